Background: an optimization exercise with open tools, aiming at small area. Do not read the settings as production practice. Only simulation tests tie the RTL to the original design; equivalence was not proved. The runs stand in the order in which they began. Some may have run side by side, so a run need not build on the results above it, and the first need not be the original design. Not every run is shown, and edits may drop behaviour that the tests do not exercise. The clock cells of runs 8 and 9 come from the design's own scripts or RTL, not from TritonCTS. The clock port is modelled as an ideal driver, which makes a skipped or thinned clock tree look cheaper than it is; a real chip needs a root buffer or a tree. No activity file was given, so power comes from the tool's default toggle rates.

--- design.v ---
module dvf(clk, rst, data_in, div);
input clk, rst;
input [19:0] data_in;
output div;
reg [19:0] cnt1, cnt2, cnt3;
reg div_odd_1, div_odd_2, div_even;
always @(posedge clk or negedge rst) begin
	if(!rst) begin
		cnt1 = 0;
		div_even = 0;
	end
	else begin
		cnt1 = cnt1 + 1;
		if(cnt1 >= data_in>>1) begin
			cnt1 = 0;
			div_even = ~div_even;
		end
	end
end
always @(posedge clk or negedge rst) begin
	if(!rst) begin
		cnt2 = 0;
		div_odd_1 = 0;
	end
	else begin
		cnt2 = cnt2 + 1;
		if(cnt2 == (data_in+20'd1)>>1) begin
			div_odd_1 = ~div_odd_1;
		end
		else if(cnt2 == data_in) begin
			cnt2 = 0;
			div_odd_1 = ~div_odd_1;
		end
	end
end
always @(negedge clk or negedge rst) begin
	if(!rst) begin
		cnt3 = 0;
		div_odd_2 = 0;
	end
	else begin
		cnt3 = cnt3 + 1;
		if(cnt3 == (data_in+20'd1)>>1) begin
			div_odd_2 = ~div_odd_2;
		end
		else if(cnt3 == data_in) begin
			cnt3 = 0;
			div_odd_2 = ~div_odd_2;
		end
	end
end
assign div = data_in[0] ? (div_odd_1 | div_odd_2) : div_even;
endmodule
--- config.mk ---
export PLATFORM = sky130hd
export DESIGN_NAME = dvf
export DESIGN_NICKNAME = dvf
export VERILOG_FILES = /design/flow/design.v
export SDC_FILE = /design/flow/constraint.sdc
export NUM_CORES = 4
export LEC_CHECK = 0
export CAP_MARGIN = 20
export CORE_MARGIN = 2
export CORE_UTILIZATION = 40
export SLEW_MARGIN = 20
--- run.sh ---
#!/bin/bash
# synth_recipe.tcl (not shown) runs the flow's synth.tcl, then flattens the netlist and writes it again
# the make line also repeats each setting of config.mk as NAME=value (left out here)
make -C /OpenROAD-flow-scripts/flow DESIGN_CONFIG=/design/flow/config.mk WORK_HOME=/design/flow/orfs CLKGATE_MAP_FILE= SYNTH_SCRIPT=/design/flow/synth_recipe.tcl finish
--- constraint.sdc ---
create_clock -name core_clock -period 12.0 [get_ports {clk}]
set_input_delay 2.4000 -clock core_clock [delete_from_list [all_inputs] [get_ports {clk}]]
set_output_delay 2.4000 -clock core_clock [all_outputs]
set_load 0.01 [all_outputs]
==> notes.md, run 1 <==
first-pass GRT wire length=24600 um; core area=0.0138 mm2; Rows=43; PostCTS Resize Cnt=0; CTS tree=built; via count=4736; HPWL Detailed=about 12000 um; Clock Latency Late Sink=approximately 0.34 ns; internal cell power=roughly 0.42 mW; Post-CTS Hold Fix Bufs=0; antenna-violating nets left=0; status=timing/DRC/antenna clean; max-slew violations=0; Slew headroom=about a third; # setup viols final=0; setup_tns=0 ns; Min-Delay Path Class=reg -> reg; largest cells by area after synthesis=dfrtp_1, xnor2_1, dfrtn_1, xor2_1, ha_1; gr usage total=a little over a fifth; Gate power share=between 10% and 20%; Slew @ Worst Pin=just over 1 ns; final hold violations=0; Fillers=between 1000 and 1500; FF+latch count, synth=63; distinct cell type count of the synthesized netlist=66; Setup CP Type=in -> reg; Sw Pwr=about 0.15 mW; Yosys top cell by area=dfrtp_1; multi-input logic area=0.00376 mm2; clock buffer depth=2; CP Launch Type=input pin; drt first-iter violations=around 370; clock slew at reported path FFs=around 0.04 ns; Placer Congestion=~0.9; Via-to-Cell Ratio=~5.6; EDFF count, synth=0; Nets=702; Setup crit end kind=register; layout cells sized above 1=a little under 6%; yosys warns=1; TritonCTS Buffers=9; clk root buf=clkbuf_16; area of the mapped netlist=0.00560 mm2; post-synthesis sequential area ratio=between 20% and 30%; Switching Fraction=~27%; Clock Sinks=63; final hold slack=0.442 ns; total power=~0.57 mW; CP Data Arrival Time=approximately 5.6 ns; Pre-Repair DR Iteration Count=4; antenna diode count=0; Reg power frac=38.7%; average cell area after synthesis=8.61 um2; Port Buffer Count=22; placed insts=between 800 and 900; register area=approximately 0.0016 mm2; post-synth top area share=around a fifth; initial antenna violation count=0; worst hold stages=1; peak supply drop=~0.000060 V; Die Wd=about 120 um; Layout Cells excl Fill=842; path depth of the worst reg2reg path=8; Chip Height=~120 um; RSZ-0062 raised after global routing=no; syn_nets=around 700; skew final=approximately 0.0033 ns; cells after synthesis=650; pwr/cell area=91.4 mW/mm2; post-route core utilization=roughly 45%; number of global-route vias before repair=between 4000 and 5000; IO Pins=23; P_leak=about 2.6 nW; routed wire length=approximately 15000 um; Initial Util=~41%; largest net degree at the start of global routing=42; ys async rst share=100%; Synth Flop Type=dfrtp_1; MaxCap Viol Count=0; Clk network pwr share=a little under half; Post-CTS Setup Repair Bufs=0; peak fanout along the critical path=19; grt total ovfl=0; H-tree levels=3; full die area=approximately 0.015 mm2; Required @ worst endpoint=about 6.2 ns; DR DRC count=0; drt wl/cell=approximately 18 um; layout overhead on the synthesized area=11.7%
routing by layer:
| layer | share of wire, % | GRT usage (%) |
|---|---|---|
| met1 | 46 | 30.1 |
| met2 | 46 | 33.9 |
| met3 | 5.7 | 4.28 |
| met4 | 1.9 | 7.54 |
| met5 | 0 | 0 |
Yosys cell counts (2+ instances only):
master     instances
buf_4              2
nand3b_1           2
nand4_1           22
o21ai_0           10
a31oi_1            3
and3_1            12
nand2_1           35
a21oi_1           11
nor3_1            22
mux2_2             2
a41oi_1            2
nor2b_1           26
o31ai_1            2
inv_1             22
nor4_1            20
xor2_1            33
and2_1             3
o32ai_1            3
xnor2_1           94
or4_1             10
o21a_1             4
nor2_1            67
o211ai_1           5
nand2b_1           7
o2111a_1           2
a21o_1            10
clkbuf_1          23
or3_1              4
nand3_1           40
dfrtp_1           42
mux2i_1            5
xnor3_1            8
ha_1              23
o2111ai_1          2
a2bb2oi_1          2
dfrtn_1           21
and4_1            10
buf_2             11
critical path, stage by stage:
cell,delay [ns]
clkdlybuf4s50_1,0.67
nand4_1,0.45
nor4_1,0.60
xnor2_1,0.24
xor2_1,0.22
nand3b_1,0.12
and4bb_2,0.24
a311oi_4,0.28
buf_4,0.28
nor2_1,0.07
sequential cells by signal, indices dropped and copies added (netlist names):
register,count
cnt1,20
cnt2,20
cnt3,20
div_even,1
div_odd_1,1
div_odd_2,1
worst paths after layout:
| kind | startpoint | endpoint | slack (ns) |
|---|---|---|---|
| max | data_in[5] | cnt3[2] | 0.59 |
| min | div_odd_2 | div_odd_2 | 0.44 |
| max reg2reg | cnt2[0] | cnt2[6] | 7.80 |
| min reg2reg | div_odd_2 | div_odd_2 | 0.44 |
| max in group asynchronous | rst | cnt3[12] | 3.56 |
| min in group asynchronous | rst | cnt2[5] | 2.05 |
cells by family after synthesis:
logic type | Yosys count | synth area share, %
xor gates and xnor gates | 135 | 23.1
adders and majority gates | 23 | 5.14
buffers and inverters | 60 | 4.56
other | 1 | 0.0670
and+or+nand+nor | 291 | 28.2
AOI/OAI and AO/OA | 70 | 9.48
DFF | 63 | 28.2
muxes | 7 | 1.30
final cells by class:
class	count	area share, %
multi-input cells	527	60.2
flip-flops and latches	63	25.2
repair buffers	34	4.88
clock buffers	10	3.82
well taps	180	3.60
inverters	22	1.32
clock inverters	6	0.960
power groups by stage:
stage | sequential [mW] | clock, mW | combinational, mW
2_1_floorplan | 0.223 | 0 | 0.0511
3_3_place_gp | 0.225 | 0 | 0.0811
3_5_place_dp | 0.225 | 0 | 0.0818
4_1_cts | 0.222 | 0.273 | 0.0825
5_1_grt | 0.222 | 0.281 | 0.0907
6_report | 0.221 | 0.268 | 0.0823
cells in the final DEF (no fill, tap or decap), drive strengths merged, types with 21 or more instances in the layout:
| cell | count |
|---|---|
| inv | 22 |
| nand3 | 40 |
| xnor2 | 94 |
| nor3 | 22 |
| nor2 | 67 |
| xor2 | 33 |
| ha | 23 |
| clkdlybuf4s50 | 21 |
| nand4 | 23 |
| nor2b | 26 |
| dfrtp | 42 |
| dfrtn | 21 |
| nor4 | 21 |
| nand2 | 35 |
through the flow:
stage | instance area, um2 | setup WS [ns]
after floorplan | 5600 | 1.05
after global placement | 5950 | 0.499
after detailed placement | 5950 | 0.311
after CTS | 6250 | 0.686
after global routing | 6250 | 0.466
final | 6250 | 0.586
==> run 2: changes to the inputs <==
==> design.v (replaced) <==
module dvf(clk, rst, data_in, div);
input clk, rst;
input [19:0] data_in;
output div;
reg [18:0] c1;
reg e;
wire [18:0] n1 = c1 + 19'd1;
always @(posedge clk or negedge rst) begin
	if(!rst) begin
		c1 <= 0;
		e <= 0;
	end else if(n1 >= data_in[19:1]) begin
		c1 <= 0;
		e <= ~e;
	end else
		c1 <= n1;
end
reg [19:0] c3;
reg o1, o2;
wire [19:0] n3 = c3 + 20'd1;
wire [19:0] half = (data_in + 20'd1) >> 1;
always @(negedge clk or negedge rst) begin
	if(!rst) begin
		c3 <= 0;
		o2 <= 0;
	end else if(n3 == half) begin
		c3 <= n3;
		o2 <= ~o2;
	end else if(n3 == data_in) begin
		c3 <= 0;
		o2 <= ~o2;
	end else
		c3 <= n3;
end
always @(posedge clk or negedge rst) begin
	if(!rst)
		o1 <= 0;
	else
		o1 <= o2;
end
assign div = data_in[0] ? (o1 | o2) : e;
endmodule
==> run 2 against run 1 <==
Still clean. Synthesized cell count decreased by 29%. Sequential share of layout area decreased by 1.2 points. Clock skew increased by 0.0055 ns. Cell count decreased by 28%. Sequential cell count decreased by 21. Power decreased by 42%. Worst hold slack improved by 0.0042 ns. Global-route usage decreased by 1.2 points. Area after synthesis decreased by 29%. Clock power decreased by 63%. Die area decreased by 28%.
==> notes.md, run 2 <==
status=timing/DRC/antenna clean; Area after DPL=approximately 0.0043 mm2; ys async rst share=100%; Post-CTS Hold Fix Bufs=0; antenna diode count=0; EDFF count, synth=0; crit-path cells=clkdlybuf4s50_1 -> ha_1 -> nand4_1 -> nor4_1 -> xnor2_1 -> xnor3_1 -> nand4_1 -> nor3_1 -> a41oi_4 -> buf_4 -> nor2_1; syn_nets=504; Initial Util=about 41%; post-synth top area share=13.2%; yosys warns=1; Post-CTS Setup Repair Bufs=0; setup_tns=0 ns; peak supply drop=between 0.00003 and 0.00004 V; clock slew at reported path FFs=0.06 ns; commonest cells after routing, fill and taps aside=xnor2_1, nor2_1, nand3_1, inv_1, nand4_1; Die Wd=around 100 um; full die area=between 0.01 and 0.015 mm2; # setup viols final=0; Largest register FFs=20; gr usage total=around a fifth; Nets=around 520; Chip Height=between 100 and 150 um; CP dominant cell by count=nand4_1; via count=~3600; CTS tree=built; Required @ worst endpoint=about 6.1 ns; clock buffer depth=2; CP Data Arrival Time=5.26 ns; largest cells by area after synthesis=dfrtn_1, dfrtp_1, xnor2_1, ha_1, xnor3_1; Synth Flop Type=dfrtp_1; H-tree levels=2; Yosys top cell by area=dfrtn_1; drt wl/cell=between 15 and 20 um; Pre-Repair DR Iteration Count=5; Placer Congestion=a little over 0.9; average cell area after synthesis=around 8.6 um2; FF+latch count, synth=42; Final Cell Area=~0.0044 mm2; number of global-route vias before repair=about 3500; register with the most flip-flops=c3; RR Startpoint=o2; Setup crit end kind=register; final hold slack=approximately 0.45 ns; RSZ-0062 raised after global routing=no; worst stage delay on the critical path=between 0.5 and 0.6 ns; grt total ovfl=0; hold_sp=o2; initial antenna violation count=0; IO Pins=23; routed wire length=~11000 um; post-synthesis sequential area ratio=approximately a quarter; CP Launch Type=input pin; drt first-iter violations=232; DR DRC count=0; Port Buffer Count=22; PostCTS Resize Cnt=0; layout overhead on the synthesized area=10.3%; clk root buf=clkbuf_8; Clock Sinks=between 40 and 50; largest net degree at the start of global routing=between 40 and 50; max-slew violations=0; Via-to-Cell Ratio=5.86; pwr/cell area=around 75 mW/mm2; Setup CP Type=in -> reg; peak fanout along the critical path=14; HPWL Detailed=between 8000 and 9000 um; P_leak=around 1.8 nW; area of the mapped netlist=0.00398 mm2; most common cell after layout, fill and taps aside=xnor2_1; count leader, synth=xnor2_1; layout cells sized above 1=around 3.4%; Slew @ Worst Pin=between 0.7 and 0.8 ns; worst setup path start=data_in[0]; distinct cell type count of the synthesized netlist=56; TritonCTS Buffers=5; Min-Delay Path Class=reg -> reg; skew final=0.00882 ns; first-pass GRT wire length=between 15000 and 20000 um; Slew headroom=between 40% and 50%; final hold violations=0; Critical Path Slowest Stage Cell=clkdlybuf4s50_1; cells after synthesis=460; core area=approximately 0.01 mm2; Post-synth top cells=xnor2_1, nor2_1, nand3_1, inv_1, nand4_1; antenna-violating nets left=0; MaxCap Viol Count=0; Rows=36; Clock Latency Late Sink=approximately 0.30 ns
[run 2: cell count changes after synthesis, moves of 6 or more]
cell	previous run	this run
a21boi_0	0	19
nor2b_1	26	10
xor2_1	33	17
nor2_1	67	40
and4_1	10	3
nand3_1	40	29
a21o_1	10	4
nand2_1	35	18
dfrtp_1	42	21
xnor2_1	94	53
clkbuf_1	23	9
buf_2	11	5
[run 2: critical path, delay by kind of cell]
family	cells	cell delay [ns]
buffers and inverters	2	0.84
AOI/OAI and AO/OA	1	0.33
and+or+nand+nor	5	1.01
adders and majority gates	1	0.25
xor gates and xnor gates	2	0.43
[run 2: kinds of logic after synthesis]
family	share of synthesized area, %
simple gates	25.6
compound gates	15.9
xor+xnor	20.6
flops	26.4
buf+inv	4.34
fa+ha+maj	6.92
mux	0.252
[run 2: layout make-up]
cell class,instances,area (um2)
Clock buffer,7,86.3
Clock inverter,1,5.00
Fill cell,994,5350
Inverter,24,90.1
Multi-Input combinational cell,377,2750
Sequential cell,42,1050
Tap cell,133,166
Timing Repair Buffer,24,233
[run 2: stage by stage]
stage                     util [%]  instances  setup WS (ns)  power (mW)
after global placement        44.1        600          0.643       0.229
after detailed placement      44.1        600          0.589       0.231
after global routing          45.0        608          0.640       0.347
after CTS                     45.0        608          0.893       0.333
after floorplan                  -        460           1.09       0.204
final                         45.0        608          0.873       0.329
[run 2: final timing paths]
check,end,slack (ns),cells after the start
worst min-delay path,o2,0.45,1
min in group asynchronous,o1,2.10,1
worst max-delay path,c3[3],0.87,11
worst min register to register,o2,0.45,1
worst max register to register,o1,5.48,0
max in group asynchronous,o2,3.61,1
[run 2: routing by layer]
metal  vias to the layer above  track usage, %  part of all wire (%)
met1                      1702            28.3                    47
met4                         0            7.05                   2.9
met5                         -               0                     0
met3                        23            2.58                   5.4
met2                       120            33.4                    45
li1                       1717               -                     -
[run 2: power breakdown]
| group | internal [mW] | switching (mW) | leakage [nW] | total (mW) |
|---|---|---|---|---|
| Sequential | 0.148 | 0.00737 | 0.532 | 0.156 |
| Combinational | 0.0345 | 0.0389 | 1.19 | 0.0733 |
| Clock | 0.0466 | 0.0535 | 0.0482 | 0.100 |
| Total | 0.229 | 0.0997 | 1.77 | 0.329 |
==> run 3: changes to the inputs <==
==> design.v (replaced) <==
module dvf(clk, rst, data_in, div);
input clk, rst;
input [19:0] data_in;
output div;
wire b = data_in[0];
wire [18:0] h = data_in[19:1];
reg [18:0] c1;
reg e;
wire [19:0] q;       
wire [18:0] n1;      
wire [19:0] g;       
assign q[0] = 1'b1;
assign g[0] = 1'b1;
genvar i;
generate for (i = 0; i < 19; i = i + 1) begin : ev
	assign n1[i] = c1[i] ^ q[i];
	assign q[i+1] = c1[i] & q[i];
	assign g[i+1] = (n1[i] & ~h[i]) | (n1[i] & g[i]) | (~h[i] & g[i]);
end endgenerate
wire hit1 = g[19];
always @(posedge clk or negedge rst) begin
	if(!rst) begin
		c1 <= 0;
		e <= 0;
	end else begin
		c1 <= n1 & {19{~hit1}};
		e <= e ^ hit1;
	end
end
reg [19:0] c3;
reg o1, o2;
wire [20:0] p;       
wire [19:0] n3;      
wire [19:0] x;
assign p[0] = 1'b1;
generate for (i = 0; i < 20; i = i + 1) begin : od
	assign n3[i] = c3[i] ^ p[i];
	assign p[i+1] = c3[i] & p[i];
	assign x[i] = b ? c3[i] : n3[i];
end endgenerate
wire hitA = (x[18:0] == h) & ~n3[19];
wire hitB = (x[19:1] == h) & ~x[0];
wire clr = hitB & ~hitA;
always @(negedge clk or negedge rst) begin
	if(!rst) begin
		c3 <= 0;
		o2 <= 0;
	end else begin
		c3 <= n3 & {20{~clr}};
		o2 <= o2 ^ (hitA | hitB);
	end
end
always @(posedge clk or negedge rst) begin
	if(!rst)
		o1 <= 0;
	else
		o1 <= o2;
end
assign div = b ? (o1 | o2) : e;
endmodule
==> flow/run.sh (new file) <==
#!/bin/bash
# Standard ORFS layout with small port buffers and a small clock tree.
set -euo pipefail
bash standard.sh \
  "BUFFER_PORTS_ARGS=-buffer_cell sky130_fd_sc_hd__buf_1" \
  "CTS_ARGS=-sink_clustering_enable -repair_clock_nets -dont_use_dummy_load -buf_list sky130_fd_sc_hd__clkbuf_4 -root_buf sky130_fd_sc_hd__clkbuf_4 -sink_clustering_size 12" \
  finish > make.log 2>&1
==> standard.sh (new file) <==
#!/bin/bash
# synth_recipe.tcl (not shown) runs the flow's synth.tcl, then flattens the netlist and writes it again
# the make line also repeats each setting of config.mk as NAME=value (left out here)
make -C /OpenROAD-flow-scripts/flow DESIGN_CONFIG=/design/flow/config.mk WORK_HOME=/design/flow/orfs CLKGATE_MAP_FILE= SYNTH_SCRIPT=/design/flow/synth_recipe.tcl "${@:-finish}"
removed: run.sh
==> run 3 against run 2 <==
Still clean. Wire length is 52% lower. Clock skew is 0.0041 ns higher. Area after synthesis down 28%. Die area down 27%. Worst hold slack better by 0.0076 ns. Critical path depth fell by 2. First-iteration DRC count decreased by 84%. Core utilization down 0.26 points. Sequential power about the same. Critical endpoint is now c3[1].
==> notes.md, run 3 <==
number of global-route vias before repair=~1900; register area=0.00105 mm2; drt wl/cell=roughly 14 um; CP Data Arrival Time=5.01 ns; P_leak=1.48 nW; EDFF count, synth=0; Final Cell Area=about 0.003 mm2; largest cells by area after synthesis=dfrtn_1, dfrtp_1, ha_1, xnor2_1, mux2i_1; Chip Height=88.6 um; via count=roughly 1800; Setup crit end kind=register; antenna-violating nets left=0; syn_nets=roughly 320; Post-synth top cells=ha_1, xnor2_1, dfrtn_1, dfrtp_1, nor2b_2; Slew @ Worst Pin=0.898 ns; Clock Latency Late Sink=0.34 ns; max-slew violations=0; post-synth top area share=~18%; Post-CTS Setup Repair Bufs=0; crit-path cells=buf_1 -> mux2i_1 -> xnor2_1 -> nor4_1 -> nand4_1 -> nor4_2 -> nor2b_2 -> buf_4 -> nor2b_2; Synth Flop Type=dfrtp_1; ys async rst share=between 90% and 100%; status=timing/DRC/antenna clean; HPWL Detailed=between 4000 and 5000 um; Placer Congestion=between 0.8 and 0.9; CP Launch Type=input pin; CP dominant cell by count=nor2b_2; distinct cell type count of the synthesized netlist=39; CTS tree=built; post-route core utilization=between 40 and 50%; Rows=30; antenna diode count=0; Layout Cells excl Fill=380; largest net degree at the start of global routing=26; Yosys top cell by area=dfrtn_1; setup_tns=0 ns; commonest cells after routing, fill and taps aside=ha_1, xnor2_1, dfrtp_1, dfrtn_1, buf_1; IO Pins=23; Required @ worst endpoint=6.16 ns; cells after synthesis=260; full die area=around 0.0078 mm2; Pre-Repair DR Iteration Count=4; Critical Path Slowest Stage Cell=buf_1; Fillers=between 600 and 700; skew final=about 0.013 ns; peak fanout along the critical path=20; grt total ovfl=0; crit path buf inv count=2; post-synthesis sequential area ratio=between 30% and 40%; first-pass GRT wire length=9020 um; area of the mapped netlist=between 0.002 and 0.003 mm2; most common cell after layout, fill and taps aside=ha_1; PostCTS Resize Cnt=0; H-tree levels=2; DR DRC count=0; Area after DPL=0.00304 mm2; Nets=roughly 340; yosys warns=1; average cell area after synthesis=approximately 11 um2; initial antenna violation count=0; TritonCTS Buffers=5; core area=0.00687 mm2; clock buffer depth=2; multi-input logic area=0.00170 mm2; Slew headroom=around two fifths; Min-Delay Path Class=reg -> reg; peak supply drop=0.0000390 V; gr usage total=between 10% and 20%; final hold violations=0; worst stage delay on the critical path=0.65 ns; # setup viols final=0; Clock Sinks=42; Largest register FFs=20; routed wire length=5320 um; drt first-iter violations=36; count leader, synth=ha_1; cell family with most CP delay=simple AND/OR/NAND/NOR gates; layout cells sized above 1=12.3%; Setup CP Type=in -> reg; Post-CTS Hold Fix Bufs=0; Die Wd=about 90 um; Port Buffer Count=22; FF+latch count, synth=between 40 and 50; Initial Util=between 40% and 50%; clock slew at reported path FFs=0.07 ns; layout overhead on the synthesized area=7.52%; pwr/cell area=approximately 96 mW/mm2; register with the most flip-flops=c3; MaxCap Viol Count=0; Via-to-Cell Ratio=between 4 and 5; placed insts=roughly 380; RSZ-0062 raised after global routing=no; clk root buf=clkbuf_4
-- run 3: cell count changes in the layout (fill, tap and decap cells not counted), moves of 20 or more --
| cell | delta |
|---|---|
| clkdlybuf4s50_1 | -21 |
| nor2_1 | -36 |
| nor3_1 | -20 |
| buf_1 | +21 |
| nand3_1 | -27 |
-- run 3: stage by stage --
stage | power [mW] | hold WS, ns | worst slack [ns]
after floorplan | 0.216 | 0.408 | 1.82
after global routing | 0.316 | 0.477 | 0.958
final | 0.295 | 0.454 | 1.16
after CTS | 0.300 | 0.458 | 1.15
after detailed placement | 0.238 | 0.455 | 0.825
after global placement | 0.236 | 0.431 | 0.815
-- run 3: logic make-up after synthesis --
kind of cell	share of synthesized area, %
fa+ha+maj	16.8
buf+inv	3.80
compound gates	5.33
simple gates	17.6
flops	36.7
mux	5.95
xor+xnor	13.8
-- run 3: path summary, 6_finish.rpt --
| check | start | end | slack, ns | cells after the start |
|---|---|---|---|---|
| worst min register to register | c3[0] | c3[0] | 0.45 | 1 |
| min in group asynchronous | rst | c1[3] | 2.07 | 1 |
| worst min-delay path | c3[0] | c3[0] | 0.45 | 1 |
| worst max-delay path | data_in[0] | c3[1] | 1.16 | 9 |
| worst max register to register | o2 | o1 | 5.49 | 0 |
| max in group asynchronous | rst | o2 | 3.34 | 2 |
-- run 3: layout make-up --
class                      count  share of cell area [%]
multi-input combinational    196                    55.3
timing repair buffer          25                    3.46
sequential                    42                    34.2
clock buffer                   5                    1.22
tap                           96                    3.90
inverter                      16                    1.95
-- run 3: routing by layer --
layer / up-vias / GRT usage, % / part of all wire (%)
met4: 0 / 3.58 / 1.0
met5: - / 0 / 0
met1: 870 / 21.7 / 52
li1: 939 / - / -
met3: 4 / 2.89 / 2.4
met2: 18 / 23.3 / 45
-- run 3: where the power goes --
group | total, mW | internal (mW) | switching, mW
combinational | 0.0745 | 0.0377 | 0.0368
clock | 0.0609 | 0.0197 | 0.0412
sequential | 0.159 | 0.155 | 0.00470
==> run 4: changes to the inputs <==
==> flow/run.sh (replaced) <==
#!/bin/bash
# Standard ORFS layout with small port buffers and a small clock tree.
set -euo pipefail
bash standard.sh \
  "BUFFER_PORTS_ARGS=-buffer_cell sky130_fd_sc_hd__buf_1" \
  "CTS_ARGS=-sink_clustering_enable -repair_clock_nets -dont_use_dummy_load -buf_list sky130_fd_sc_hd__clkbuf_4 -root_buf sky130_fd_sc_hd__clkbuf_4 -sink_clustering_size 10" \
  finish > make.log 2>&1
==> run 4 against run 3 <==
Clock power about the same. Sequential power barely moved. Combinational power barely moved. Core utilization unchanged. Via count stayed put. Area after synthesis did not move. Sequential cell count did not move. Synthesized cell count did not move. Sequential share of layout area did not move. Critical path depth stayed put. Register-to-register slack is essentially flat.
==> notes.md, run 4 <==
DR DRC count=0; register with the most flip-flops=c3; EDFF count, synth=0; MaxCap Viol Count=0; Sw Pwr=around 0.083 mW; Slew @ Worst Pin=between 0.8 and 0.9 ns; final hold slack=between 0.4 and 0.5 ns; post-synthesis sequential area ratio=36.7%; layout overhead on the synthesized area=7.52%; drt first-iter violations=36; Min-Delay Path Class=reg -> reg; first-pass GRT wire length=roughly 9000 um; peak fanout along the critical path=20; clk root buf=clkbuf_4; Synth Flop Type=dfrtp_1; Area after DPL=roughly 0.0030 mm2; peak supply drop=between 0.00003 and 0.00004 V; Via-to-Cell Ratio=around 4.8; commonest cells after routing, fill and taps aside=ha_1, xnor2_1, dfrtp_1, dfrtn_1, buf_1; ys async rst share=100%; Fillers=688; Rows=30; antenna diode count=0; hold worst-path end=c3[0]; setup_tns=0 ns; Setup crit end kind=register; skew final=roughly 0.013 ns; clock slew at reported path FFs=0.07 ns; Yosys top cell by area=dfrtn_1; count leader, synth=ha_1; Reg power frac=54.1%; CP Data Arrival Time=5.01 ns; largest cells by area after synthesis=dfrtn_1, dfrtp_1, ha_1, xnor2_1, mux2i_1; P_leak=1.48 nW; CTS tree=built; Required @ worst endpoint=between 6 and 7 ns; Slew headroom=40.2%; Switching Fraction=28.1%; worst hold stages=1; total power=0.295 mW; Final Cell Area=between 0.003 and 0.004 mm2; RR Startpoint=o2; drt wl/cell=between 10 and 15 um; status=timing/DRC/antenna clean; clock buffer depth=2; via count=~1800; routed wire length=~5300 um; yosys warns=1; Chip Height=between 80 and 90 um; Reg-to-Reg End=o1; layout cells sized above 1=about an eighth; grt total ovfl=0; TritonCTS Buffers=5; Clock Latency Late Sink=0.34 ns; distinct cell type count of the synthesized netlist=39; multi-input logic area=0.00170 mm2; internal cell power=roughly 0.21 mW; full die area=roughly 0.008 mm2; post-synth top area share=a little under a fifth; Initial Util=a little over two fifths; Clock Sinks=between 40 and 50; register area=between 0.001 and 0.0015 mm2; post-route core utilization=between 40% and 50%; Clk network pwr share=between 20% and 30%; Post-synth top cells=ha_1, xnor2_1, dfrtn_1, dfrtp_1, nor2b_2; syn_nets=317; Nets=343; largest net degree at the start of global routing=26; max-slew violations=0; # setup viols final=0; Largest register FFs=20; average cell area after synthesis=~11 um2; Setup WS pre-CTS=between 0.8 and 0.9 ns; pwr/cell area=around 96 mW/mm2; IO Pins=23; Placer Congestion=around 0.82; gr usage total=approximately 15%; RSZ-0062 raised after global routing=no; cells after synthesis=260; most common cell after layout, fill and taps aside=ha_1; Port Buffer Count=22; hold_sp=c3[0]; FF+latch count, synth=42; r2r setup slk=~5.5 ns; placed insts=between 300 and 400; core area=0.00687 mm2; final hold violations=0; Die Wd=~89 um; Pre-Repair DR Iteration Count=4; Post-CTS Setup Repair Bufs=0; CP Launch Type=input pin; Gate power share=between 20% and 30%; HPWL Detailed=4380 um; area of the mapped netlist=0.00286 mm2; path depth of the worst reg2reg path=0; PostCTS Resize Cnt=0; initial antenna violation count=0; H-tree levels=2; Post-CTS Hold Fix Bufs=0; Layout Cells excl Fill=380; Setup CP Type=in -> reg; worst setup margin=around 1.2 ns; number of global-route vias before repair=about 1900; antenna-violating nets left=0
-- run 4: cell counts in the layout (fill, tap and decap cells not counted) --
No cell type changed its count.
-- run 4: layout make-up --
cell class                      count  share of cell area, %
Tap cell                           96                   3.90
Clock buffer                        5                   1.22
Multi-Input combinational cell    196                   55.3
Inverter                           16                   1.95
Timing Repair Buffer               25                   3.46
Sequential cell                    42                   34.2
-- run 4: how the worst max path moves through the flow --
stage | start | to | slack [ns] | depth (start not counted)
final | data_in[0] | c3[1] | 1.16 | 9
after detailed placement | data_in[0] | c3[1] | 0.82 | 9
after CTS | data_in[0] | c3[1] | 1.15 | 9
after global routing | data_in[0] | c3[4] | 0.96 | 9
after floorplan | data_in[0] | c3[11] | 1.82 | 9
after global placement | data_in[0] | c3[13] | 0.82 | 9
-- run 4: worst max-delay path, stage by stage --
cell and delay [ns]:
buf_1 0.65, mux2i_1 0.46, xnor2_1 0.11, nor4_1 0.34, nand4_1 0.16, nor4_2 0.31, nor2b_2 0.18, buf_4 0.31
nor2b_2 0.07
-- run 4: metal layers --
layer | vias to the layer above | GRT usage, % | wire length [um]
li1 | 939 | - | -
met1 | 870 | 21.7 | 2750
met2 | 18 | 23.3 | 2380
met3 | 4 | 2.89 | 125
met4 | 0 | 3.58 | 55
met5 | - | 0 | 0
-- run 4: power by group through the flow --
stage / logic [mW] / registers [mW] / clock network (mW)
2_1_floorplan: 0.0547 / 0.161 / 0
4_1_cts: 0.0758 / 0.160 / 0.0643
3_5_place_dp: 0.0753 / 0.163 / 0
3_3_place_gp: 0.0739 / 0.162 / 0
5_1_grt: 0.0857 / 0.161 / 0.0688
6_report: 0.0745 / 0.159 / 0.0609
-- run 4: kinds of logic after synthesis --
kind of cell    synth area share [%]
compound gates                  5.33
simple gates                    17.6
mux                             5.95
fa+ha+maj                       16.8
xor+xnor                        13.8
flops                           36.7
buf+inv                         3.80
==> run 5: changes to the inputs <==
--- a/design.v
+++ b/design.v
@@ -18,37 +18,35 @@
 	assign g[i+1] = (n1[i] & ~h[i]) | (n1[i] & g[i]) | (~h[i] & g[i]);
 end endgenerate
 wire hit1 = g[19];
+always @(posedge clk)
+	c1 <= n1 & {19{rst & ~hit1}};
 always @(posedge clk or negedge rst) begin
-	if(!rst) begin
-		c1 <= 0;
+	if(!rst)
 		e <= 0;
-	end else begin
-		c1 <= n1 & {19{~hit1}};
+	else
 		e <= e ^ hit1;
-	end
 end
-reg [19:0] c3;
+reg [19:0] c2;
 reg o1, o2;
 wire [20:0] p;       
-wire [19:0] n3;      
+wire [19:0] n2;      
 wire [19:0] x;
 assign p[0] = 1'b1;
 generate for (i = 0; i < 20; i = i + 1) begin : od
-	assign n3[i] = c3[i] ^ p[i];
-	assign p[i+1] = c3[i] & p[i];
-	assign x[i] = b ? c3[i] : n3[i];
+	assign n2[i] = c2[i] ^ p[i];
+	assign p[i+1] = c2[i] & p[i];
+	assign x[i] = b ? c2[i] : n2[i];
 end endgenerate
-wire hitA = (x[18:0] == h) & ~n3[19];
+wire hitA = (x[18:0] == h) & ~n2[19];
 wire hitB = (x[19:1] == h) & ~x[0];
 wire clr = hitB & ~hitA;
+always @(posedge clk)
+	c2 <= n2 & {20{rst & ~clr}};
 always @(negedge clk or negedge rst) begin
-	if(!rst) begin
-		c3 <= 0;
+	if(!rst)
 		o2 <= 0;
-	end else begin
-		c3 <= n3 & {20{~clr}};
-		o2 <= o2 ^ (hitA | hitB);
-	end
+	else
+		o2 <= o1 ^ (hitA | hitB);
 end
 always @(posedge clk or negedge rst) begin
 	if(!rst)
==> run 5 against run 4 <==
Worst hold slack better by 0.018 ns. Die area down 7.2%. Power down 20%. Clock power about the same. Critical endpoint is now o2. Largest cell class unchanged.
==> notes.md, run 5 <==
status=timing/DRC/antenna clean; Placer Congestion=approximately 0.78; Post-CTS Hold Fix Bufs=0; antenna-violating nets left=0; yosys warns=1; CP Launch Type=register; Clock Latency Late Sink=0.36 ns; Port Buffer Count=22; most common cell after layout, fill and taps aside=dfxtp_1; Synth Flop Type=dfxtp_1; MaxCap Viol Count=0; distinct cell type count of the synthesized netlist=39; Via-to-Cell Ratio=between 5 and 6; post-synthesis sequential area ratio=around a third; CTS tree=built; count leader, synth=dfxtp_1; ys async rst share=7.14%; drt first-iter violations=approximately 50; final hold violations=0; pwr/cell area=84.0 mW/mm2; Pre-Repair DR Iteration Count=5; H-tree levels=2; Chip Height=about 85 um; full die area=about 0.0073 mm2; clk root buf=clkbuf_4; P_leak=about 1.3 nW; Reg-to-Reg End=o2; Clock Sinks=42; number of global-route vias before repair=approximately 1700; CP dominant cell by count=ha_1; Fillers=about 630; commonest cells after routing, fill and taps aside=dfxtp_1, xnor2_1, and2_1, ha_1, buf_1; Nets=roughly 340; DR DRC count=0; register with the most flip-flops=c2; Setup crit end kind=register; area of the mapped netlist=~0.0026 mm2; hold worst-path end=c1[0]; cells after synthesis=~260; worst stage delay on the critical path=roughly 0.37 ns; Post-synth top cells=dfxtp_1, xnor2_1, and2_1, ha_1, mux2i_1; Min-Delay Path Class=reg -> reg; clock slew at reported path FFs=between 0.1 and 0.15 ns; TritonCTS Buffers=5; # setup viols final=0; peak fanout along the critical path=5; skew final=approximately 0.024 ns; cell family with most CP delay=adder cells; largest net degree at the start of global routing=21; FF+latch count, synth=42; setup_tns=0 ns; core area=around 0.0064 mm2; drt wl/cell=between 10 and 15 um; layout overhead on the synthesized area=6.39%; EDFF count, synth=0; via count=1800; Yosys top cell by area=dfxtp_1; multi-input logic area=about 0.0017 mm2; antenna diode count=0; Initial Util=41.4%; crit path buf inv count=0; RSZ-0062 raised after global routing=no; IO Pins=23; gr usage total=14.6%; PostCTS Resize Cnt=0; routed wire length=slightly below 5000 um; Post-CTS Setup Repair Bufs=0; hold_sp=c1[0]; crit-path cells=ha_1 -> ha_1 -> ha_1 -> ha_1 -> ha_1 -> ha_1 -> ha_1 -> ha_1 -> ha_1 -> ha_1 -> ha_1 -> ha_1 -> ha_1 -> ha_1 -> ha_1 -> ha_1 -> ha_1 -> ha_1 -> mux2i_1 -> xnor2_1 -> nor4_1 -> nand4_1 -> nor2b_1 -> xnor2_1; Slew @ Worst Pin=between 0.6 and 0.7 ns; Largest register FFs=20; path depth of the worst reg2reg path=24; register area=856 um2; HPWL Detailed=between 3000 and 4000 um; Slew headroom=a little under 60%; max-slew violations=0; CP Data Arrival Time=roughly 5.2 ns; placed insts=~350; layout cells sized above 1=around 4.3%; first-pass GRT wire length=about 8300 um; largest cells by area after synthesis=dfxtp_1, ha_1, xnor2_1, and2_1, mux2i_1; Die Wd=between 80 and 90 um; Layout Cells excl Fill=~360; peak supply drop=approximately 0.000042 V; average cell area after synthesis=10.3 um2; syn_nets=between 300 and 400; Rows=29; worst hold stages=1; grt total ovfl=0; Setup CP Type=reg -> reg; r2r setup slk=around 1.0 ns; Required @ worst endpoint=a little over 6 ns; Critical Path Slowest Stage Cell=dfxtp_1; clock buffer depth=2; RR Startpoint=c2[0]; initial antenna violation count=0; post-synth top area share=between 20 and 30%
run 5: cell types whose count changed in the layout (fill, tap and decap cells not counted), moves of 5 or more:
| cell | previous run | this run |
|---|---|---|
| nor2b_2 | 19 | 1 |
| dfrtp_1 | 21 | 2 |
| and2_1 | 17 | 36 |
| dfxtp_1 | 0 | 39 |
| dfrtn_1 | 21 | 1 |
| nor2b_1 | 8 | 13 |
run 5: per-layer routing:
metal / wire length, um / global-route usage [%]
met1: 2380 / 19.3
met2: 2260 / 23.2
met3: 162 / 3.31
met4: 71 / 5.34
met5: 0 / 0
run 5: worst max path at each step:
stage,from,end,slack (ns),depth (start not counted)
after floorplan,c2[0],o2,1.36,24
after global placement,c2[0],o2,1.08,24
after detailed placement,c2[0],o2,1.04,24
after CTS,c2[0],o2,1.0,24
after global routing,c2[0],o2,0.68,24
final,c2[0],o2,1.04,24
run 5: cell type report:
| cell class | instances | share of cell area, % |
|---|---|---|
| multi-input combinational | 197 | 59.9 |
| sequential | 42 | 30.4 |
| tap | 77 | 3.42 |
| timing repair buffer | 23 | 3.20 |
| inverter | 13 | 1.73 |
| clock buffer | 5 | 1.33 |
run 5: logic make-up (layout without fill, tap and decap cells):
kind of cell             count (synthesis)  in the layout  synth area share (%)
AND/OR/NAND/NOR                         74             74                  17.0
XOR/XNOR                                45             45                  14.9
flip-flops                              42             42                  32.4
adder cells (fa/ha/maj)                 38             38                  17.7
AO/OA/AOI/OAI                           22             22                  7.14
buffers and inverters                   19             41                  3.93
multiplexers                            18             18                  6.95
run 5: worst reg2reg max path: stages, from the launching register on:
cell and delay (ns):
dfxtp_1 0.37, ha_1 0.23, ha_1 0.18, ha_1 0.18, ha_1 0.18, ha_1 0.18
ha_1 0.18, ha_1 0.18, ha_1 0.18, ha_1 0.18, ha_1 0.18, ha_1 0.18
ha_1 0.17, ha_1 0.17, ha_1 0.17, ha_1 0.17, ha_1 0.18, ha_1 0.18
ha_1 0.28, mux2i_1 0.24, xnor2_1 0.10, nor4_1 0.33, nand4_1 0.15, nor2b_1 0.16
xnor2_1 0.11
run 5: metrics by stage:
stage	hold WS (ns)	instance area [um2]	total power, mW	utilization (%)	worst slack, ns
CTS	0.466	2810	0.240	44.1	0.995
finish	0.472	2810	0.236	44.1	1.04
detailed placement	0.447	2780	0.179	43.5	1.04
global placement	0.448	2780	0.179	43.5	1.08
floorplan	0.420	2650	0.169	-	1.36
global route	0.489	2810	0.248	44.1	0.682
run 5: where the power goes:
group	switching, mW	internal [mW]
clock	0.0415	0.0196
combinational	0.0183	0.0141
sequential	0.00141	0.142
total	0.0612	0.175
==> run 6: changes to the inputs <==
==> flow/run.sh (replaced) <==
#!/bin/bash
# ORFS layout as standard.sh runs it, with:
#  - synthesis mapped by an area-oriented ABC script, without half-adder cells
#  - sky130_fd_sc_hd__buf_1 as the port buffers
#  - a small clock tree of clkbuf_4 without dummy loads
set -euo pipefail
F=$PWD/flow
export MY_ABC_SCRIPT=$F/abc_area.script
bash standard.sh \
  "SYNTH_SCRIPT=$F/synth.tcl" \
  "ADDER_MAP_FILE=" \
  "BUFFER_PORTS_ARGS=-buffer_cell sky130_fd_sc_hd__buf_1" \
  "CTS_ARGS=-sink_clustering_enable -repair_clock_nets -dont_use_dummy_load -buf_list sky130_fd_sc_hd__clkbuf_4 -root_buf sky130_fd_sc_hd__clkbuf_4 -sink_clustering_size 10" \
  finish > make.log 2>&1
==> flow/abc_area.script (new file) <==
strash
&get -n
&st
&dc2
&dch -f
&nf -p -R 1000
&put
topo
dnsize
==> flow/synth.tcl (new file) <==
# The standard synthesis (synth_recipe.tcl), with ABC run on an
# area-oriented script instead of ORFS's speed script.
proc synth {args} { yosys synth -nofsm -noshare {*}$args }
proc abc {args} {
  set keep {}
  set i 0
  while {$i < [llength $args]} {
    set a [lindex $args $i]
    if {$a eq "-script" || $a eq "-D"} { incr i 2; continue }
    lappend keep $a
    incr i
  }
  yosys abc -script $::env(MY_ABC_SCRIPT) {*}$keep
}
source $::env(SCRIPTS_DIR)/synth.tcl
# left out here: clear keep_hierarchy, flatten, clean up, hide names made inside functions, write 1_2_yosys.v
==> run 6 against run 5 <==
Sequential cell count unchanged. Critical path type is now in -> reg. Global-route usage increased by 0.35 points. Critical path depth shrank 11. Largest power group unchanged. Via count up 6.1%. Still clean on timing, DRC and antenna. Core utilization increased by 1.5 points. Count of clock-buffer cells in the layout is the same.
==> notes.md, run 6 <==
Slew headroom=between 50% and 60%; register with the most flip-flops=c2; distinct cell type count of the synthesized netlist=26; initial antenna violation count=0; average cell area after synthesis=between 8 and 9 um2; layout cells sized above 1=between 2 and 2.5%; most common cell after layout, fill and taps aside=nor2_1; final hold violations=0; CP Launch Type=input pin; Fillers=578; Slew @ Worst Pin=just under 0.7 ns; grt total ovfl=0; yosys warns=1; count leader, synth=nor2_1; HPWL Detailed=about 3400 um; r2r setup slk=approximately 1.8 ns; IO Pins=23; routed wire length=4430 um; Die Wd=between 70 and 80 um; Pre-Repair DR Iteration Count=4; Rows=27; Setup crit end kind=register; status=timing/DRC/antenna clean; Nets=roughly 330; Clock Sinks=42; Setup WS pre-CTS=~0.51 ns; Clock Latency Late Sink=0.35 ns; post-synthesis sequential area ratio=between 30% and 40%; drt first-iter violations=slightly below 80; Post-synth top cells=nor2_1, dfxtp_1, xnor2_1, xor2_1, nand2_1; RSZ-0062 raised after global routing=no; TritonCTS Buffers=5; clk root buf=clkbuf_4; peak fanout along the critical path=14; first-pass GRT wire length=7600 um; Post-CTS Setup Repair Bufs=0; area of the mapped netlist=0.00230 mm2; Largest register FFs=20; DR DRC count=0; antenna diode count=0; RR Startpoint=c2[0]; syn_nets=301; hold worst-path end=c1[0]; Required @ worst endpoint=between 6 and 7 ns; clock buffer depth=2; Setup CP Type=in -> reg; gr usage total=between 10 and 15%; via count=about 1900; hold_sp=c1[0]; cells after synthesis=around 280; Post-CTS Hold Fix Bufs=0; max-slew violations=0; skew final=between 0.015 and 0.02 ns; Yosys top cell by area=dfxtp_1; Initial Util=between 40% and 50%; layout overhead on the synthesized area=9.80%; antenna-violating nets left=0; worst hold stages=1; setup_tns=0 ns; H-tree levels=2; peak supply drop=0.0000512 V; commonest cells after routing, fill and taps aside=nor2_1, dfxtp_1, xnor2_1, xor2_1, nand2_1; core area=about 0.0055 mm2; full die area=between 0.006 and 0.007 mm2; pwr/cell area=between 90 and 100 mW/mm2; largest net degree at the start of global routing=29; drt wl/cell=11.7 um; # setup viols final=0; MaxCap Viol Count=0; Placer Congestion=roughly 0.78; FF+latch count, synth=42; ys async rst share=about 7.1%; P_leak=0.869 nW; EDFF count, synth=0; Chip Height=about 80 um; Min-Delay Path Class=reg -> reg; path depth of the worst reg2reg path=17; Synth Flop Type=dfxtp_1; PostCTS Resize Cnt=0; Reg-to-Reg End=o2; CTS tree=built; post-synth top area share=about a third; largest cells by area after synthesis=dfxtp_1, xnor2_1, xor2_1, nor2_1, o21ai_0; Via-to-Cell Ratio=slightly above 5; post-route core utilization=a little under half; CP Data Arrival Time=5.31 ns; clock slew at reported path FFs=around 0.12 ns; worst setup margin=between 0.8 and 0.9 ns; Port Buffer Count=22; number of global-route vias before repair=about 1800
## run 6: cell count changes in the layout (fill, tap and decap cells not counted), moves of 5 or more
cell,before,now
mux2i_1,17,0
inv_1,13,0
nor2_1,4,48
ha_1,35,0
a21o_1,0,8
nand2_1,3,26
nand4_1,3,8
nand3_1,0,9
o21ai_0,0,19
a22oi_1,1,6
a21oi_1,1,12
xor2_1,7,30
and2_1,36,0
## run 6: metrics by stage
stage / area, um2 / std cells / hold WS (ns) / power (mW)
2_1_floorplan: 2300 / 279 / 0.460 / 0.160
3_3_place_gp: 2490 / 375 / 0.490 / 0.171
3_5_place_dp: 2490 / 375 / 0.496 / 0.171
4_1_cts: 2520 / 380 / 0.526 / 0.233
5_1_grt: 2520 / 380 / 0.546 / 0.241
6_report: 2520 / 380 / 0.516 / 0.228
## run 6: final cells by class
| cell class | count | area, um2 | share of cell area [%] |
|---|---|---|---|
| Inverter | 2 | 7.51 | 0.297 |
| Sequential cell | 42 | 856 | 33.9 |
| Multi-Input combinational cell | 235 | 1440 | 56.9 |
| Clock buffer | 5 | 37.5 | 1.49 |
| Timing Repair Buffer | 24 | 97.6 | 3.87 |
| Tap cell | 72 | 90.1 | 3.57 |
## run 6: logic make-up (layout without fill, tap and decap cells)
kind of cell | count (synthesis) | count (layout) | share of synthesized area, %
xor gates and xnor gates | 64 | 64 | 24.4
buffers and inverters | 2 | 31 | 0.327
DFF | 42 | 42 | 37.2
AOI/OAI and AO/OA | 63 | 63 | 17.3
and+or+nand+nor | 108 | 108 | 20.8
## run 6: layer usage
metal	wire length, um	track usage [%]
met1	2130	18.6
met2	2010	24.6
met3	221	4.30
met4	63	5.08
met5	0	0
## run 6: worst max path at each step
stage	startpoint	to
CTS	data_in[0]	o2
global route	data_in[0]	o2
detailed placement	data_in[0]	o2
global placement	data_in[0]	o2
floorplan	data_in[0]	o2
finish	data_in[0]	o2
## run 6: report_power, final
| part | switching, mW | internal (mW) | total (mW) |
|---|---|---|---|
| Combinational | 0.0146 | 0.00995 | 0.0245 |
| Clock | 0.0406 | 0.0196 | 0.0603 |
| Sequential | 0.00237 | 0.141 | 0.144 |
## run 6: worst max-delay path, cell delays in order
cell       delay, ns
buf_1           0.39
o21ai_0         0.27
xnor2_1         0.21
o2111ai_1       0.13
nor4_1          0.30
nand4_1         0.13
nor4_1          0.32
nand4_1         0.13
a21oi_1         0.12
o21ai_0         0.09
a2111oi_0       0.53
nor2b_1         0.13
xnor2_1         0.15
==> run 7: changes to the inputs <==
--- a/flow/run.sh
+++ b/flow/run.sh
@@ -10,5 +10,5 @@
   "SYNTH_SCRIPT=$F/synth.tcl" \
   "ADDER_MAP_FILE=" \
   "BUFFER_PORTS_ARGS=-buffer_cell sky130_fd_sc_hd__buf_1" \
-  "CTS_ARGS=-sink_clustering_enable -repair_clock_nets -dont_use_dummy_load -buf_list sky130_fd_sc_hd__clkbuf_4 -root_buf sky130_fd_sc_hd__clkbuf_4 -sink_clustering_size 10" \
+  "CTS_ARGS=-sink_clustering_enable -repair_clock_nets -dont_use_dummy_load -buf_list sky130_fd_sc_hd__clkbuf_16 -root_buf sky130_fd_sc_hd__clkbuf_16 -sink_clustering_size 50 -sink_clustering_max_diameter 500" \
   finish > make.log 2>&1
==> run 7 against run 6 <==
Still clean. First-iteration DRC count up 27%. Sequential cell count did not move. Sequential power hardly changed. Clock power is 99% higher. Via count is 0.26% lower. Non-clock buffer count unchanged. Synthesized cell count did not move. Critical path type unchanged. Largest power group unchanged.
==> notes.md, run 7 <==
distinct cell type count of the synthesized netlist=26; FF+latch count, synth=between 40 and 50; initial antenna violation count=0; r2r setup slk=around 1.8 ns; average cell area after synthesis=roughly 8 um2; max-slew violations=0; worst setup margin=between 0.8 and 0.9 ns; commonest cells after routing, fill and taps aside=nor2_1, dfxtp_1, xnor2_1, xor2_1, nand2_1; antenna diode count=0; drt first-iter violations=98; Clock Sinks=42; first-pass GRT wire length=approximately 7600 um; Layout Cells excl Fill=380; setup_tns=0 ns; syn_nets=301; layout overhead on the synthesized area=13.6%; full die area=roughly 0.0064 mm2; Critical Path Slowest Stage Cell=a2111oi_0; EDFF count, synth=0; antenna-violating nets left=0; Post-CTS Setup Repair Bufs=0; PostCTS Resize Cnt=0; status=timing/DRC/antenna clean; Nets=around 330; largest cells by area after synthesis=dfxtp_1, xnor2_1, xor2_1, nor2_1, o21ai_0; # setup viols final=0; DR DRC count=0; Synth Flop Type=dfxtp_1; clock buffer depth=2; Die Wd=between 70 and 80 um; Slew @ Worst Pin=0.687 ns; CTS tree=built; area of the mapped netlist=0.00230 mm2; cells after synthesis=about 280; gr usage total=between 10 and 15%; HPWL Detailed=between 3000 and 4000 um; MaxCap Viol Count=0; layout cells sized above 1=under 10%; H-tree levels=2; Largest register FFs=20; Min-Delay Path Class=reg -> reg; clock slew at reported path FFs=about 0.06 ns; register with the most flip-flops=c2; P_leak=slightly above 0.9 nW; Clock Latency Late Sink=around 0.30 ns; yosys warns=1; Chip Height=79.8 um; Yosys top cell by area=dfxtp_1; RSZ-0062 raised after global routing=no; Post-CTS Hold Fix Bufs=0; via count=between 1500 and 2000; Post-synth top cells=nor2_1, dfxtp_1, xnor2_1, xor2_1, nand2_1; post-route core utilization=a little under half; Required @ worst endpoint=approximately 6 ns; worst stage delay on the critical path=roughly 0.53 ns; Slew headroom=a little over half; Via-to-Cell Ratio=~5; skew final=0.0251 ns; Initial Util=approximately 41%; Pre-Repair DR Iteration Count=4; Setup WS pre-CTS=between 0.5 and 0.6 ns; number of global-route vias before repair=roughly 1800; ys async rst share=approximately 7.1%; Port Buffer Count=22; cell family with most CP delay=compound AO/OA/AOI/OAI gates; Placer Congestion=about 0.8; crit path buf inv count=1; placed insts=about 380; grt total ovfl=0; Setup crit end kind=register; count leader, synth=nor2_1; drt wl/cell=11.6 um; CP Data Arrival Time=about 5.3 ns; routed wire length=4420 um; most common cell after layout, fill and taps aside=nor2_1; largest net degree at the start of global routing=29; crit-path cells=buf_1 -> o21ai_0 -> xnor2_1 -> o2111ai_1 -> nor4_1 -> nand4_1 -> nor4_1 -> nand4_1 -> a21oi_1 -> o21ai_0 -> a2111oi_0 -> nor2b_1 -> xnor2_1; post-synthesis sequential area ratio=~37%; Setup CP Type=in -> reg; core area=roughly 0.0055 mm2; CP Launch Type=input pin; IO Pins=23; clk root buf=clkbuf_16; TritonCTS Buffers=5; peak supply drop=0.0000652 V; final hold violations=0; post-synth top area share=34.0%; Rows=27; peak fanout along the critical path=14; pwr/cell area=111 mW/mm2
[run 7: changes by cell type in the layout (fill, tap and decap cells not counted)]
| cell | before | now |
|---|---|---|
| clkbuf_16 | 0 | 5 |
| clkbuf_4 | 5 | 0 |
[run 7: cells by family (layout without fill, tap and decap cells)]
logic type / Yosys count / after routing / share of synthesized area [%]
flops: 42 / 42 / 37.2
simple gates: 108 / 108 / 20.8
buf+inv: 2 / 31 / 0.327
compound gates: 63 / 63 / 17.3
xor+xnor: 64 / 64 / 24.4
[run 7: per-layer routing]
metal	share of wire, %	track usage, %
met5	0	0
met4	1.6	5.59
met3	5.2	4.30
met2	45	24.7
met1	48	18.4
[run 7: stage by stage]
step / instance area (um2) / power [mW] / hold WS (ns)
global placement: 2490 / 0.171 / 0.490
finish: 2610 / 0.289 / 0.502
detailed placement: 2490 / 0.171 / 0.496
CTS: 2610 / 0.294 / 0.510
floorplan: 2300 / 0.160 / 0.460
global route: 2610 / 0.302 / 0.536
[run 7: cell type report]
cell class / count / area (um2)
tap: 72 / 90.1
clock buffer: 5 / 125
inverter: 2 / 7.51
sequential: 42 / 856
multi-input combinational: 235 / 1440
fill: 568 / 2930
timing repair buffer: 24 / 97.6
[run 7: path summary, 6_finish.rpt]
path / start / to / cells past startpoint
worst min register to register: c1[0] / c1[0] / 1
min in group asynchronous: rst / o1 / 1
worst min-delay path: c1[0] / c1[0] / 1
max in group asynchronous: rst / o2 / 1
worst max-delay path: data_in[0] / o2 / 13
worst max register to register: c2[0] / o2 / 17
[run 7: where the power goes]
part	internal (mW)	total, mW	switching [mW]
combinational	0.00995	0.0246	0.0146
clock	0.0734	0.120	0.0471
sequential	0.141	0.144	0.00237
total	0.225	0.289	0.0640
[run 7: worst register-to-register path: cells and delay by family, from the launching register on]
kind,cells,cell delay (ns)
flops,1,0.44
compound gates,3,0.91
simple gates,12,2.39
xor+xnor,2,0.32
==> run 8: changes to the inputs <==
==> flow/run.sh (replaced) <==
#!/bin/bash
# ORFS layout as standard.sh runs it, with:
#  - synthesis mapped by an area-oriented ABC script, without half-adder cells
#  - sky130_fd_sc_hd__buf_1 as the port buffers
#  - two clkbuf_8 on the clock port, each driving half the flip-flops,
#    instead of TritonCTS's tree
#    (flow/cts.tcl: ORFS's cts.tcl with the clock_tree_synthesis call replaced)
set -euo pipefail
F=$PWD/flow
# ORFS's scripts, with cts.tcl replaced by flow/cts.tcl
S=$PWD/scripts
rm -rf $S; mkdir -p $S
for f in $FLOW_HOME/scripts/*; do ln -s $f $S/; done
rm $S/cts.tcl; cp $F/cts.tcl $S/cts.tcl
export MY_ABC_SCRIPT=$F/abc_area.script
export FLOW_CLOCK_PORT=clk
export FLOW_CLOCK_BUF=sky130_fd_sc_hd__clkbuf_8
export FLOW_CLOCK_GROUPS=2
bash standard.sh \
  "SCRIPTS_DIR=$S" \
  "SYNTH_SCRIPT=$F/synth.tcl" \
  "ADDER_MAP_FILE=" \
  "BUFFER_PORTS_ARGS=-buffer_cell sky130_fd_sc_hd__buf_1" \
  finish > make.log 2>&1
==> flow/cts.tcl (new file) <==
utl::set_metrics_stage "cts__{}"
source $::env(SCRIPTS_DIR)/load.tcl
source $::env(SCRIPTS_DIR)/lec_check.tcl
erase_non_stage_variables cts
load_design 3_place.odb 3_place.sdc
source_step_tcl PRE CTS

# Clone clock tree inverters next to register loads
# so cts does not try to buffer the inverted clocks.
repair_clock_inverters

proc save_progress { stage } {
  puts "Run 'make gui_$stage.odb' to load progress snapshot"
  orfs_write_db $::env(RESULTS_DIR)/$stage.odb
  orfs_write_sdc $::env(RESULTS_DIR)/$stage.sdc
}

# Run CTS
set cts_args [list \
  -sink_clustering_enable \
  -repair_clock_nets]

append_env_var cts_args CTS_BUF_DISTANCE -distance_between_buffers 1
append_env_var cts_args CTS_CLUSTER_SIZE -sink_clustering_size 1
append_env_var cts_args CTS_CLUSTER_DIAMETER -sink_clustering_max_diameter 1
append_env_var cts_args CTS_BUF_LIST -buf_list 1
append_env_var cts_args CTS_LIB_NAME -library 1


if { [env_var_exists_and_non_empty CTS_ARGS] } {
  set cts_args $::env(CTS_ARGS)
}

set_dont_use $::env(DONT_USE_CELLS)

# The clock port drives FLOW_CLOCK_GROUPS clock buffers directly, each
# driving the flip-flops of one group, placed at the middle of its group,
# instead of TritonCTS's two-level tree. Groups are made by splitting the
# flip-flops at the median of their x (then y) coordinates.
proc split_sinks { sinks groups axis } {
  if { $groups <= 1 } { return [list $sinks] }
  set keyed {}
  foreach it $sinks {
    set loc [[$it getInst] getLocation]
    lappend keyed [list [lindex $loc $axis] $it]
  }
  set keyed [lsort -integer -index 0 $keyed]
  set half [expr {[llength $keyed] / 2}]
  set a {}
  set b {}
  set k 0
  foreach e $keyed {
    if { $k < $half } { lappend a [lindex $e 1] } else { lappend b [lindex $e 1] }
    incr k
  }
  set g [expr {$groups / 2}]
  return [concat [split_sinks $a $g [expr {1 - $axis}]] [split_sinks $b [expr {$groups - $g}] [expr {1 - $axis}]]]
}
proc port_clock_buffers { cell groups } {
  set block [ord::get_db_block]
  set master [[ord::get_db] findMaster $cell]
  set clk_net [[$block findBTerm $::env(FLOW_CLOCK_PORT)] getNet]
  set k 0
  foreach grp [split_sinks [$clk_net getITerms] $groups 0] {
    set sx 0
    set sy 0
    foreach it $grp {
      set loc [[$it getInst] getLocation]
      set sx [expr {$sx + [lindex $loc 0]}]
      set sy [expr {$sy + [lindex $loc 1]}]
    }
    set n [llength $grp]
    set buf [odb::dbInst_create $block $master clkbuf_$k]
    set leaf [odb::dbNet_create $block clknet_$k]
    $leaf setSigType CLOCK
    foreach it $grp {
      $it disconnect
      $it connect $leaf
    }
    [$buf findITerm A] connect $clk_net
    [$buf findITerm X] connect $leaf
    $buf setLocation [expr {$sx / $n}] [expr {$sy / $n}]
    $buf setPlacementStatus PLACED
    puts "port_clock_buffers: clkbuf_$k ($cell) drives $n clock sinks"
    incr k
  }
}
port_clock_buffers $::env(FLOW_CLOCK_BUF) $::env(FLOW_CLOCK_GROUPS)
set_propagated_clock [all_clocks]

utl::push_metrics_stage "cts__{}__pre_repair_timing"
log_cmd estimate_parasitics -placement
if { $::env(DETAILED_METRICS) } {
  report_metrics 4 "cts pre-repair-timing"
}
utl::pop_metrics_stage

set_placement_padding -global \
  -left $::env(CELL_PAD_IN_SITES_DETAIL_PLACEMENT) \
  -right $::env(CELL_PAD_IN_SITES_DETAIL_PLACEMENT)

set result [catch { detailed_placement } msg]
if { $result != 0 } {
  save_progress 4_1_error
  error "Detailed placement failed in CTS: $msg"
}

log_cmd estimate_parasitics -placement

if { $::env(CTS_SNAPSHOTS) } {
  save_progress 4_1_pre_repair_hold_setup
}

if { !$::env(SKIP_CTS_REPAIR_TIMING) } {
  if { $::env(EQUIVALENCE_CHECK) } {
    write_eqy_verilog 4_before_rsz.v
  }
  if { $::env(LEC_CHECK) } {
    write_lec_verilog 4_before_rsz_lec.v
  }

  repair_timing_helper

  if { $::env(EQUIVALENCE_CHECK) } {
    run_equivalence_test
  }
  if { $::env(LEC_CHECK) } {
    write_lec_verilog 4_after_rsz_lec.v
    run_lec_test 4_rsz 4_before_rsz_lec.v 4_after_rsz_lec.v
  }

  set result [catch { detailed_placement } msg]
  if { $result != 0 } {
    save_progress 4_1_error
    error "Detailed placement failed in CTS: $msg"
  }

  check_placement -verbose
}

report_metrics 4 "cts final"

source_step_tcl POST CTS

orfs_write_db $::env(RESULTS_DIR)/4_1_cts.odb
orfs_write_sdc $::env(RESULTS_DIR)/4_cts.sdc
--- a/config.mk
+++ b/config.mk
@@ -7,5 +7,5 @@
 export LEC_CHECK = 0
 export CAP_MARGIN = 20
 export CORE_MARGIN = 2
-export CORE_UTILIZATION = 40
+export CORE_UTILIZATION = 70
 export SLEW_MARGIN = 20
==> run 8 against run 7 <==
Critical path depth increased by 1. Setup slack got worse by 0.12 ns. Sequential share of layout area increased by 1.8 points. Wire length decreased by 1.3%. Sequential power about the same. Largest power group unchanged. Highest routed layer unchanged.
==> notes.md, run 8 <==
count leader, synth=nor2_1; pwr/cell area=approximately 87 mW/mm2; RSZ-0062 raised after global routing=no; Synth Flop Type=dfxtp_1; status=timing/DRC/antenna clean; layout cells sized above 1=1.31%; final hold violations=0; post-synth top area share=between 30% and 40%; distinct cell type count of the synthesized netlist=26; gr usage total=roughly a quarter; largest net degree at the start of global routing=35; MaxCap Viol Count=0; commonest cells after routing, fill and taps aside=nor2_1, dfxtp_1, xnor2_1, xor2_1, nand2_1; antenna-violating nets left=0; cell family with most CP delay=simple AND/OR/NAND/NOR gates; P_leak=0.861 nW; DR DRC count=0; CP Launch Type=input pin; Largest register FFs=20; first-pass GRT wire length=~7000 um; Min-Delay Path Class=reg -> reg; IO Pins=23; Port Buffer Count=22; average cell area after synthesis=slightly above 8 um2; drt first-iter violations=88; Sw Pwr=0.0499 mW; Clock Latency Late Sink=approximately 0.17 ns; Rows=20; Placer Congestion=between 0.7 and 0.8; max-slew violations=0; cells after synthesis=279; Fillers=242; Pre-Repair DR Iteration Count=4; r2r setup slk=~1.8 ns; yosys warns=1; Yosys top cell by area=dfxtp_1; HPWL Detailed=around 3500 um; antenna diode count=0; multi-input logic area=0.00144 mm2; Post-CTS Hold Fix Bufs=0; EDFF count, synth=0; Setup crit end kind=register; Reg power frac=between 60% and 70%; Post-synth top cells=nor2_1, dfxtp_1, xnor2_1, xor2_1, nand2_1; Critical Path Slowest Stage Cell=a2111oi_0; post-synthesis sequential area ratio=37.2%; Post-CTS Setup Repair Bufs=0; Switching Fraction=between 20 and 25%; crit-path cells=buf_1 -> buf_4 -> nor2_1 -> a21oi_1 -> xnor2_1 -> nor4_1 -> nand4_1 -> nor4_1 -> nand4_1 -> a21oi_1 -> o21ai_0 -> a2111oi_0 -> nor2b_1 -> xnor2_1; skew final=~0.0080 ns; syn_nets=~300; full die area=0.00376 mm2; via count=between 1500 and 2000; total power=approximately 0.22 mW; Slew @ Worst Pin=0.707 ns; worst stage delay on the critical path=0.53 ns; Gate power share=between 10% and 20%; # setup viols final=0; Die Wd=~60 um; Required @ worst endpoint=about 6 ns; core area=roughly 0.0031 mm2; Initial Util=between 70 and 80%; Setup CP Type=in -> reg; register area=~860 um2; most common cell after layout, fill and taps aside=nor2_1; peak fanout along the critical path=34; largest cells by area after synthesis=dfxtp_1, xnor2_1, xor2_1, nor2_1, o21ai_0; FF+latch count, synth=42; Slew headroom=52.9%; grt total ovfl=0; internal cell power=approximately 0.17 mW; crit path buf inv count=2; Setup WS pre-CTS=between 0.5 and 0.6 ns; drt wl/cell=between 10 and 15 um; initial antenna violation count=0; Nets=between 300 and 400; clock slew at reported path FFs=~0.12 ns; area of the mapped netlist=~0.0023 mm2; number of global-route vias before repair=around 1700; routed wire length=between 4000 and 5000 um; PostCTS Resize Cnt=0; worst setup margin=~0.69 ns; register with the most flip-flops=c2; Clk network pwr share=roughly 22%; setup_tns=0 ns; ys async rst share=under 10%; Chip Height=roughly 61 um; CP Data Arrival Time=approximately 5.3 ns; peak supply drop=~0.0001 V; layout overhead on the synthesized area=7.84%; Via-to-Cell Ratio=approximately 5.6
## run 8: per-layer routing
layer	share of wire (%)	track usage (%)
met4	0.53	1.86
met3	2.2	1.47
met1	50	34.0
met2	47	40.7
met5	0	0
## run 8: area by class of cell
cell class / count / area share, %
Tap cell: 44 / 2.22
Sequential cell: 42 / 34.5
Buffer: 2 / 1.11
Inverter: 2 / 0.303
Timing Repair Buffer: 24 / 3.94
Multi-Input combinational cell: 235 / 57.9
## run 8: final timing paths
check | to | startpoint | depth (start not counted)
setup / recovery | o2 | data_in[0] | 14
hold / removal | c1[0] | c1[0] | 1
setup reg to reg | o2 | c2[0] | 18
hold reg to reg | c1[0] | c1[0] | 1
max in group asynchronous | o2 | rst | 1
min in group asynchronous | e | rst | 1
## run 8: kinds of logic after synthesis
family / count (synthesis) / synth area share (%)
and+or+nand+nor: 108 / 20.8
xor gates and xnor gates: 64 / 24.4
AOI/OAI and AO/OA: 63 / 17.3
DFF: 42 / 37.2
buffers and inverters: 2 / 0.327
## run 8: power groups by stage
stage | Clock, mW | Combinational [mW] | Sequential, mW
5_1_grt | 0.0533 | 0.0274 | 0.144
4_1_cts | 0.0498 | 0.0247 | 0.144
3_3_place_gp | 0 | 0.0238 | 0.147
3_5_place_dp | 0 | 0.0246 | 0.147
2_1_floorplan | 0 | 0.0140 | 0.146
6_report | 0.0483 | 0.0247 | 0.144
## run 8: stage by stage
| step | cells | hold WS [ns] | area [um2] | util [%] |
|---|---|---|---|---|
| floorplan | 279 | 0.460 | 2300 | - |
| global placement | 347 | 0.483 | 2450 | 79.6 |
| detailed placement | 347 | 0.501 | 2450 | 79.6 |
| CTS | 349 | 0.529 | 2480 | 80.5 |
| global route | 349 | 0.545 | 2480 | 80.5 |
| finish | 349 | 0.519 | 2480 | 80.5 |
==> run 9: changes to the inputs <==
--- a/design.v
+++ b/design.v
@@ -18,35 +18,37 @@
 	assign g[i+1] = (n1[i] & ~h[i]) | (n1[i] & g[i]) | (~h[i] & g[i]);
 end endgenerate
 wire hit1 = g[19];
-always @(posedge clk)
-	c1 <= n1 & {19{rst & ~hit1}};
 always @(posedge clk or negedge rst) begin
-	if(!rst)
+	if(!rst) begin
+		c1 <= 0;
 		e <= 0;
-	else
+	end else begin
+		c1 <= n1 & {19{~hit1}};
 		e <= e ^ hit1;
+	end
 end
-reg [19:0] c2;
+reg [19:0] c3;
 reg o1, o2;
 wire [20:0] p;       
-wire [19:0] n2;      
+wire [19:0] n3;      
 wire [19:0] x;
 assign p[0] = 1'b1;
 generate for (i = 0; i < 20; i = i + 1) begin : od
-	assign n2[i] = c2[i] ^ p[i];
-	assign p[i+1] = c2[i] & p[i];
-	assign x[i] = b ? c2[i] : n2[i];
+	assign n3[i] = c3[i] ^ p[i];
+	assign p[i+1] = c3[i] & p[i];
+	assign x[i] = b ? c3[i] : n3[i];
 end endgenerate
-wire hitA = (x[18:0] == h) & ~n2[19];
+wire hitA = (x[18:0] == h) & ~n3[19];
 wire hitB = (x[19:1] == h) & ~x[0];
 wire clr = hitB & ~hitA;
-always @(posedge clk)
-	c2 <= n2 & {20{rst & ~clr}};
 always @(negedge clk or negedge rst) begin
-	if(!rst)
+	if(!rst) begin
+		c3 <= 0;
 		o2 <= 0;
-	else
-		o2 <= o1 ^ (hitA | hitB);
+	end else begin
+		c3 <= n3 & {20{~clr}};
+		o2 <= o2 ^ (hitA | hitB);
+	end
 end
 always @(posedge clk or negedge rst) begin
 	if(!rst)
==> run 9 against run 8 <==
Still clean. Area after synthesis rose by 8.5%. Core utilization fell by 1.2 points. Setup slack got worse by 0.044 ns. Sequential power rose by 8%. Critical endpoint is now c3[14].
==> notes.md, run 9 <==
worst stage delay on the critical path=roughly 0.62 ns; Fillers=~240; Nets=between 300 and 400; largest net degree at the start of global routing=43; full die area=just over 0.004 mm2; cells after synthesis=~280; first-pass GRT wire length=just under 8000 um; Final Cell Area=~0.0027 mm2; post-synthesis sequential area ratio=a little over two fifths; Via-to-Cell Ratio=5.56; Post-CTS Setup Repair Bufs=0; # setup viols final=0; Rows=21; layout cells sized above 1=between 2 and 2.5%; ys async rst share=100%; layer with the highest usage=met2; crit path buf inv count=1; grt total ovfl=0; crit-path cells=buf_1 -> nor2_1 -> a21oi_1 -> xor2_1 -> nand4_1 -> nor4_1 -> nand4_1 -> nor4_1 -> nand3_1 -> nor3_1 -> nand4_1 -> nor2_2 -> nor2_1; status=timing/DRC/antenna clean; Port Buffer Count=22; drt first-iter violations=129; Largest register FFs=20; most common cell after layout, fill and taps aside=nor2_1; Die Wd=approximately 64 um; Min-Delay Path Class=reg -> reg; Required @ worst endpoint=roughly 6 ns; via count=1958; commonest cells after routing, fill and taps aside=nor2_1, xnor2_1, xor2_1, nand2_1; peak supply drop=between 0.0001 and 0.00015 V; count leader, synth=nor2_1; setup_tns=0 ns; final hold violations=0; max-slew violations=0; clock slew at reported path FFs=about 0.070 ns; peak fanout along the critical path=20; routed wire length=~4400 um; average cell area after synthesis=8.94 um2; largest cells by area after synthesis=dfrtn_1, dfrtp_1, xnor2_1, xor2_1, nor2_1; Synth Flop Type=dfrtp_1; core area=roughly 0.0034 mm2; RSZ-0062 raised after global routing=no; MaxCap Viol Count=0; PostCTS Resize Cnt=0; post-synth top area share=around a fifth; Post-CTS Hold Fix Bufs=0; gr usage total=a little under a quarter; IO Pins=23; Clock Latency Late Sink=0.17 ns; Placer Congestion=about 0.85; skew final=roughly 0.011 ns; antenna-violating nets left=0; syn_nets=301; post-route core utilization=79.3%; EDFF count, synth=0; CP Data Arrival Time=5.33 ns; CP dominant cell by count=nand4_1; CP Launch Type=input pin; Slew headroom=approximately half; register area=0.00105 mm2; Setup CP Type=in -> reg; final hold slack=between 0.4 and 0.5 ns; DR DRC count=0; Critical Path Slowest Stage Cell=nor2_2; Yosys top cell by area=dfrtn_1; antenna diode count=0; Post-synth top cells=nor2_1, xnor2_1, xor2_1, nand2_1; drt wl/cell=around 13 um; pwr/cell area=about 90 mW/mm2; distinct cell type count of the synthesized netlist=25; Slew @ Worst Pin=0.749 ns; Chip Height=63.7 um; multi-input logic area=around 0.0014 mm2; Area after DPL=0.00266 mm2; Pre-Repair DR Iteration Count=4; area of the mapped netlist=around 0.0025 mm2; Setup crit end kind=register; P_leak=around 1.1 nW; layout overhead on the synthesized area=7.77%; FF+latch count, synth=42; register with the most flip-flops=c3; Initial Util=73.6%; met3 Use GR=under 10%; cell family with most CP delay=simple AND/OR/NAND/NOR gates; number of global-route vias before repair=between 1500 and 2000; yosys warns=1; met2 usage in global routing=around two fifths; GR Util met1=between 30 and 40%; initial antenna violation count=0; HPWL Detailed=between 3000 and 4000 um
==> run 9: cell count changes after synthesis, moves of 2 or more <==
cell	before	now
dfrtp_1	2	21
xor2_1	30	32
dfrtn_1	1	21
nand2_1	26	28
dfxtp_1	39	0
a21oi_1	12	9
==> run 9: final timing paths <==
kind	start	to	slack, ns	cells past startpoint
min in group asynchronous	rst	c1[1]	2.28	2
worst max register to register	o2	o1	5.50	0
worst min-delay path	o2	o2	0.44	1
worst min register to register	o2	o2	0.44	1
worst max-delay path	data_in[0]	c3[14]	0.65	13
max in group asynchronous	rst	c3[17]	3.45	2
==> run 9: stage by stage <==
stage,cells,power (mW),setup WS (ns)
floorplan,279,0.186,1.14
global placement,350,0.201,0.256
detailed placement,350,0.204,0.455
CTS,352,0.251,0.640
global route,352,0.262,0.258
finish,352,0.249,0.649
==> run 9: cell type report <==
type | instances | share of cell area (%)
plain buffers | 2 | 1.02
inverters | 3 | 0.419
multi-input cells | 234 | 53.4
flip-flops and latches | 42 | 39.1
well taps | 46 | 2.14
repair buffers | 25 | 3.96
==> run 9: per-layer routing <==
layer	vias up	routed length [um]
li1	1031	-
met1	904	2360
met2	20	1960
met3	3	79
met4	0	29
met5	-	0
==> run 9: kinds of logic after synthesis <==
family / count (synthesis) / share of synthesized area (%)
and+or+nand+nor: 110 / 19.4
DFF: 42 / 42.1
xor gates and xnor gates: 66 / 23.2
AOI/OAI and AO/OA: 58 / 14.9
buffers and inverters: 3 / 0.451
==> run 9: report_power, final <==
| group | switching [mW] | internal, mW | leakage, nW |
|---|---|---|---|
| logic | 0.0255 | 0.0194 | 0.555 |
| clock network | 0.0318 | 0.0156 | 0.0144 |
| registers | 0.00622 | 0.150 | 0.564 |
